Context: an optimization exercise on an open-source flow, tuned for small area. The choices shown serve that exercise and are no tape-out recipe.
The RTL was checked by simulation tests, not by an equivalence proof against the original design.
Order is by start time. A run may have started before the one above it ended, and the first run may already hold edits.
Some runs may be left out. An edit can pass the tests and still lose a function that they never use.
No activity file was given, so power comes from the tool's default toggle rates.

## run.sh

```bash
#!/bin/bash
# synth_recipe.tcl (not shown) runs the flow's synth.tcl, then flattens the netlist and writes it again
# the make line also repeats each setting of config.mk as NAME=value (left out here)
make -C /OpenROAD-flow-scripts/flow DESIGN_CONFIG=/design/flow/config.mk WORK_HOME=/design/flow/orfs CLKGATE_MAP_FILE= SYNTH_SCRIPT=/design/flow/synth_recipe.tcl finish
```

## config.mk

```make
export PLATFORM = sky130hd
export DESIGN_NAME = mav_core
export DESIGN_NICKNAME = mav_core
export VERILOG_FILES = /design/flow/design.v
export SDC_FILE = /design/flow/constraint.sdc
export NUM_CORES = 4
export LEC_CHECK = 0
export CAP_MARGIN = 20
export CORE_MARGIN = 2
export CORE_UTILIZATION = 40
export SLEW_MARGIN = 20
```

## constraint.sdc

```tcl
create_clock -name core_clock -period 12.0 [get_ports {clock}]
set_input_delay 2.4000 -clock core_clock [delete_from_list [all_inputs] [get_ports {clock}]]
set_output_delay 2.4000 -clock core_clock [all_outputs]
set_load 0.01 [all_outputs]
```

## design.v

```verilog
`default_nettype none
`timescale 1ns/1ns
module decoder (
    input  wire        clock,
    input  wire        reset,
    input  wire [2:0]  core_state,
    input  wire [15:0] instruction,
    output wire [3:0]  decoded_rd_address,
    output wire [3:0]  decoded_rs_address,
    output wire [3:0]  decoded_rt_address,
    output wire [2:0]  decoded_nzp,
    output wire [7:0]  decoded_immediate,
    output wire        decoded_reg_write_enable,
    output wire        decoded_mem_read_enable,
    output wire        decoded_mem_write_enable,
    output wire        decoded_nzp_write_enable,    
    output wire        decoded_reg_from_memory,     
    output wire        decoded_reg_from_constant,   
    output wire        decoded_alu_sub,
    output wire        decoded_alu_mul,
    output wire        decoded_alu_div,
    output wire        decoded_alu_cmp,
    output wire        decoded_pc_mux,
    output wire        decoded_ret
);
    localparam DECODE = 3'b010;
    reg [15:0] instr;
    always @(posedge clock)
        if (reset | (core_state == DECODE))
            instr <= instruction & {16{~reset}};
    wire [3:0] op = instr[15:12];
    assign decoded_rd_address = instr[11:8];
    assign decoded_rs_address = instr[7:4];
    assign decoded_rt_address = instr[3:0];
    assign decoded_nzp        = instr[11:9];
    assign decoded_immediate  = instr[7:0];
    assign decoded_pc_mux            = (op == 4'b0001);
    assign decoded_alu_cmp           = (op == 4'b0010);
    assign decoded_nzp_write_enable  = (op == 4'b0010);
    assign decoded_alu_sub           = (op == 4'b0100);
    assign decoded_alu_mul           = (op == 4'b0101);
    assign decoded_alu_div           = (op == 4'b0110);
    assign decoded_mem_read_enable   = (op == 4'b0111);
    assign decoded_reg_from_memory   = (op == 4'b0111);
    assign decoded_mem_write_enable  = (op == 4'b1000);
    assign decoded_reg_from_constant = (op == 4'b1001);
    assign decoded_ret               = (op == 4'b1111);
    assign decoded_reg_write_enable  = ((op >= 4'b0011) & (op <= 4'b0111)) | (op == 4'b1001);
endmodule
`default_nettype none
`timescale 1ns/1ns
module alu (
    input  wire       clock,
    input  wire       reset,
    input  wire       load,       
    input  wire       sub,        
    input  wire       sel_add,    
    input  wire       sel_mul,
    input  wire       sel_div,
    input  wire       sel_cmp,
    input  wire [7:0] rs,
    input  wire [7:0] rt,
    output reg  [7:0] alu_out
);
    wire [7:0] as_b = rt ^ {8{sub}};
    wire [8:0] as_c;
    wire [7:0] as_s;
    assign as_c[0] = sub;
    assign as_s[0] = rs[0] ^ as_b[0] ^ as_c[0];
    assign as_c[1] = (rs[0] & as_b[0]) | (rs[0] & as_c[0]) | (as_b[0] & as_c[0]);
    assign as_s[1] = rs[1] ^ as_b[1] ^ as_c[1];
    assign as_c[2] = (rs[1] & as_b[1]) | (rs[1] & as_c[1]) | (as_b[1] & as_c[1]);
    assign as_s[2] = rs[2] ^ as_b[2] ^ as_c[2];
    assign as_c[3] = (rs[2] & as_b[2]) | (rs[2] & as_c[2]) | (as_b[2] & as_c[2]);
    assign as_s[3] = rs[3] ^ as_b[3] ^ as_c[3];
    assign as_c[4] = (rs[3] & as_b[3]) | (rs[3] & as_c[3]) | (as_b[3] & as_c[3]);
    assign as_s[4] = rs[4] ^ as_b[4] ^ as_c[4];
    assign as_c[5] = (rs[4] & as_b[4]) | (rs[4] & as_c[4]) | (as_b[4] & as_c[4]);
    assign as_s[5] = rs[5] ^ as_b[5] ^ as_c[5];
    assign as_c[6] = (rs[5] & as_b[5]) | (rs[5] & as_c[5]) | (as_b[5] & as_c[5]);
    assign as_s[6] = rs[6] ^ as_b[6] ^ as_c[6];
    assign as_c[7] = (rs[6] & as_b[6]) | (rs[6] & as_c[6]) | (as_b[6] & as_c[6]);
    assign as_s[7] = rs[7] ^ as_b[7] ^ as_c[7];
    assign as_c[8] = (rs[7] & as_b[7]) | (rs[7] & as_c[7]) | (as_b[7] & as_c[7]);
    wire cmp_eq = ~|as_s;
    wire cmp_lt = ~as_c[8];
    wire cmp_gt = as_c[8] & ~cmp_eq;
    wire pp_0_0 = rs[0] & rt[0];
    wire pp_0_1 = rs[0] & rt[1];
    wire pp_0_2 = rs[0] & rt[2];
    wire pp_0_3 = rs[0] & rt[3];
    wire pp_0_4 = rs[0] & rt[4];
    wire pp_0_5 = rs[0] & rt[5];
    wire pp_0_6 = rs[0] & rt[6];
    wire pp_0_7 = rs[0] & rt[7];
    wire pp_1_0 = rs[1] & rt[0];
    wire pp_1_1 = rs[1] & rt[1];
    wire pp_1_2 = rs[1] & rt[2];
    wire pp_1_3 = rs[1] & rt[3];
    wire pp_1_4 = rs[1] & rt[4];
    wire pp_1_5 = rs[1] & rt[5];
    wire pp_1_6 = rs[1] & rt[6];
    wire pp_2_0 = rs[2] & rt[0];
    wire pp_2_1 = rs[2] & rt[1];
    wire pp_2_2 = rs[2] & rt[2];
    wire pp_2_3 = rs[2] & rt[3];
    wire pp_2_4 = rs[2] & rt[4];
    wire pp_2_5 = rs[2] & rt[5];
    wire pp_3_0 = rs[3] & rt[0];
    wire pp_3_1 = rs[3] & rt[1];
    wire pp_3_2 = rs[3] & rt[2];
    wire pp_3_3 = rs[3] & rt[3];
    wire pp_3_4 = rs[3] & rt[4];
    wire pp_4_0 = rs[4] & rt[0];
    wire pp_4_1 = rs[4] & rt[1];
    wire pp_4_2 = rs[4] & rt[2];
    wire pp_4_3 = rs[4] & rt[3];
    wire pp_5_0 = rs[5] & rt[0];
    wire pp_5_1 = rs[5] & rt[1];
    wire pp_5_2 = rs[5] & rt[2];
    wire pp_6_0 = rs[6] & rt[0];
    wire pp_6_1 = rs[6] & rt[1];
    wire pp_7_0 = rs[7] & rt[0];
    wire ms1;
    wire mc2;
    assign ms1 = pp_0_1 ^ pp_1_0;
    assign mc2 = pp_0_1 & pp_1_0;
    wire ms3;
    wire mc4;
    assign ms3 = pp_0_2 ^ pp_1_1 ^ pp_2_0;
    assign mc4 = (pp_0_2 & pp_1_1) | (pp_0_2 & pp_2_0) | (pp_1_1 & pp_2_0);
    wire ms5;
    wire mc6;
    assign ms5 = mc2 ^ ms3;
    assign mc6 = mc2 & ms3;
    wire ms7;
    wire mc8;
    assign ms7 = pp_0_3 ^ pp_1_2 ^ pp_2_1;
    assign mc8 = (pp_0_3 & pp_1_2) | (pp_0_3 & pp_2_1) | (pp_1_2 & pp_2_1);
    wire ms9;
    wire mc10;
    assign ms9 = pp_3_0 ^ mc4 ^ mc6;
    assign mc10 = (pp_3_0 & mc4) | (pp_3_0 & mc6) | (mc4 & mc6);
    wire ms11;
    wire mc12;
    assign ms11 = ms7 ^ ms9;
    assign mc12 = ms7 & ms9;
    wire ms13;
    wire mc14;
    assign ms13 = pp_0_4 ^ pp_1_3 ^ pp_2_2;
    assign mc14 = (pp_0_4 & pp_1_3) | (pp_0_4 & pp_2_2) | (pp_1_3 & pp_2_2);
    wire ms15;
    wire mc16;
    assign ms15 = pp_3_1 ^ pp_4_0 ^ mc8;
    assign mc16 = (pp_3_1 & pp_4_0) | (pp_3_1 & mc8) | (pp_4_0 & mc8);
    wire ms17;
    wire mc18;
    assign ms17 = mc10 ^ mc12 ^ ms13;
    assign mc18 = (mc10 & mc12) | (mc10 & ms13) | (mc12 & ms13);
    wire ms19;
    wire mc20;
    assign ms19 = ms15 ^ ms17;
    assign mc20 = ms15 & ms17;
    wire ms21;
    wire mc22;
    assign ms21 = pp_0_5 ^ pp_1_4 ^ pp_2_3;
    assign mc22 = (pp_0_5 & pp_1_4) | (pp_0_5 & pp_2_3) | (pp_1_4 & pp_2_3);
    wire ms23;
    wire mc24;
    assign ms23 = pp_3_2 ^ pp_4_1 ^ pp_5_0;
    assign mc24 = (pp_3_2 & pp_4_1) | (pp_3_2 & pp_5_0) | (pp_4_1 & pp_5_0);
    wire ms25;
    wire mc26;
    assign ms25 = mc14 ^ mc16 ^ mc18;
    assign mc26 = (mc14 & mc16) | (mc14 & mc18) | (mc16 & mc18);
    wire ms27;
    wire mc28;
    assign ms27 = mc20 ^ ms21 ^ ms23;
    assign mc28 = (mc20 & ms21) | (mc20 & ms23) | (ms21 & ms23);
    wire ms29;
    wire mc30;
    assign ms29 = ms25 ^ ms27;
    assign mc30 = ms25 & ms27;
    wire ms31;
    wire mc32;
    assign ms31 = pp_0_6 ^ pp_1_5 ^ pp_2_4;
    assign mc32 = (pp_0_6 & pp_1_5) | (pp_0_6 & pp_2_4) | (pp_1_5 & pp_2_4);
    wire ms33;
    wire mc34;
    assign ms33 = pp_3_3 ^ pp_4_2 ^ pp_5_1;
    assign mc34 = (pp_3_3 & pp_4_2) | (pp_3_3 & pp_5_1) | (pp_4_2 & pp_5_1);
    wire ms35;
    wire mc36;
    assign ms35 = pp_6_0 ^ mc22 ^ mc24;
    assign mc36 = (pp_6_0 & mc22) | (pp_6_0 & mc24) | (mc22 & mc24);
    wire ms37;
    wire mc38;
    assign ms37 = mc26 ^ mc28 ^ mc30;
    assign mc38 = (mc26 & mc28) | (mc26 & mc30) | (mc28 & mc30);
    wire ms39;
    wire mc40;
    assign ms39 = ms31 ^ ms33 ^ ms35;
    assign mc40 = (ms31 & ms33) | (ms31 & ms35) | (ms33 & ms35);
    wire ms41;
    wire mc42;
    assign ms41 = ms37 ^ ms39;
    assign mc42 = ms37 & ms39;
    wire ms43;
    wire mc44;
    assign ms43 = pp_0_7 ^ pp_1_6 ^ pp_2_5;
    assign mc44 = (pp_0_7 & pp_1_6) | (pp_0_7 & pp_2_5) | (pp_1_6 & pp_2_5);
    wire ms45;
    wire mc46;
    assign ms45 = pp_3_4 ^ pp_4_3 ^ pp_5_2;
    assign mc46 = (pp_3_4 & pp_4_3) | (pp_3_4 & pp_5_2) | (pp_4_3 & pp_5_2);
    wire ms47;
    wire mc48;
    assign ms47 = pp_6_1 ^ pp_7_0 ^ mc32;
    assign mc48 = (pp_6_1 & pp_7_0) | (pp_6_1 & mc32) | (pp_7_0 & mc32);
    wire ms49;
    wire mc50;
    assign ms49 = mc34 ^ mc36 ^ mc38;
    assign mc50 = (mc34 & mc36) | (mc34 & mc38) | (mc36 & mc38);
    wire ms51;
    wire mc52;
    assign ms51 = mc40 ^ mc42 ^ ms43;
    assign mc52 = (mc40 & mc42) | (mc40 & ms43) | (mc42 & ms43);
    wire ms53;
    wire mc54;
    assign ms53 = ms45 ^ ms47 ^ ms49;
    assign mc54 = (ms45 & ms47) | (ms45 & ms49) | (ms47 & ms49);
    wire ms55;
    wire mc56;
    assign ms55 = ms51 ^ ms53;
    assign mc56 = ms51 & ms53;
    wire [7:0] mul_lo = {ms55, ms41, ms29, ms19, ms11, ms5, ms1, pp_0_0};
    wire [6:0] rt_hi;    
    assign rt_hi[6] = rt[7];
    assign rt_hi[5] = rt_hi[6] | rt[6];
    assign rt_hi[4] = rt_hi[5] | rt[5];
    assign rt_hi[3] = rt_hi[4] | rt[4];
    assign rt_hi[2] = rt_hi[3] | rt[3];
    assign rt_hi[1] = rt_hi[2] | rt[2];
    assign rt_hi[0] = rt_hi[1] | rt[1];
    wire mul_ovf = (rs[1] & rt_hi[6]) | (rs[2] & rt_hi[5]) | (rs[3] & rt_hi[4]) | (rs[4] & rt_hi[3]) | (rs[5] & rt_hi[2]) | (rs[6] & rt_hi[1]) | (rs[7] & rt_hi[0]) | mc44 | mc46 | mc48 | mc50 | mc52 | mc54 | mc56;
    wire [7:0] mul_res = mul_lo | {8{mul_ovf}};
    wire [7:0] nrt = ~rt;
    wire [7:0] quo;
    wire [7:0] rt_top0;    
    assign rt_top0[7] = ~rt[7];
    assign rt_top0[6] = rt_top0[7] & ~rt[6];
    assign rt_top0[5] = rt_top0[6] & ~rt[5];
    assign rt_top0[4] = rt_top0[5] & ~rt[4];
    assign rt_top0[3] = rt_top0[4] & ~rt[3];
    assign rt_top0[2] = rt_top0[3] & ~rt[2];
    assign rt_top0[1] = rt_top0[2] & ~rt[1];
    wire d7_c57;
    assign d7_c57 = (rs[7] & nrt[0]) | (1'b1 & (rs[7] | nrt[0]));
    assign quo[7] = rt_top0[1] & d7_c57;
    wire r7_58;
    assign r7_58 = rs[7] ^ (quo[7] & (nrt[0] ^ 1'b1));
    wire d6_c59;
    assign d6_c59 = (rs[6] & nrt[0]) | (1'b1 & (rs[6] | nrt[0]));
    wire d6_c60;
    assign d6_c60 = (r7_58 & nrt[1]) | (d6_c59 & (r7_58 | nrt[1]));
    assign quo[6] = rt_top0[2] & d6_c60;
    wire r6_61;
    assign r6_61 = rs[6] ^ (quo[6] & (nrt[0] ^ 1'b1));
    wire r6_62;
    assign r6_62 = r7_58 ^ (quo[6] & (nrt[1] ^ d6_c59));
    wire d5_c63;
    assign d5_c63 = (rs[5] & nrt[0]) | (1'b1 & (rs[5] | nrt[0]));
    wire d5_c64;
    assign d5_c64 = (r6_61 & nrt[1]) | (d5_c63 & (r6_61 | nrt[1]));
    wire d5_c65;
    assign d5_c65 = (r6_62 & nrt[2]) | (d5_c64 & (r6_62 | nrt[2]));
    assign quo[5] = rt_top0[3] & d5_c65;
    wire r5_66;
    assign r5_66 = rs[5] ^ (quo[5] & (nrt[0] ^ 1'b1));
    wire r5_67;
    assign r5_67 = r6_61 ^ (quo[5] & (nrt[1] ^ d5_c63));
    wire r5_68;
    assign r5_68 = r6_62 ^ (quo[5] & (nrt[2] ^ d5_c64));
    wire d4_c69;
    assign d4_c69 = (rs[4] & nrt[0]) | (1'b1 & (rs[4] | nrt[0]));
    wire d4_c70;
    assign d4_c70 = (r5_66 & nrt[1]) | (d4_c69 & (r5_66 | nrt[1]));
    wire d4_c71;
    assign d4_c71 = (r5_67 & nrt[2]) | (d4_c70 & (r5_67 | nrt[2]));
    wire d4_c72;
    assign d4_c72 = (r5_68 & nrt[3]) | (d4_c71 & (r5_68 | nrt[3]));
    assign quo[4] = rt_top0[4] & d4_c72;
    wire r4_73;
    assign r4_73 = rs[4] ^ (quo[4] & (nrt[0] ^ 1'b1));
    wire r4_74;
    assign r4_74 = r5_66 ^ (quo[4] & (nrt[1] ^ d4_c69));
    wire r4_75;
    assign r4_75 = r5_67 ^ (quo[4] & (nrt[2] ^ d4_c70));
    wire r4_76;
    assign r4_76 = r5_68 ^ (quo[4] & (nrt[3] ^ d4_c71));
    wire d3_c77;
    assign d3_c77 = (rs[3] & nrt[0]) | (1'b1 & (rs[3] | nrt[0]));
    wire d3_c78;
    assign d3_c78 = (r4_73 & nrt[1]) | (d3_c77 & (r4_73 | nrt[1]));
    wire d3_c79;
    assign d3_c79 = (r4_74 & nrt[2]) | (d3_c78 & (r4_74 | nrt[2]));
    wire d3_c80;
    assign d3_c80 = (r4_75 & nrt[3]) | (d3_c79 & (r4_75 | nrt[3]));
    wire d3_c81;
    assign d3_c81 = (r4_76 & nrt[4]) | (d3_c80 & (r4_76 | nrt[4]));
    assign quo[3] = rt_top0[5] & d3_c81;
    wire r3_82;
    assign r3_82 = rs[3] ^ (quo[3] & (nrt[0] ^ 1'b1));
    wire r3_83;
    assign r3_83 = r4_73 ^ (quo[3] & (nrt[1] ^ d3_c77));
    wire r3_84;
    assign r3_84 = r4_74 ^ (quo[3] & (nrt[2] ^ d3_c78));
    wire r3_85;
    assign r3_85 = r4_75 ^ (quo[3] & (nrt[3] ^ d3_c79));
    wire r3_86;
    assign r3_86 = r4_76 ^ (quo[3] & (nrt[4] ^ d3_c80));
    wire d2_c87;
    assign d2_c87 = (rs[2] & nrt[0]) | (1'b1 & (rs[2] | nrt[0]));
    wire d2_c88;
    assign d2_c88 = (r3_82 & nrt[1]) | (d2_c87 & (r3_82 | nrt[1]));
    wire d2_c89;
    assign d2_c89 = (r3_83 & nrt[2]) | (d2_c88 & (r3_83 | nrt[2]));
    wire d2_c90;
    assign d2_c90 = (r3_84 & nrt[3]) | (d2_c89 & (r3_84 | nrt[3]));
    wire d2_c91;
    assign d2_c91 = (r3_85 & nrt[4]) | (d2_c90 & (r3_85 | nrt[4]));
    wire d2_c92;
    assign d2_c92 = (r3_86 & nrt[5]) | (d2_c91 & (r3_86 | nrt[5]));
    assign quo[2] = rt_top0[6] & d2_c92;
    wire r2_93;
    assign r2_93 = rs[2] ^ (quo[2] & (nrt[0] ^ 1'b1));
    wire r2_94;
    assign r2_94 = r3_82 ^ (quo[2] & (nrt[1] ^ d2_c87));
    wire r2_95;
    assign r2_95 = r3_83 ^ (quo[2] & (nrt[2] ^ d2_c88));
    wire r2_96;
    assign r2_96 = r3_84 ^ (quo[2] & (nrt[3] ^ d2_c89));
    wire r2_97;
    assign r2_97 = r3_85 ^ (quo[2] & (nrt[4] ^ d2_c90));
    wire r2_98;
    assign r2_98 = r3_86 ^ (quo[2] & (nrt[5] ^ d2_c91));
    wire d1_s99;
    wire d1_c100;
    assign d1_s99 = rs[1] ^ nrt[0] ^ 1'b1;
    assign d1_c100 = (rs[1] & nrt[0]) | (rs[1] & 1'b1) | (nrt[0] & 1'b1);
    wire d1_s101;
    wire d1_c102;
    assign d1_s101 = r2_93 ^ nrt[1] ^ d1_c100;
    assign d1_c102 = (r2_93 & nrt[1]) | (r2_93 & d1_c100) | (nrt[1] & d1_c100);
    wire d1_s103;
    wire d1_c104;
    assign d1_s103 = r2_94 ^ nrt[2] ^ d1_c102;
    assign d1_c104 = (r2_94 & nrt[2]) | (r2_94 & d1_c102) | (nrt[2] & d1_c102);
    wire d1_s105;
    wire d1_c106;
    assign d1_s105 = r2_95 ^ nrt[3] ^ d1_c104;
    assign d1_c106 = (r2_95 & nrt[3]) | (r2_95 & d1_c104) | (nrt[3] & d1_c104);
    wire d1_s107;
    wire d1_c108;
    assign d1_s107 = r2_96 ^ nrt[4] ^ d1_c106;
    assign d1_c108 = (r2_96 & nrt[4]) | (r2_96 & d1_c106) | (nrt[4] & d1_c106);
    wire d1_s109;
    wire d1_c110;
    assign d1_s109 = r2_97 ^ nrt[5] ^ d1_c108;
    assign d1_c110 = (r2_97 & nrt[5]) | (r2_97 & d1_c108) | (nrt[5] & d1_c108);
    wire d1_s111;
    wire d1_c112;
    assign d1_s111 = r2_98 ^ nrt[6] ^ d1_c110;
    assign d1_c112 = (r2_98 & nrt[6]) | (r2_98 & d1_c110) | (nrt[6] & d1_c110);
    assign quo[1] = rt_top0[7] & d1_c112;
    wire r1_113;
    assign r1_113 = quo[1] ? d1_s99 : rs[1];
    wire r1_114;
    assign r1_114 = quo[1] ? d1_s101 : r2_93;
    wire r1_115;
    assign r1_115 = quo[1] ? d1_s103 : r2_94;
    wire r1_116;
    assign r1_116 = quo[1] ? d1_s105 : r2_95;
    wire r1_117;
    assign r1_117 = quo[1] ? d1_s107 : r2_96;
    wire r1_118;
    assign r1_118 = quo[1] ? d1_s109 : r2_97;
    wire r1_119;
    assign r1_119 = quo[1] ? d1_s111 : r2_98;
    wire d0_s120;
    wire d0_c121;
    assign d0_s120 = rs[0] ^ nrt[0] ^ 1'b1;
    assign d0_c121 = (rs[0] & nrt[0]) | (rs[0] & 1'b1) | (nrt[0] & 1'b1);
    wire d0_s122;
    wire d0_c123;
    assign d0_s122 = r1_113 ^ nrt[1] ^ d0_c121;
    assign d0_c123 = (r1_113 & nrt[1]) | (r1_113 & d0_c121) | (nrt[1] & d0_c121);
    wire d0_s124;
    wire d0_c125;
    assign d0_s124 = r1_114 ^ nrt[2] ^ d0_c123;
    assign d0_c125 = (r1_114 & nrt[2]) | (r1_114 & d0_c123) | (nrt[2] & d0_c123);
    wire d0_s126;
    wire d0_c127;
    assign d0_s126 = r1_115 ^ nrt[3] ^ d0_c125;
    assign d0_c127 = (r1_115 & nrt[3]) | (r1_115 & d0_c125) | (nrt[3] & d0_c125);
    wire d0_s128;
    wire d0_c129;
    assign d0_s128 = r1_116 ^ nrt[4] ^ d0_c127;
    assign d0_c129 = (r1_116 & nrt[4]) | (r1_116 & d0_c127) | (nrt[4] & d0_c127);
    wire d0_s130;
    wire d0_c131;
    assign d0_s130 = r1_117 ^ nrt[5] ^ d0_c129;
    assign d0_c131 = (r1_117 & nrt[5]) | (r1_117 & d0_c129) | (nrt[5] & d0_c129);
    wire d0_s132;
    wire d0_c133;
    assign d0_s132 = r1_118 ^ nrt[6] ^ d0_c131;
    assign d0_c133 = (r1_118 & nrt[6]) | (r1_118 & d0_c131) | (nrt[6] & d0_c131);
    wire d0_s134;
    wire d0_c135;
    assign d0_s134 = r1_119 ^ nrt[7] ^ d0_c133;
    assign d0_c135 = (r1_119 & nrt[7]) | (r1_119 & d0_c133) | (nrt[7] & d0_c133);
    assign quo[0] = d0_c135;
    wire [7:0] result = ({8{sel_add}} & as_s) | ({8{sel_mul}} & mul_res) |
                        ({8{sel_div}} & quo) | {5'b0, {3{sel_cmp}} & {cmp_lt, cmp_eq, cmp_gt}};
    always @(posedge clock)
        if (reset | load) alu_out <= result;
endmodule
`default_nettype none
`timescale 1ns/1ns
module registers #(
    parameter THREAD_ID = 0
) (
    input  wire        clock,
    input  wire        reset,
    input  wire        enable,
    input  wire [7:0]  block_id_or_zero,  
    input  wire        read_load,         
    input  wire [15:0] rs_sel,            
    input  wire [15:0] rt_sel,            
    input  wire [12:0] wr_sel,            
    input  wire [7:0]  wdata,             
    output reg  [7:0]  rs,
    output reg  [7:0]  rt
);
    reg [8*14-1:0] register_file;    
    integer k;
    always @(posedge clock) begin
        for (k = 0; k < 13; k = k + 1)
            if (reset | (enable & wr_sel[k]))
                register_file[8*k +: 8] <= wdata;
        if (reset | enable)
            register_file[8*13 +: 8] <= block_id_or_zero;
    end
    wire [7:0] r14 = 8'd4;
    wire [7:0] r15 = THREAD_ID;
    reg [7:0] rs_val, rt_val;
    always @(*) begin
        rs_val = ({8{rs_sel[14]}} & r14) | ({8{rs_sel[15]}} & r15);
        rt_val = ({8{rt_sel[14]}} & r14) | ({8{rt_sel[15]}} & r15);
        for (k = 0; k < 14; k = k + 1) begin
            rs_val = rs_val | ({8{rs_sel[k]}} & register_file[8*k +: 8]);
            rt_val = rt_val | ({8{rt_sel[k]}} & register_file[8*k +: 8]);
        end
    end
    always @(posedge clock)
        if (reset | read_load) begin
            rs <= rs_val;
            rt <= rt_val;
        end
endmodule
`default_nettype none
`timescale 1ns/1ns
module pc (
    input  wire       clock,
    input  wire       reset,
    input  wire       exec_load,         
    input  wire       nzp_load,          
    input  wire [2:0] decoded_nzp,
    input  wire [7:0] imm_or_zero,       
    input  wire       decoded_pc_mux,
    input  wire [2:0] alu_flags,
    input  wire [7:0] pc_plus_one,       
    output reg  [7:0] next_pc
);
    reg [2:0] nzp;
    wire taken = decoded_pc_mux & |(nzp & decoded_nzp);
    always @(posedge clock) begin
        if (reset | exec_load)
            next_pc <= taken ? imm_or_zero : pc_plus_one;
        if (reset | nzp_load)
            nzp <= alu_flags & {3{~reset}};
    end
endmodule
`default_nettype none
`timescale 1ns/1ns
module mav_core #(
    parameter THREADS_PER_BLOCK = 4
) (
    input  wire        clock,
    input  wire        reset,
    input  wire [2:0]  core_state,
    input  wire [15:0] instruction,
    input  wire [7:0]  block_id,
    input  wire [THREADS_PER_BLOCK-1:0] thread_enable,
    input  wire [7:0]  current_pc,
    input  wire [8*THREADS_PER_BLOCK-1:0] lsu_out,
    output wire [8*THREADS_PER_BLOCK-1:0] rs_out,
    output wire [8*THREADS_PER_BLOCK-1:0] rt_out,
    output wire [8*THREADS_PER_BLOCK-1:0] next_pc,
    output wire        decoded_mem_read_enable,
    output wire        decoded_mem_write_enable,
    output wire        decoded_ret
);
    localparam REQUEST = 3'b011,
               EXECUTE = 3'b101,
               UPDATE  = 3'b110;
    wire [3:0] decoded_rd_address;
    wire [3:0] decoded_rs_address;
    wire [3:0] decoded_rt_address;
    wire [2:0] decoded_nzp;
    wire [7:0] decoded_immediate;
    wire       decoded_reg_write_enable;
    wire       decoded_nzp_write_enable;
    wire       decoded_reg_from_memory;
    wire       decoded_reg_from_constant;
    wire       decoded_alu_sub;
    wire       decoded_alu_mul;
    wire       decoded_alu_div;
    wire       decoded_alu_cmp;
    wire       decoded_pc_mux;
    decoder decoder_instance (
        .clock(clock),
        .reset(reset),
        .core_state(core_state),
        .instruction(instruction),
        .decoded_rd_address(decoded_rd_address),
        .decoded_rs_address(decoded_rs_address),
        .decoded_rt_address(decoded_rt_address),
        .decoded_nzp(decoded_nzp),
        .decoded_immediate(decoded_immediate),
        .decoded_reg_write_enable(decoded_reg_write_enable),
        .decoded_mem_read_enable(decoded_mem_read_enable),
        .decoded_mem_write_enable(decoded_mem_write_enable),
        .decoded_nzp_write_enable(decoded_nzp_write_enable),
        .decoded_reg_from_memory(decoded_reg_from_memory),
        .decoded_reg_from_constant(decoded_reg_from_constant),
        .decoded_alu_sub(decoded_alu_sub),
        .decoded_alu_mul(decoded_alu_mul),
        .decoded_alu_div(decoded_alu_div),
        .decoded_alu_cmp(decoded_alu_cmp),
        .decoded_pc_mux(decoded_pc_mux),
        .decoded_ret(decoded_ret)
    );
    wire is_request = (core_state == REQUEST);
    wire is_execute = (core_state == EXECUTE);
    wire is_update  = (core_state == UPDATE);
    wire run        = ~reset;
    wire [15:0] rs_sel = (16'b1 << decoded_rs_address) & {16{run}};
    wire [15:0] rt_sel = (16'b1 << decoded_rt_address) & {16{run}};
    wire [15:0] rd_dec = 16'b1 << decoded_rd_address;
    wire [12:0] wr_sel = rd_dec[12:0] & {13{is_update & decoded_reg_write_enable}};
    wire [7:0] pc_plus_one = (current_pc + 8'd1) & {8{run}};
    wire [7:0] imm_or_zero = decoded_immediate & {8{run}};
    wire [7:0] block_id_or_zero = block_id & {8{run}};
    wire wsel_mem   = run & decoded_reg_from_memory;
    wire wsel_const = run & decoded_reg_from_constant;
    wire wsel_alu   = run & ~decoded_reg_from_memory & ~decoded_reg_from_constant;
    wire alu_sub     = decoded_alu_sub | decoded_alu_cmp;
    wire alu_sel_mul = run & decoded_alu_mul;
    wire alu_sel_div = run & decoded_alu_div;
    wire alu_sel_cmp = run & decoded_alu_cmp;
    wire alu_sel_add = run & ~decoded_alu_mul & ~decoded_alu_div & ~decoded_alu_cmp;
    genvar i;
    generate
        for (i = 0; i < THREADS_PER_BLOCK; i = i + 1) begin : threads
            wire [7:0] alu_out;
            wire [7:0] rs;
            wire [7:0] rt;
            wire       en = thread_enable[i];
            wire [7:0] wdata = ({8{wsel_mem}}   & lsu_out[8*i +: 8]) |
                               ({8{wsel_const}} & decoded_immediate) |
                               ({8{wsel_alu}}   & alu_out);
            alu alu_instance (
                .clock(clock),
                .reset(reset),
                .load(en & is_execute),
                .sub(alu_sub),
                .sel_add(alu_sel_add),
                .sel_mul(alu_sel_mul),
                .sel_div(alu_sel_div),
                .sel_cmp(alu_sel_cmp),
                .rs(rs),
                .rt(rt),
                .alu_out(alu_out)
            );
            registers #(
                .THREAD_ID(i)
            ) register_instance (
                .clock(clock),
                .reset(reset),
                .enable(en),
                .block_id_or_zero(block_id_or_zero),
                .read_load(en & is_request),
                .rs_sel(rs_sel),
                .rt_sel(rt_sel),
                .wr_sel(wr_sel),
                .wdata(wdata),
                .rs(rs),
                .rt(rt)
            );
            pc pc_instance (
                .clock(clock),
                .reset(reset),
                .exec_load(en & is_execute),
                .nzp_load(en & is_update & decoded_nzp_write_enable),
                .decoded_nzp(decoded_nzp),
                .imm_or_zero(imm_or_zero),
                .decoded_pc_mux(decoded_pc_mux),
                .alu_flags(alu_out[2:0]),
                .pc_plus_one(pc_plus_one),
                .next_pc(next_pc[8*i +: 8])
            );
            assign rs_out[8*i +: 8] = rs;
            assign rt_out[8*i +: 8] = rt;
        end
    endgenerate
endmodule
```

==> reports/summary.txt, run 1 <==
Status - finished clean
Clock Skews - 0.03448 ns
Commonest non-fill, non-tap cells in the layout - edfxtp_1 (604), nor2_1 (258), nand2_1 (234)
Clock transition at path regs - 0.06 ns
Adder-Cell Fraction of Synth Area - 9.539%
CP Data Arrival Time - 11.35 ns
Number of global-route vias before repair - 28691
Sequential share of the synthesized area - 49.88%
Total gr overflow - 0
Max_slew headroom - 20.73%
Final net count - 3572
Hold buffer count at cts - 0
Worst Tran Pin Value - 1.185 ns
Worst VDD drop - 111.8 uV
Initial drt markers - 5143
Post-Syn Area - 36360 sq um
Die W - 305.5 um
CTS tree - built
GPL Wtd Cong - 0.9121
Post-synthesis mux area share - 1.542%
CP max FO - 30
Syn_nets - 3470
Post-Route Setup TNS - 0 ns
EDFF count, synth - 604
Largest net degree at the start of global routing - 47
Initial core utilization - 40.39%
Pre-antenna DRT Iters - 6
Worst skew pair latency - 0.65 ns
Async set-reset flop share out of synthesis - 0%
HPWL Detailed - 85370 um
# port buffers - 171
Pwr per Cell Area - 159.7 nW/um^2
Simple-gate portion of the synthesized area - 12.43%
CTS Buf Count - 61
Final Hold Fails - 0
Crit. End Element - register
Fin crit period - 10.96 ns
Hold Path Class - register to register
Routed WL per cell - 30.01 um
Largest family of logic cells by synthesized area - compound AO/OA/AOI/OAI gates
Main synth FF type - edfxtp_1
Syn. warnings - 7
Post-Syn Instances - 3216
Dpl cell area - 39540 sq um
Post-synthesis area per instance - 11.31 sq um
Worst hold margin - 0.5974 ns
Layout cell share with drive strength beyond 1 - 9.421%
Total track usage - 28.35%
Final antenna-violating net count - 0
Crit path largest cell delay - 1.05 ns
Core ar. - 90010 sq um
Final worst-path cycle share - 91.37%
Crit Path Class - register to register
Post-synthesis compound-gate area fraction - 19.95%
Slowest CP cell - edfxtp_1
RSZ-0062 raised after global routing - false
Site Rows - 110
Antenna Cells - 0
Vias post-DR - 29879
H-tree depth - 2
Clock root buffer - clkbuf_16
Die Footprint - 93330 sq um
Most common cell after layout, fill and taps aside - edfxtp_1
Design Area, Final - 41570 sq um
Antenna violations before repair - 1
Post-Synth XOR/XNOR Area - 2.746%
Pins Over Slew Limit - 0
Post-CTS Setup Bufs - 0
Seq cells post-synth - 604
Die height - 305.5 um
Peak Freq - 91.20 MHz
DRT Wirelength - 136300 um
CTS resizes - 0
DRC Markers - 0
Area growth syn-to-layout - 14.34%
Final Setup Violations - 0
Multi-input logic area - 17070 sq um
Distinct cells, synth - 115
TritonCTS Sinks - 604
First-pass GRT wire length - 196300 um
Io pins - 172
Critical Path RT - 12.38 ns
Worst setup SP type - register
CP most frequent cell - fa_1
Max Cap Viol - 0
Flip-flop and latch area - 18140 sq um
Number of fill cells - 8271
Vias/cell - 6.580
Leak - 14.30 nW
Clock Tree Buf Depth - 3
## registers in the layout (all words and copies together) (netlist names)
signal,flops
decoder_instance.instr,16
threads.alu_instance.alu_out,32
threads.pc_instance.next_pc,32
threads.pc_instance.nzp,12
threads.register_instance.register_file,448
threads.register_instance.rs,32
threads.register_instance.rt,32
## cells in the mapped netlist, drive strengths merged (44+ instances only)
cell type  count  area (sq um)
a221oi       113          1020
buf           44         202.7
nand2        234         878.3
nand4         77         481.7
o21ai        110         554.3
fa           132          2643
xnor2         96         840.8
edfxtp       604         18140
nor2b         60         375.4
nand3         44         225.2
ha            49         613.1
a22oi        223          1674
a221o         53         530.5
a22o          80         700.7
inv          145         544.3
a21oi        107         550.5
nor2         292          1106
clkbuf       172         645.6
nor3          59         316.6
## final timing paths
path	cells past startpoint	endpoint	slack, ns	from
worst min-delay path	1	threads[0].pc_instance.nzp[2]	0.60	threads[0].alu_instance.alu_out[2]
worst max-delay path	35	threads[0].alu_instance.alu_out[0]	1.04	threads[0].register_instance.rt[1]
worst min register to register	1	threads[0].pc_instance.nzp[2]	0.60	threads[0].alu_instance.alu_out[2]
worst max register to register	35	threads[0].alu_instance.alu_out[0]	1.04	threads[0].register_instance.rt[1]
## layout make-up
class	instances	share of cell area [%]
timing repair buffer	255	5.655
multi-input combinational	2243	41.05
tap	1176	3.539
clock inverter	33	0.8788
clock buffer	77	3.867
sequential	604	43.63
inverter	153	1.381
## kinds of logic after synthesis
logic type	Yosys count
adder cells (fa/ha/maj)	201
flip-flops	604
AO/OA/AOI/OAI	944
AND/OR/NAND/NOR	931
multiplexers	53
XOR/XNOR	114
buffers and inverters	369
## metrics by stage
stage / power [W] / std cells / utilization (%) / setup slack, ns
final: 0.006641 / 4541 / 46.19 / 1.036
after global routing: 0.006936 / 4541 / 46.19 / 0.2996
after CTS: 0.006613 / 4537 / 46.12 / 1.143
after detailed placement: 0.004726 / 4427 / 43.93 / 1.153
after global placement: 0.004707 / 4423 / 43.87 / 1.432
after floorplan: 0.004045 / 3216 / - / 2.259
## metal layers
layer / part of all wire (%) / track usage [%] / up-vias
li1: - / - / 12650
met1: 40 / 40.24 / 14686
met2: 43 / 41.78 / 2209
met3: 13 / 7.813 / 334
met4: 3.6 / 9.497 / 0
met5: 0 / 0 / -
## where the power goes
group / switching, W / internal [W]
combinational: 0.00117 / 0.000726
sequential: 0.000216 / 0.00262
clock: 0.000814 / 0.00110
## critical path, delay by kind of cell (launching register included)
family	cells	cell delay, ns
multiplexers	1	0.33
adder cells (fa/ha/maj)	9	3.45
flip-flops	1	1.05
AO/OA/AOI/OAI	14	3.26
AND/OR/NAND/NOR	7	1.68
XOR/XNOR	3	0.42
buffers and inverters	1	0.53
==> inputs of run 2 (changes only) <==
==> flow/run.sh (new file) <==
#!/bin/bash
# Own layout flow: the standard flow (standard.sh, unchanged synthesis) with
# smaller port buffers and a clock tree built from small clock buffers without
# dummy loads. Each tool's full output goes to a log file in the work folder.
set -euo pipefail
export BUFFER_PORTS_ARGS="-buffer_cell sky130_fd_sc_hd__buf_1"
export CTS_ARGS="-sink_clustering_enable -repair_clock_nets -dont_use_dummy_load -buf_list {sky130_fd_sc_hd__clkbuf_4 sky130_fd_sc_hd__clkbuf_8}"
bash standard.sh > standard_flow.log 2>&1
==> standard.sh (new file) <==
#!/bin/bash
# synth_recipe.tcl (not shown) runs the flow's synth.tcl, then flattens the netlist and writes it again
# the make line also repeats each setting of config.mk as NAME=value (left out here)
make -C /OpenROAD-flow-scripts/flow DESIGN_CONFIG=/design/flow/config.mk WORK_HOME=/design/flow/orfs CLKGATE_MAP_FILE= SYNTH_SCRIPT=/design/flow/synth_recipe.tcl "${@:-finish}"
removed: run.sh
==> run 2 against run 1 <==
Clock-buffer cell count rose by 21. Global-route usage fell by 0.28 points. First-iteration DRC count fell by 7.1%.
==> reports/summary.txt, run 2 <==
Setup crit start - threads[0].register_instance.rt[1]
Commonest non-fill, non-tap cells in the layout - edfxtp_1 (604), nor2_1 (263), nand2_1 (234)
Number of global-route vias before repair - 28616
CP Data Arrival Time - 11.39 ns
Hold buffer count at cts - 0
Top reg by flops - threads.register_instance.register_file
# port buffers - 171
Site Rows - 110
Final worst-path cycle share - 91.20%
Layout cell share with drive strength beyond 1 - 9.687%
EDFF count, synth - 604
Post-synth top cells - edfxtp_1 (604), nor2_1 (290), nand2_1 (234), a22oi_1 (223), clkbuf_1 (172)
H-tree depth - 3
Top-count cell post-synth - edfxtp_1
Peak Freq - 91.38 MHz
Clock transition at path regs - 0.06 ns
Number of flip-flops under the largest register name - 448
Max Cap Viol - 0
Post-Syn Instances - 3216
Most common cell after layout, fill and taps aside - edfxtp_1
Clock Tree Buf Depth - 3
DRT met1 WL - 54100 um
Leak - 13.61 nW
Status - finished clean
Final Setup Violations - 0
TritonCTS Sinks - 604
Synth area leader - edfxtp_1
Largest net degree at the start of global routing - 76
Critical Path RT - 12.44 ns
Total gr overflow - 0
CTS Buf Count - 98
Post-CTS Setup Bufs - 0
Pins Over Slew Limit - 0
Vias/cell - 6.633
Pwr per Cell Area - 153.1 nW/um^2
Max_slew headroom - 16.23%
Highest metal used - met4
GPL Wtd Cong - 0.9048
Initial core utilization - 40.39%
Crit Path Class - register to register
HPWL Detailed - 85440 um
Final Hold Fails - 0
Routed WL per cell - 29.75 um
Area growth syn-to-layout - 9.742%
DRT Wirelength - 134800 um
Met3 wire length - 18000 um
Die W - 305.5 um
Number of fill cells - 8351
CTS resizes - 0
Flip-flop and latch area - 18140 sq um
Crit. End Element - register
CTS tree - built
Seq cells post-synth - 604
CP max FO - 30
RSZ-0062 raised after global routing - false
Worst VDD drop - 68.76 uV
Multi-input logic area - 17060 sq um
Post-synth top area share - 49.88%
Post-Syn Area - 36360 sq um
Clock root buffer - clkbuf_8
CP most frequent cell - fa_1
RR Startpoint - threads[0].register_instance.rt[1]
Sequential share of the synthesized area - 49.88%
Initial drt markers - 4777
DRC Markers - 0
Final net count - 3611
Async set-reset flop share out of synthesis - 0%
Slowest CP cell - edfxtp_1
Syn. warnings - 7
Post-synthesis area per instance - 11.31 sq um
Dpl cell area - 38520 sq um
Worst hold start - threads[0].register_instance.register_file[97]
Antenna violations before repair - 2
Main synth FF type - edfxtp_1
Total track usage - 28.06%
Die height - 305.5 um
Design Area, Final - 39900 sq um
Synth top area cells - edfxtp_1 (50%), fa_1 (7.3%), a22oi_1 (4.6%)
Final core occ - 44.33%
Crit path largest cell delay - 1.02 ns
Worst Tran Pin Value - 1.252 ns
Clock Skews - 0.08332 ns
Die Footprint - 93330 sq um
Met2 wire len - 58030 um
Pre-antenna DRT Iters - 7
Final antenna-violating net count - 0
Distinct cells, synth - 115
Worst setup SP type - register
Vias post-DR - 30063
Core ar. - 90010 sq um
Worst skew pair latency - 0.70 ns
First-pass GRT wire length - 194000 um
Syn_nets - 3470
Hold Path Class - register to register
Post-Route Setup TNS - 0 ns
Fin crit period - 10.94 ns
Io pins - 172
## run 2: metal layers
metal  vias to the layer above  global-route usage [%]
met1                     14786                   39.77
met5                         -                       0
met2                      2283                   41.14
met3                       333                   8.195
li1                      12661                       -
met4                         0                   9.314
## run 2: stage by stage
stage                     instances  worst slack (ns)  hold slack [ns]  total power (W)
after global placement         4428             1.409           0.5715         0.004645
after detailed placement       4433             1.192           0.5738         0.004661
after global routing           4531            0.1948           0.6056         0.006412
after floorplan                3216             2.259           0.5371         0.004045
final                          4532             1.056           0.5961         0.006110
after CTS                      4531             1.153           0.5794         0.006090
## run 2: path summary, 6_finish.rpt
path,endpoint,slack [ns],cells past startpoint
worst max-delay path,threads[0].alu_instance.alu_out[0],1.06,35
worst min-delay path,threads[0].register_instance.rs[1],0.60,2
worst max register to register,threads[0].alu_instance.alu_out[0],1.06,35
worst min register to register,threads[0].register_instance.rs[1],0.60,2
## run 2: final cells by class
| class | instances | share of cell area, % |
|---|---|---|
| Antenna cell | 1 | 0.006271 |
| Clock buffer | 98 | 3.380 |
| Inverter | 153 | 1.439 |
| Multi-Input combinational cell | 2243 | 42.75 |
| Sequential cell | 604 | 45.45 |
| Tap cell | 1176 | 3.688 |
| Timing Repair Buffer | 257 | 3.283 |
## run 2: worst max-delay path, delay by kind of cell, from the launching register on
kind            cells  cell delay, ns
flops               1            1.02
fa+ha+maj           9            3.51
mux                 1            0.32
xor+xnor            3            0.43
simple gates        7            1.67
compound gates     14            3.25
buf+inv             1            0.51
## run 2: report_power, final
part           switching, W  internal (W)
clock network      0.000731      0.000716
registers          0.000220       0.00263
logic               0.00115      0.000668
total               0.00210       0.00401
## run 2: logic make-up after synthesis
kind of cell	share of synthesized area, %
AOI/OAI and AO/OA	19.95
xor gates and xnor gates	2.746
and+or+nand+nor	12.43
DFF	49.88
muxes	1.542
buffers and inverters	3.913
adders and majority gates	9.539
==> inputs of run 3 (changes only) <==
==> flow/run.sh (replaced) <==
#!/bin/bash
# Own layout flow: the standard flow (standard.sh, with its unchanged
# synthesis) with two changes: the port buffers are the smallest buffer cell,
# and the clock tree is built from clkbuf_8 cells in clusters of up to 16
# sinks, without dummy loads. make's full output goes to standard_flow.log and
# each ORFS step writes its own log under orfs/logs.
set -euo pipefail
export BUFFER_PORTS_ARGS="-buffer_cell sky130_fd_sc_hd__buf_1"
export CTS_ARGS="-sink_clustering_enable -repair_clock_nets -dont_use_dummy_load -buf_list {sky130_fd_sc_hd__clkbuf_8} -sink_clustering_size 16 -sink_clustering_max_diameter 60"
bash standard.sh > standard_flow.log 2>&1
==> run 3 against run 2 <==
Still clean on timing, DRC and antenna. Non-clock buffer count unchanged. Sequential cell count unchanged. Worst setup slack worse by 0.026 ns. Critical path depth unchanged. Clock-buffer cell count down 51. Sequential power about the same. Largest power group unchanged. Highest routed layer is now met5.
==> reports/summary.txt, run 3 <==
CTS resizes - 0
Syn. warnings - 7
Async set-reset flop share out of synthesis - 0%
DRT Wirelength - 134100 um
Pre-antenna DRT Iters - 7
Clock transition at path regs - 0.10 ns
Routed WL per cell - 29.94 um
Final Setup Violations - 0
Top reg by flops - threads.register_instance.register_file
Total gr overflow - 0
CTS Buf Count - 47
Vias post-DR - 29824
Slowest CP cell - edfxtp_1
Most common cell after layout, fill and taps aside - edfxtp_1
Commonest non-fill, non-tap cells in the layout - edfxtp_1 (604), nor2_1 (263), nand2_1 (234)
Core ar. - 90010 sq um
Hold Path Class - register to register
Antenna violations before repair - 1
Clock Skews - 0.06455 ns
Io pins - 172
GPL Wtd Cong - 0.9048
Worst skew pair latency - 0.69 ns
Initial core utilization - 40.39%
Max_slew headroom - 17.26%
Crit Path Class - register to register
Worst hold margin - 0.5961 ns
Top-count cell post-synth - edfxtp_1
HPWL Detailed - 85440 um
Pwr Total - 0.005660 W
Final Hold Fails - 0
Seq cells post-synth - 604
Crit. End Element - register
Area growth syn-to-layout - 7.805%
Initial drt markers - 5065
Clock Tree Buf Depth - 3
CTS tree - built
Worst slack at placement - 1.192 ns
Final worst-path cycle share - 91.41%
Critical Path RT - 12.43 ns
Die height - 305.5 um
Number of flip-flops under the largest register name - 448
Max Cap Viol - 0
Pwr per Cell Area - 144.4 nW/um^2
Syn_nets - 3470
Synth area leader - edfxtp_1
Layout cell share with drive strength beyond 1 - 8.293%
Total track usage - 27.91%
Sequential share of the synthesized area - 49.88%
# port buffers - 171
Site Rows - 110
DRC Markers - 0
Peak Freq - 91.16 MHz
Post-Syn Area - 36360 sq um
Post-Route Setup TNS - 0 ns
CP most frequent cell - fa_1
Vias/cell - 6.657
Post-synth top area share - 49.88%
Post-synth top cells - edfxtp_1 (604), nor2_1 (290), nand2_1 (234), a22oi_1 (223), clkbuf_1 (172)
Post-CTS Setup Bufs - 0
Number of global-route vias before repair - 28185
Post-Syn Instances - 3216
H-tree depth - 2
RSZ-0062 raised after global routing - false
Antenna Cells - 0
Final net count - 3560
Distinct cells, synth - 115
Die Footprint - 93330 sq um
Fin crit period - 10.97 ns
Worst VDD drop - 61.18 uV
Hold buffer count at cts - 0
Worst setup SP type - register
Leak - 13.24 nW
Post-synthesis area per instance - 11.31 sq um
First-pass GRT wire length - 192900 um
Synth top area cells - edfxtp_1 (50%), fa_1 (7.3%), a22oi_1 (4.6%)
Status - finished clean
Die W - 305.5 um
CP max FO - 30
Final antenna-violating net count - 0
Pins Over Slew Limit - 0
Main synth FF type - edfxtp_1
Crit path largest cell delay - 1.04 ns
Largest net degree at the start of global routing - 76
Final WS setup - 1.031 ns
TritonCTS Sinks - 604
Clock root buffer - clkbuf_8
EDFF count, synth - 604
Worst Tran Pin Value - 1.237 ns
CP Data Arrival Time - 11.39 ns
[run 3: cell counts after synthesis]
No cell type changed its count.
[run 3: metrics by stage]
| stage | instance area [sq um] | utilization, % | std cells |
|---|---|---|---|
| 4_1_cts | 39170 | 43.52 | 4480 |
| 5_1_grt | 39200 | 43.55 | 4480 |
| 2_1_floorplan | 36360 | - | 3216 |
| 6_report | 39200 | 43.55 | 4480 |
| 3_3_place_gp | 38460 | 42.73 | 4428 |
| 3_5_place_dp | 38520 | 42.80 | 4433 |
[run 3: area by class of cell]
type / count / area, sq um
Inverter: 153 / 574.3
Fill cell: 8407 / 50810
Tap cell: 1176 / 1471
Timing Repair Buffer: 257 / 1310
Clock buffer: 47 / 646.9
Multi-Input combinational cell: 2243 / 17060
Sequential cell: 604 / 18140
[run 3: power breakdown]
group	switching [W]	total (W)	leakage, nW	internal [W]
sequential	0.000220	0.00284	6.03	0.00262
combinational	0.00115	0.00182	6.87	0.000668
clock	0.000652	0.00100	0.338	0.000350
[run 3: worst paths after layout]
path,startpoint,end,slack [ns],cells past startpoint
min,threads[2].register_instance.register_file[94],threads[2].register_instance.rs[6],0.60,2
max,threads[0].register_instance.rt[1],threads[0].alu_instance.alu_out[0],1.03,35
max reg2reg,threads[0].register_instance.rt[1],threads[0].alu_instance.alu_out[0],1.03,35
min reg2reg,threads[2].register_instance.register_file[94],threads[2].register_instance.rs[6],0.60,2
[run 3: logic make-up after synthesis]
family | after synthesis | share of synthesized area, %
AOI/OAI and AO/OA | 944 | 19.95
and+or+nand+nor | 931 | 12.43
DFF | 604 | 49.88
buffers and inverters | 369 | 3.913
adders and majority gates | 201 | 9.539
xor gates and xnor gates | 114 | 2.746
muxes | 53 | 1.542
[run 3: metal layers]
metal  track usage, %  routed length, um
met4            8.878               4623
met3            7.585              17880
met2            41.14              57600
met5                0                 33
met1            39.87              54000
[run 3: critical path, delay by kind of cell (launching register included)]
kind            cells  cell delay (ns)
xor+xnor            3             0.42
simple gates        7             1.68
mux                 1             0.32
fa+ha+maj           9             3.52
flops               1             1.04
compound gates     14             3.24
buf+inv             1             0.52
==> inputs of run 4 (changes only) <==
--- a/design.v
+++ b/design.v
@@ -281,145 +281,153 @@
     assign r5_67 = r6_61 ^ (quo[5] & (nrt[1] ^ d5_c63));
     wire r5_68;
     assign r5_68 = r6_62 ^ (quo[5] & (nrt[2] ^ d5_c64));
-    wire d4_c69;
-    assign d4_c69 = (rs[4] & nrt[0]) | (1'b1 & (rs[4] | nrt[0]));
+    wire d4_s69;
     wire d4_c70;
-    assign d4_c70 = (r5_66 & nrt[1]) | (d4_c69 & (r5_66 | nrt[1]));
-    wire d4_c71;
-    assign d4_c71 = (r5_67 & nrt[2]) | (d4_c70 & (r5_67 | nrt[2]));
+    assign d4_s69 = rs[4] ^ nrt[0] ^ 1'b1;
+    assign d4_c70 = (rs[4] & nrt[0]) | (rs[4] & 1'b1) | (nrt[0] & 1'b1);
+    wire d4_s71;
     wire d4_c72;
-    assign d4_c72 = (r5_68 & nrt[3]) | (d4_c71 & (r5_68 | nrt[3]));
-    assign quo[4] = rt_top0[4] & d4_c72;
-    wire r4_73;
-    assign r4_73 = rs[4] ^ (quo[4] & (nrt[0] ^ 1'b1));
-    wire r4_74;
-    assign r4_74 = r5_66 ^ (quo[4] & (nrt[1] ^ d4_c69));
-    wire r4_75;
-    assign r4_75 = r5_67 ^ (quo[4] & (nrt[2] ^ d4_c70));
-    wire r4_76;
-    assign r4_76 = r5_68 ^ (quo[4] & (nrt[3] ^ d4_c71));
-    wire d3_c77;
-    assign d3_c77 = (rs[3] & nrt[0]) | (1'b1 & (rs[3] | nrt[0]));
-    wire d3_c78;
-    assign d3_c78 = (r4_73 & nrt[1]) | (d3_c77 & (r4_73 | nrt[1]));
-    wire d3_c79;
-    assign d3_c79 = (r4_74 & nrt[2]) | (d3_c78 & (r4_74 | nrt[2]));
-    wire d3_c80;
-    assign d3_c80 = (r4_75 & nrt[3]) | (d3_c79 & (r4_75 | nrt[3]));
+    assign d4_s71 = r5_66 ^ nrt[1] ^ d4_c70;
+    assign d4_c72 = (r5_66 & nrt[1]) | (r5_66 & d4_c70) | (nrt[1] & d4_c70);
+    wire d4_s73;
+    wire d4_c74;
+    assign d4_s73 = r5_67 ^ nrt[2] ^ d4_c72;
+    assign d4_c74 = (r5_67 & nrt[2]) | (r5_67 & d4_c72) | (nrt[2] & d4_c72);
+    wire d4_s75;
+    wire d4_c76;
+    assign d4_s75 = r5_68 ^ nrt[3] ^ d4_c74;
+    assign d4_c76 = (r5_68 & nrt[3]) | (r5_68 & d4_c74) | (nrt[3] & d4_c74);
+    assign quo[4] = rt_top0[4] & d4_c76;
+    wire r4_77;
+    assign r4_77 = quo[4] ? d4_s69 : rs[4];
+    wire r4_78;
+    assign r4_78 = quo[4] ? d4_s71 : r5_66;
+    wire r4_79;
+    assign r4_79 = quo[4] ? d4_s73 : r5_67;
+    wire r4_80;
+    assign r4_80 = quo[4] ? d4_s75 : r5_68;
     wire d3_c81;
-    assign d3_c81 = (r4_76 & nrt[4]) | (d3_c80 & (r4_76 | nrt[4]));
-    assign quo[3] = rt_top0[5] & d3_c81;
-    wire r3_82;
-    assign r3_82 = rs[3] ^ (quo[3] & (nrt[0] ^ 1'b1));
-    wire r3_83;
-    assign r3_83 = r4_73 ^ (quo[3] & (nrt[1] ^ d3_c77));
-    wire r3_84;
-    assign r3_84 = r4_74 ^ (quo[3] & (nrt[2] ^ d3_c78));
-    wire r3_85;
-    assign r3_85 = r4_75 ^ (quo[3] & (nrt[3] ^ d3_c79));
+    assign d3_c81 = (rs[3] & nrt[0]) | (1'b1 & (rs[3] | nrt[0]));
+    wire d3_c82;
+    assign d3_c82 = (r4_77 & nrt[1]) | (d3_c81 & (r4_77 | nrt[1]));
+    wire d3_c83;
+    assign d3_c83 = (r4_78 & nrt[2]) | (d3_c82 & (r4_78 | nrt[2]));
+    wire d3_c84;
+    assign d3_c84 = (r4_79 & nrt[3]) | (d3_c83 & (r4_79 | nrt[3]));
+    wire d3_c85;
+    assign d3_c85 = (r4_80 & nrt[4]) | (d3_c84 & (r4_80 | nrt[4]));
+    assign quo[3] = rt_top0[5] & d3_c85;
     wire r3_86;
-    assign r3_86 = r4_76 ^ (quo[3] & (nrt[4] ^ d3_c80));
-    wire d2_c87;
-    assign d2_c87 = (rs[2] & nrt[0]) | (1'b1 & (rs[2] | nrt[0]));
-    wire d2_c88;
-    assign d2_c88 = (r3_82 & nrt[1]) | (d2_c87 & (r3_82 | nrt[1]));
-    wire d2_c89;
-    assign d2_c89 = (r3_83 & nrt[2]) | (d2_c88 & (r3_83 | nrt[2]));
-    wire d2_c90;
-    assign d2_c90 = (r3_84 & nrt[3]) | (d2_c89 & (r3_84 | nrt[3]));
+    assign r3_86 = rs[3] ^ (quo[3] & (nrt[0] ^ 1'b1));
+    wire r3_87;
+    assign r3_87 = r4_77 ^ (quo[3] & (nrt[1] ^ d3_c81));
+    wire r3_88;
+    assign r3_88 = r4_78 ^ (quo[3] & (nrt[2] ^ d3_c82));
+    wire r3_89;
+    assign r3_89 = r4_79 ^ (quo[3] & (nrt[3] ^ d3_c83));
+    wire r3_90;
+    assign r3_90 = r4_80 ^ (quo[3] & (nrt[4] ^ d3_c84));
     wire d2_c91;
-    assign d2_c91 = (r3_85 & nrt[4]) | (d2_c90 & (r3_85 | nrt[4]));
+    assign d2_c91 = (rs[2] & nrt[0]) | (1'b1 & (rs[2] | nrt[0]));
     wire d2_c92;
-    assign d2_c92 = (r3_86 & nrt[5]) | (d2_c91 & (r3_86 | nrt[5]));
-    assign quo[2] = rt_top0[6] & d2_c92;
-    wire r2_93;
-    assign r2_93 = rs[2] ^ (quo[2] & (nrt[0] ^ 1'b1));
-    wire r2_94;
-    assign r2_94 = r3_82 ^ (quo[2] & (nrt[1] ^ d2_c87));
-    wire r2_95;
-    assign r2_95 = r3_83 ^ (quo[2] & (nrt[2] ^ d2_c88));
-    wire r2_96;
-    assign r2_96 = r3_84 ^ (quo[2] & (nrt[3] ^ d2_c89));
+    assign d2_c92 = (r3_86 & nrt[1]) | (d2_c91 & (r3_86 | nrt[1]));
+    wire d2_c93;
+    assign d2_c93 = (r3_87 & nrt[2]) | (d2_c92 & (r3_87 | nrt[2]));
+    wire d2_c94;
+    assign d2_c94 = (r3_88 & nrt[3]) | (d2_c93 & (r3_88 | nrt[3]));
+    wire d2_c95;
+    assign d2_c95 = (r3_89 & nrt[4]) | (d2_c94 & (r3_89 | nrt[4]));
+    wire d2_c96;
+    assign d2_c96 = (r3_90 & nrt[5]) | (d2_c95 & (r3_90 | nrt[5]));
+    assign quo[2] = rt_top0[6] & d2_c96;
     wire r2_97;
-    assign r2_97 = r3_85 ^ (quo[2] & (nrt[4] ^ d2_c90));
+    assign r2_97 = rs[2] ^ (quo[2] & (nrt[0] ^ 1'b1));
     wire r2_98;
-    assign r2_98 = r3_86 ^ (quo[2] & (nrt[5] ^ d2_c91));
-    wire d1_s99;
-    wire d1_c100;
-    assign d1_s99 = rs[1] ^ nrt[0] ^ 1'b1;
-    assign d1_c100 = (rs[1] & nrt[0]) | (rs[1] & 1'b1) | (nrt[0] & 1'b1);
-    wire d1_s101;
-    wire d1_c102;
-    assign d1_s101 = r2_93 ^ nrt[1] ^ d1_c100;
-    assign d1_c102 = (r2_93 & nrt[1]) | (r2_93 & d1_c100) | (nrt[1] & d1_c100);
+    assign r2_98 = r3_86 ^ (quo[2] & (nrt[1] ^ d2_c91));
+    wire r2_99;
+    assign r2_99 = r3_87 ^ (quo[2] & (nrt[2] ^ d2_c92));
+    wire r2_100;
+    assign r2_100 = r3_88 ^ (quo[2] & (nrt[3] ^ d2_c93));
+    wire r2_101;
+    assign r2_101 = r3_89 ^ (quo[2] & (nrt[4] ^ d2_c94));
+    wire r2_102;
+    assign r2_102 = r3_90 ^ (quo[2] & (nrt[5] ^ d2_c95));
     wire d1_s103;
     wire d1_c104;
-    assign d1_s103 = r2_94 ^ nrt[2] ^ d1_c102;
-    assign d1_c104 = (r2_94 & nrt[2]) | (r2_94 & d1_c102) | (nrt[2] & d1_c102);
+    assign d1_s103 = rs[1] ^ nrt[0] ^ 1'b1;
+    assign d1_c104 = (rs[1] & nrt[0]) | (rs[1] & 1'b1) | (nrt[0] & 1'b1);
     wire d1_s105;
     wire d1_c106;
-    assign d1_s105 = r2_95 ^ nrt[3] ^ d1_c104;
-    assign d1_c106 = (r2_95 & nrt[3]) | (r2_95 & d1_c104) | (nrt[3] & d1_c104);
+    assign d1_s105 = r2_97 ^ nrt[1] ^ d1_c104;
+    assign d1_c106 = (r2_97 & nrt[1]) | (r2_97 & d1_c104) | (nrt[1] & d1_c104);
     wire d1_s107;
     wire d1_c108;
-    assign d1_s107 = r2_96 ^ nrt[4] ^ d1_c106;
-    assign d1_c108 = (r2_96 & nrt[4]) | (r2_96 & d1_c106) | (nrt[4] & d1_c106);
+    assign d1_s107 = r2_98 ^ nrt[2] ^ d1_c106;
+    assign d1_c108 = (r2_98 & nrt[2]) | (r2_98 & d1_c106) | (nrt[2] & d1_c106);
     wire d1_s109;
     wire d1_c110;
-    assign d1_s109 = r2_97 ^ nrt[5] ^ d1_c108;
-    assign d1_c110 = (r2_97 & nrt[5]) | (r2_97 & d1_c108) | (nrt[5] & d1_c108);
+    assign d1_s109 = r2_99 ^ nrt[3] ^ d1_c108;
+    assign d1_c110 = (r2_99 & nrt[3]) | (r2_99 & d1_c108) | (nrt[3] & d1_c108);
     wire d1_s111;
     wire d1_c112;
-    assign d1_s111 = r2_98 ^ nrt[6] ^ d1_c110;
-    assign d1_c112 = (r2_98 & nrt[6]) | (r2_98 & d1_c110) | (nrt[6] & d1_c110);
-    assign quo[1] = rt_top0[7] & d1_c112;
-    wire r1_113;
-    assign r1_113 = quo[1] ? d1_s99 : rs[1];
-    wire r1_114;
-    assign r1_114 = quo[1] ? d1_s101 : r2_93;
-    wire r1_115;
-    assign r1_115 = quo[1] ? d1_s103 : r2_94;
-    wire r1_116;
-    assign r1_116 = quo[1] ? d1_s105 : r2_95;
+    assign d1_s111 = r2_100 ^ nrt[4] ^ d1_c110;
+    assign d1_c112 = (r2_100 & nrt[4]) | (r2_100 & d1_c110) | (nrt[4] & d1_c110);
+    wire d1_s113;
+    wire d1_c114;
+    assign d1_s113 = r2_101 ^ nrt[5] ^ d1_c112;
+    assign d1_c114 = (r2_101 & nrt[5]) | (r2_101 & d1_c112) | (nrt[5] & d1_c112);
+    wire d1_s115;
+    wire d1_c116;
+    assign d1_s115 = r2_102 ^ nrt[6] ^ d1_c114;
+    assign d1_c116 = (r2_102 & nrt[6]) | (r2_102 & d1_c114) | (nrt[6] & d1_c114);
+    assign quo[1] = rt_top0[7] & d1_c116;
     wire r1_117;
-    assign r1_117 = quo[1] ? d1_s107 : r2_96;
+    assign r1_117 = quo[1] ? d1_s103 : rs[1];
     wire r1_118;
-    assign r1_118 = quo[1] ? d1_s109 : r2_97;
+    assign r1_118 = quo[1] ? d1_s105 : r2_97;
     wire r1_119;
-    assign r1_119 = quo[1] ? d1_s111 : r2_98;
-    wire d0_s120;
-    wire d0_c121;
-    assign d0_s120 = rs[0] ^ nrt[0] ^ 1'b1;
-    assign d0_c121 = (rs[0] & nrt[0]) | (rs[0] & 1'b1) | (nrt[0] & 1'b1);
-    wire d0_s122;
-    wire d0_c123;
-    assign d0_s122 = r1_113 ^ nrt[1] ^ d0_c121;
-    assign d0_c123 = (r1_113 & nrt[1]) | (r1_113 & d0_c121) | (nrt[1] & d0_c121);
+    assign r1_119 = quo[1] ? d1_s107 : r2_98;
+    wire r1_120;
+    assign r1_120 = quo[1] ? d1_s109 : r2_99;
+    wire r1_121;
+    assign r1_121 = quo[1] ? d1_s111 : r2_100;
+    wire r1_122;
+    assign r1_122 = quo[1] ? d1_s113 : r2_101;
+    wire r1_123;
+    assign r1_123 = quo[1] ? d1_s115 : r2_102;
     wire d0_s124;
     wire d0_c125;
-    assign d0_s124 = r1_114 ^ nrt[2] ^ d0_c123;
-    assign d0_c125 = (r1_114 & nrt[2]) | (r1_114 & d0_c123) | (nrt[2] & d0_c123);
+    assign d0_s124 = rs[0] ^ nrt[0] ^ 1'b1;
+    assign d0_c125 = (rs[0] & nrt[0]) | (rs[0] & 1'b1) | (nrt[0] & 1'b1);
     wire d0_s126;
     wire d0_c127;
-    assign d0_s126 = r1_115 ^ nrt[3] ^ d0_c125;
-    assign d0_c127 = (r1_115 & nrt[3]) | (r1_115 & d0_c125) | (nrt[3] & d0_c125);
+    assign d0_s126 = r1_117 ^ nrt[1] ^ d0_c125;
+    assign d0_c127 = (r1_117 & nrt[1]) | (r1_117 & d0_c125) | (nrt[1] & d0_c125);
     wire d0_s128;
     wire d0_c129;
-    assign d0_s128 = r1_116 ^ nrt[4] ^ d0_c127;
-    assign d0_c129 = (r1_116 & nrt[4]) | (r1_116 & d0_c127) | (nrt[4] & d0_c127);
+    assign d0_s128 = r1_118 ^ nrt[2] ^ d0_c127;
+    assign d0_c129 = (r1_118 & nrt[2]) | (r1_118 & d0_c127) | (nrt[2] & d0_c127);
     wire d0_s130;
     wire d0_c131;
-    assign d0_s130 = r1_117 ^ nrt[5] ^ d0_c129;
-    assign d0_c131 = (r1_117 & nrt[5]) | (r1_117 & d0_c129) | (nrt[5] & d0_c129);
+    assign d0_s130 = r1_119 ^ nrt[3] ^ d0_c129;
+    assign d0_c131 = (r1_119 & nrt[3]) | (r1_119 & d0_c129) | (nrt[3] & d0_c129);
     wire d0_s132;
     wire d0_c133;
-    assign d0_s132 = r1_118 ^ nrt[6] ^ d0_c131;
-    assign d0_c133 = (r1_118 & nrt[6]) | (r1_118 & d0_c131) | (nrt[6] & d0_c131);
+    assign d0_s132 = r1_120 ^ nrt[4] ^ d0_c131;
+    assign d0_c133 = (r1_120 & nrt[4]) | (r1_120 & d0_c131) | (nrt[4] & d0_c131);
     wire d0_s134;
     wire d0_c135;
-    assign d0_s134 = r1_119 ^ nrt[7] ^ d0_c133;
-    assign d0_c135 = (r1_119 & nrt[7]) | (r1_119 & d0_c133) | (nrt[7] & d0_c133);
-    assign quo[0] = d0_c135;
+    assign d0_s134 = r1_121 ^ nrt[5] ^ d0_c133;
+    assign d0_c135 = (r1_121 & nrt[5]) | (r1_121 & d0_c133) | (nrt[5] & d0_c133);
+    wire d0_s136;
+    wire d0_c137;
+    assign d0_s136 = r1_122 ^ nrt[6] ^ d0_c135;
+    assign d0_c137 = (r1_122 & nrt[6]) | (r1_122 & d0_c135) | (nrt[6] & d0_c135);
+    wire d0_s138;
+    wire d0_c139;
+    assign d0_s138 = r1_123 ^ nrt[7] ^ d0_c137;
+    assign d0_c139 = (r1_123 & nrt[7]) | (r1_123 & d0_c137) | (nrt[7] & d0_c137);
+    assign quo[0] = d0_c139;
     wire [7:0] result = ({8{sel_add}} & as_s) | ({8{sel_mul}} & mul_res) |
                         ({8{sel_div}} & quo) | {5'b0, {3{sel_cmp}} & {cmp_lt, cmp_eq, cmp_gt}};
     always @(posedge clock)
==> run 4 against run 3 <==
Core utilization grew 0.57 points. Via count shrank 2.6%. Sequential power is essentially flat. Die area shrank 2.0%. First-iteration DRC count grew 1.1%. Cell area shrank 0.69%. Combinational power grew 4%. Clock-buffer cell count grew 6. Worst hold slack lost 0.0093 ns. Non-clock buffer count grew 43. Synthesized area shrank 2.1%. Final cell count shrank 2.1%. Critical endpoint is now threads[3].alu_instance.alu_out[0].
==> reports/summary.txt, run 4 <==
Status - finished clean
EDFF count, synth - 604
Critical R2R Capture - threads[3].alu_instance.alu_out[0]
Crit. End Element - register
Worst Tran Pin Value - 1.301 ns
Post-synth top area share - 50.94%
Syn_nets - 3349
Antenna violations before repair - 8
Max_slew headroom - 12.85%
Pwr per Cell Area - 148.2 nW/um^2
FF-to-FF setup slack - 0.54 ns
Site Rows - 109
Finished Layout Cells - 4387
Worst hold margin - 0.5868 ns
Initial core utilization - 40.35%
Number of global-route vias before repair - 27120
CP Data Arrival Time - 11.93 ns
Max Cap Viol - 0
GPL Wtd Cong - 0.9510
Placed cell count - 4317
Slowest CP cell - or4_4
Seq cells post-synth - 604
Commonest non-fill, non-tap cells in the layout - edfxtp_1 (604), nor2_1 (253), nand2_1 (229)
Largest net degree at the start of global routing - 71
TritonCTS Sinks - 604
Final worst-path cycle share - 95.48%
Sequential share of the synthesized area - 50.94%
Die Footprint - 91420 sq um
CTS Buf Count - 53
Fin crit period - 11.46 ns
Worst skew pair latency - 0.73 ns
Final net count - 3495
Layout cell share with drive strength beyond 1 - 9.692%
Worst VDD drop - 91.00 uV
Worst path depth - 38
Initial drt markers - 5120
Dpl cell area - 37980 sq um
DRC Markers - 0
Crit Path Class - register to register
Design Area, Final - 38930 sq um
Clock root buffer - clkbuf_8
Number of fill cells - 8217
Leak - 13.42 nW
Critical path buffers and inverters - 1
Critical Path RT - 12.47 ns
CP max FO - 15
CTS tree - built
Vias post-DR - 29042
Post-synthesis area per instance - 11.58 sq um
Hold Path Class - register to register
# port buffers - 171
Main synth FF type - edfxtp_1
Post-Syn Instances - 3075
R2R cell count - 38
DRT Wirelength - 134700 um
Setup crit start - threads[3].register_instance.rt[7]
Worst setup SP type - register
Synth top area cells - edfxtp_1 (51%), fa_1 (8.1%), a22oi_1 (3.7%)
First-pass GRT wire length - 191100 um
Async set-reset flop share out of synthesis - 0%
Total track usage - 28.72%
Core ar. - 88240 sq um
Final core occ - 44.12%
Syn. warnings - 7
Clock Skews - 0.1136 ns
Distinct cells, synth - 101
Post-synth top cells - edfxtp_1 (604), nor2_1 (279), nand2_1 (229), a22oi_1 (176), clkbuf_1 (167)
Die W - 302.4 um
Final Setup Violations - 0
CP most frequent cell - fa_1
Number of flip-flops under the largest register name - 448
Pre-antenna DRT Iters - 9
Hold buffer count at cts - 0
Final Hold Fails - 0
Crit path largest cell delay - 0.59 ns
Worst slack at placement - 0.4863 ns
Routed WL per cell - 30.71 um
Most common cell after layout, fill and taps aside - edfxtp_1
Pins Over Slew Limit - 0
Vias/cell - 6.620
HPWL Detailed - 89800 um
RR Startpoint - threads[3].register_instance.rt[7]
CP endpoint - threads[3].alu_instance.alu_out[0]
Total gr overflow - 0
Die height - 302.4 um
Post-Syn Area - 35610 sq um
Final antenna-violating net count - 0
Area growth syn-to-layout - 9.330%
Crit path max-delay family - adder cells
Top reg by flops - threads.register_instance.register_file
Clock transition at path regs - 0.10 ns
Io pins - 172
Top-count cell post-synth - edfxtp_1
Final WS setup - 0.5428 ns
H-tree depth - 2
Clock Tree Buf Depth - 3
Synth area leader - edfxtp_1
Peak Freq - 87.28 MHz
run 4: cell count changes after synthesis, moves of 13 or more:
cell / change
o21ai_0: -18
nand4_1: -14
a221o_1: +13
a22oi_1: -47
a22o_1: -29
mux2i_1: +25
a221oi_1: -15
a222oi_1: +22
xnor2_1: -18
nand3_1: +21
run 4: area by class of cell:
class                   count  area [sq um]  area share, %
multi-input cells        2115         16420          42.19
clock buffers              53         729.5          1.874
repair buffers            300          1622          4.166
inverters                 147         551.8          1.417
well taps                1165          1458          3.745
flip-flops and latches    604         18140          46.59
diodes                      3         7.507        0.01929
run 4: logic make-up after synthesis:
logic type,count (synthesis),synth area share [%]
AND/OR/NAND/NOR,900,12.17
AO/OA/AOI/OAI,812,17.58
flip-flops,604,50.94
buffers and inverters,356,3.792
adder cells (fa/ha/maj),223,10.73
XOR/XNOR,100,2.460
multiplexers,80,2.330
run 4: metrics by stage:
stage                      TNS (ns)  power (W)
final                             0   0.005767
after global routing      -0.004411   0.006027
after CTS                         0   0.005710
after detailed placement          0   0.004672
after global placement            0   0.004669
after floorplan                   0   0.004022
run 4: worst min path at each step:
| stage | from | to | slack [ns] | cells after the start |
|---|---|---|---|---|
| floorplan | threads[1].register_instance.register_file[82] | threads[1].register_instance.rt[2] | 0.53 | 2 |
| global placement | threads[2].alu_instance.alu_out[1] | threads[2].pc_instance.nzp[1] | 0.56 | 1 |
| detailed placement | threads[3].alu_instance.alu_out[1] | threads[3].pc_instance.nzp[1] | 0.57 | 1 |
| CTS | threads[1].register_instance.register_file[88] | threads[1].register_instance.rs[0] | 0.58 | 2 |
| global route | threads[3].register_instance.register_file[23] | threads[3].register_instance.rs[7] | 0.61 | 2 |
| finish | threads[3].alu_instance.alu_out[1] | threads[3].pc_instance.nzp[1] | 0.59 | 1 |
run 4: metal layers:
layer	wire length (um)	global-route usage (%)
met5	66	0
met4	6174	11.90
met3	18290	7.290
met2	57090	41.48
met1	53100	41.06
run 4: report_power, final:
part           leakage (nW)  internal (W)  switching, W
logic                  7.02      0.000695       0.00120
clock network         0.381      0.000392      0.000671
registers              6.03       0.00262      0.000187
total                  13.4       0.00371       0.00206
run 4: worst register-to-register path, delay by kind of cell (launching register included):
kind	cells	cell delay, ns
buffers and inverters	1	0.20
multiplexers	1	0.37
AO/OA/AOI/OAI	16	3.44
adder cells (fa/ha/maj)	12	4.87
flip-flops	1	0.37
AND/OR/NAND/NOR	8	2.03
run 4: timing repair:
item,4_1_cts,5_1_grt
resized for setup,0,15
buffers inserted,0,13
endpoints found under the setup margin,0,4
==> inputs of run 5 (changes only) <==
--- a/config.mk
+++ b/config.mk
@@ -7,5 +7,5 @@
 export LEC_CHECK = 0
 export CAP_MARGIN = 20
 export CORE_MARGIN = 2
-export CORE_UTILIZATION = 40
+export CORE_UTILIZATION = 55
 export SLEW_MARGIN = 20
==> run 5 against run 4 <==
Still clean. Sequential share of layout area grew 0.47 points. Total power shrank 0.55%. Core utilization grew 16 points. First-iteration DRC count rose by 8.7%. Sequential power is essentially flat. Clock-buffer cell count down 5. Clock power fell by 5%. Critical path type unchanged. Largest power group unchanged. Highest routed layer unchanged.
==> reports/summary.txt, run 5 <==
Crit Path Class - register to register
Vias post-DR - 29633
DRC Markers - 0
Hold Path Class - register to register
Vias/cell - 7.249
Max_slew headroom - 14.91%
Die Footprint - 66790 sq um
Distinct cells, synth - 101
Top reg by flops - threads.register_instance.register_file
Async set-reset flop share out of synthesis - 0%
Pre-antenna DRT Iters - 9
R2R cell count - 38
Fin crit period - 11.45 ns
Worst skew pair latency - 0.71 ns
Initial core utilization - 55.43%
TritonCTS Sinks - 604
Area growth syn-to-layout - 8.244%
Seq cells post-synth - 604
Most common cell after layout, fill and taps aside - edfxtp_1
Pins Over Slew Limit - 0
Status - finished clean
Critical Path RT - 12.48 ns
Post-synth top area share - 50.94%
Hold buffer count at cts - 0
Pwr Total - 0.005736 W
Peak Freq - 87.33 MHz
Largest net degree at the start of global routing - 66
CTS tree - built
Post-synthesis area per instance - 11.58 sq um
Final Hold Fails - 0
Site Rows - 93
Total track usage - 39.58%
CTS Buf Count - 48
Io pins - 172
Slowest CP cell - or4_4
Routed WL per cell - 32.80 um
Antenna violations before repair - 9
Synth top area cells - edfxtp_1 (51%), fa_1 (8.1%), a22oi_1 (3.7%)
Clock root buffer - clkbuf_8
Worst slack at placement - 0.1821 ns
FF-to-FF setup slack - 0.55 ns
Sequential share of the synthesized area - 50.94%
Final WS setup - 0.5488 ns
Final antenna-violating net count - 0
First-pass GRT wire length - 192400 um
Die height - 258.4 um
Final worst-path cycle share - 95.43%
Final Setup Violations - 0
Worst hold start - threads[3].alu_instance.alu_out[1]
Top-count cell post-synth - edfxtp_1
Syn. warnings - 7
Layout cell share with drive strength beyond 1 - 9.950%
Synth area leader - edfxtp_1
Initial drt markers - 5566
EDFF count, synth - 604
Post-Syn Instances - 3075
Worst VDD drop - 100.4 uV
CP endpoint - threads[3].alu_instance.alu_out[0]
Critical R2R Capture - threads[3].alu_instance.alu_out[0]
HPWL Detailed - 88740 um
# port buffers - 171
CP max FO - 10
DRT Wirelength - 134100 um
Final net count - 3502
Main synth FF type - edfxtp_1
Die W - 258.4 um
Post-synth top cells - edfxtp_1 (604), nor2_1 (279), nand2_1 (229), a22oi_1 (176), clkbuf_1 (167)
Crit. End Element - register
RR Startpoint - threads[3].register_instance.rt[6]
Clock transition at path regs - 0.10 ns
Setup crit start - threads[3].register_instance.rt[6]
Clock Tree Buf Depth - 3
Number of fill cells - 5305
GPL Wtd Cong - 0.9660
Worst Tran Pin Value - 1.274 ns
Total gr overflow - 0
Commonest non-fill, non-tap cells in the layout - edfxtp_1 (604), nor2_1 (255), nand2_1 (229)
Crit path largest cell delay - 0.58 ns
CP Data Arrival Time - 11.93 ns
Number of global-route vias before repair - 28257
Number of flip-flops under the largest register name - 448
Clock Skews - 0.1007 ns
Max Cap Viol - 0
Pwr per Cell Area - 148.8 nW/um^2
Syn_nets - 3349
H-tree depth - 2
Worst setup SP type - register
Post-Syn Area - 35610 sq um
CP most frequent cell - fa_1
Core ar. - 64230 sq um
Leak - 13.45 nW
## run 5: cell count changes in the layout (fill, tap and decap cells not counted), moves of 2 or more
cell,before,now
a21oi_1,97,95
a21oi_2,3,5
buf_4,128,138
buf_6,0,2
clkbuf_8,53,48
diode_2,3,7
nor2_1,253,255
nor2_4,11,8
## run 5: routing by layer
layer / vias up / part of all wire (%) / wire length (um) / track usage (%)
li1: 12085 / - / - / -
met3: 418 / 15 / 20160 / 11.73
met4: 4 / 4.1 / 5492 / 13.82
met5: - / 0.020 / 27 / 0
met1: 14628 / 38 / 51620 / 57.22
met2: 2498 / 42 / 56800 / 57.07
## run 5: critical path, delay by kind of cell, from the launching register on
kind	cells	cell delay, ns
mux	1	0.37
simple gates	9	2.10
flops	1	0.38
buf+inv	1	0.20
fa+ha+maj	12	4.84
compound gates	15	3.36
## run 5: kinds of logic (layout without fill, tap and decap cells)
family | Yosys count | in the layout | share of synthesized area (%)
AND/OR/NAND/NOR | 900 | 900 | 12.17
other | 0 | 7 | 0
adder cells (fa/ha/maj) | 223 | 223 | 10.73
buffers and inverters | 356 | 507 | 3.792
flip-flops | 604 | 604 | 50.94
AO/OA/AOI/OAI | 812 | 812 | 17.58
XOR/XNOR | 100 | 100 | 2.460
multiplexers | 80 | 80 | 2.330
## run 5: per-stage QoR
stage	util, %	cells	setup TNS, ns	area [sq um]	hold slack, ns
3_3_place_gp	58.38	3998	0	37500	0.5795
2_1_floorplan	-	3075	0	35610	0.5314
3_5_place_dp	58.43	4001	0	37530	0.5792
6_report	60.00	4088	0	38540	0.6106
5_1_grt	59.98	4082	-0.007875	38530	0.6361
4_1_cts	59.46	4049	0	38190	0.6079
## run 5: layout make-up
| class | instances | area [sq um] | share of cell area [%] |
|---|---|---|---|
| timing repair buffer | 312 | 1709 | 4.435 |
| sequential | 604 | 18140 | 47.06 |
| clock buffer | 48 | 660.6 | 1.714 |
| multi-input combinational | 2115 | 16390 | 42.54 |
| antenna | 7 | 17.52 | 0.04545 |
| inverter | 147 | 551.8 | 1.432 |
| tap | 855 | 1070 | 2.776 |
## run 5: worst min path at each step
stage,end,slack [ns],cells after the start
2_1_floorplan,threads[1].register_instance.rt[2],0.53,2
5_1_grt,threads[2].register_instance.rt[6],0.64,2
3_5_place_dp,threads[0].register_instance.rs[6],0.58,2
3_3_place_gp,threads[3].pc_instance.nzp[1],0.58,1
6_report,threads[3].pc_instance.nzp[1],0.61,1
4_1_cts,threads[3].pc_instance.nzp[1],0.61,1
## run 5: power by group
part | switching, W | total [W] | internal [W]
combinational | 0.00121 | 0.00192 | 0.000703
clock | 0.000649 | 0.00101 | 0.000357
sequential | 0.000194 | 0.00281 | 0.00262
## run 5: repair_timing
item,CTS,global route
setup buffers,0,30
setup endpoints to repair,0,4
gates resized for setup,0,18
==> inputs of run 6 (changes only) <==
--- a/config.mk
+++ b/config.mk
@@ -7,5 +7,5 @@
 export LEC_CHECK = 0
 export CAP_MARGIN = 20
 export CORE_MARGIN = 2
-export CORE_UTILIZATION = 55
+export CORE_UTILIZATION = 70
 export SLEW_MARGIN = 20
==> run 6 against run 5 <==
Fmax shrank 0.39%. Worst hold slack worse by 0.0049 ns. Total power fell by 1.4%. Clock skew is 0.018 ns lower. Combinational power fell by 3%. Largest cell class unchanged. Still clean. Non-clock buffer count is 25 lower. Critical path type unchanged. Final cell count fell by 5.1%.
==> reports/summary.txt, run 6 <==
Top-count cell post-synth - edfxtp_1
Pwr Total - 0.005654 W
Critical path buffers and inverters - 0
Peak Freq - 86.99 MHz
HPWL Detailed - 81540 um
Crit. End Element - register
Routed WL per cell - 32.41 um
TritonCTS Sinks - 604
Antenna violations before repair - 7
DRC Markers - 0
Crit path max-delay family - adder cells
Area growth syn-to-layout - 6.775%
Syn. warnings - 7
EDFF count, synth - 604
Critical Path RT - 12.43 ns
Layout cell share with drive strength beyond 1 - 8.784%
Vias post-DR - 30226
Final net count - 3475
Number of global-route vias before repair - 28707
Largest net degree at the start of global routing - 46
CP most frequent cell - fa_1
Final Hold Fails - 0
CP Data Arrival Time - 11.93 ns
Worst slack at placement - 0.4273 ns
Site Rows - 82
Post-Syn Area - 35610 sq um
Number of fill cells - 3267
Distinct cells, synth - 101
Sequential share of the synthesized area - 50.94%
Crit Path Class - register to register
Worst skew pair latency - 0.72 ns
Hold Path Class - register to register
Synth area leader - edfxtp_1
Clock Tree Buf Depth - 3
Max Cap Viol - 0
Initial core utilization - 70.97%
Met2 wire len - 52850 um
H-tree depth - 2
Vias/cell - 7.792
Highest metal used - met5
Async set-reset flop share out of synthesis - 0%
Worst setup SP type - register
Post-synthesis area per instance - 11.58 sq um
# port buffers - 171
Hold buffer count at cts - 0
Met3 wire length - 23390 um
Clock transition at path regs - 0.10 ns
Worst Tran Pin Value - 1.292 ns
Final WS setup - 0.5045 ns
Io pins - 172
Seq cells post-synth - 604
RSZ-0062 raised after global routing - true
Worst VDD drop - 151.8 uV
FF-to-FF setup slack - 0.50 ns
Post-synth top cells - edfxtp_1 (604), nor2_1 (279), nand2_1 (229), a22oi_1 (176), clkbuf_1 (167)
Pwr per Cell Area - 148.7 nW/um^2
Clock root buffer - clkbuf_8
Final worst-path cycle share - 95.80%
Total track usage - 47.23%
Core ar. - 50170 sq um
CP max FO - 11
Initial drt markers - 7398
DRT met1 WL - 40390 um
Status - finished clean
Slowest CP cell - or4_4
Number of flip-flops under the largest register name - 448
Synth top area cells - edfxtp_1 (51%), fa_1 (8.1%), a22oi_1 (3.7%)
Syn_nets - 3349
Main synth FF type - edfxtp_1
Leak - 13.29 nW
Crit path largest cell delay - 0.68 ns
First-pass GRT wire length - 181800 um
Clock Skews - 0.08260 ns
Die W - 229.5 um
Max_slew headroom - 13.70%
Post-synth top area share - 50.94%
Commonest non-fill, non-tap cells in the layout - edfxtp_1 (604), nor2_1 (261), nand2_1 (229)
Pre-antenna DRT Iters - 10
Die height - 229.5 um
Most common cell after layout, fill and taps aside - edfxtp_1
Fin crit period - 11.50 ns
DRT Wirelength - 125700 um
CTS tree - built
Final Setup Violations - 0
Total gr overflow - 0
GPL Wtd Cong - 0.9973
Pins Over Slew Limit - 0
Top reg by flops - threads.register_instance.register_file
Post-Syn Instances - 3075
CTS Buf Count - 46
Final antenna-violating net count - 0
Die Footprint - 52680 sq um
run 6: tightest hold or removal path: stages (launching register included):
cell      delay, ns
edfxtp_1       0.36
a221oi_1       0.08
nand4_1        0.07
run 6: logic make-up after synthesis:
logic type / after synthesis / share of synthesized area [%]
muxes: 80 / 2.330
xor gates and xnor gates: 100 / 2.460
and+or+nand+nor: 900 / 12.17
AOI/OAI and AO/OA: 812 / 17.58
DFF: 604 / 50.94
adders and majority gates: 223 / 10.73
buffers and inverters: 356 / 3.792
run 6: path summary, 6_finish.rpt:
path / endpoint / cells after the start / from
worst max-delay path: threads[1].alu_instance.alu_out[0] / 39 / threads[1].register_instance.rt[6]
worst min-delay path: threads[2].register_instance.rs[7] / 2 / threads[2].register_instance.register_file[95]
worst max register to register: threads[1].alu_instance.alu_out[0] / 39 / threads[1].register_instance.rt[6]
worst min register to register: threads[2].register_instance.rs[7] / 2 / threads[2].register_instance.register_file[95]
run 6: what timing repair did:
action,in CTS,in global routing
buffers inserted,0,22
gates resized for setup,0,9
endpoints found under the setup margin,0,4
run 6: layout make-up:
class | instances | area [sq um] | share of cell area (%)
Clock buffer | 46 | 633.1 | 1.665
Sequential cell | 604 | 18140 | 47.71
Multi-Input combinational cell | 2115 | 16310 | 42.91
Timing Repair Buffer | 287 | 1520 | 3.999
Antenna cell | 8 | 20.02 | 0.05266
Tap cell | 672 | 840.8 | 2.212
Inverter | 147 | 551.8 | 1.451
run 6: metrics by stage:
stage               utilization, %  hold WS, ns  cell area (sq um)  setup TNS, ns  instances
finish                       75.78       0.6058              38020              0       3879
detailed placement           74.00       0.5770              37120              0       3801
global route                 75.74       0.6332              38000        -0.1480       3872
global placement             73.98       0.5674              37120              0       3800
floorplan                        -       0.5314              35610              0       3075
CTS                          75.26       0.6026              37760              0       3847
run 6: report_power, final:
group / internal [W] / leakage [nW] / switching [W]
clock network: 0.000343 / 0.331 / 0.000628
logic: 0.000690 / 6.93 / 0.00117
registers: 0.00262 / 6.03 / 0.000205
total: 0.00365 / 13.3 / 0.00200
run 6: routing by layer:
layer / vias to the layer above / global-route usage, %
met5: - / 0
met3: 801 / 17.54
met4: 10 / 23.78
met1: 14097 / 62.49
met2: 3297 / 68.94
li1: 12021 / -

afterwards: timing with drivers on the ports:
Ports are ideal in the flow. The routed layouts listed here were re-timed in OpenROAD.
Step 1 (the two cells are an assumption about what drives the block):
set clk [get_ports {clock}]
set_driving_cell -lib_cell sky130_fd_sc_hd__clkbuf_16 $clk
set_driving_cell -lib_cell sky130_fd_sc_hd__buf_2 [delete_from_list [all_inputs] $clk]
Step 2 times the ports against the registers' clock, not the clock port: input delays grow and output delays shrink by t, the midpoint of the rising clock arrivals with the driver on.
Three values: ideal ports, drivers, drivers and shift; two values: the first two.
| run | shift t [ns] | setup WS [ns] | worst setup path at the end | slew at the worst register clock pin (ns) |
|---|---|---|---|---|
| run 1 | 0.703 | 1.036 / 1.036 / 1.036 | register to register | 0.06 / 0.06 |
| run 2 | 0.722 | 1.056 / 1.056 / 1.056 | register to register | 0.07 / 0.07 |
| run 3 | 0.720 | 1.031 / 1.031 / 1.031 | register to register | 0.11 / 0.11 |
| run 4 | 0.747 | 0.543 / 0.543 / 0.543 | register to register | 0.11 / 0.11 |
| run 5 | 0.724 | 0.549 / 0.549 / 0.549 | register to register | 0.11 / 0.11 |
| run 6 | 0.721 | 0.504 / 0.504 / 0.504 | register to register | 0.11 / 0.11 |
After both steps every run listed still meets setup and hold.
